What follows belongs to an exercise in optimizing a design on an open flow for small area; a production flow would make more cautious choices. Function was checked by simulation only, so behaviour that the tests miss may differ from the original. Order is by start time. A run may have started before the one above it ended, and the first run may already hold edits. Not every run is shown, and edits may drop behaviour that the tests do not exercise. Power is estimated from default activity; no workload was simulated.

File: flow/design.v
`timescale 1ns / 1ps
module shifter(shifted_out, shift_amount_in, b_in, shift_operation_in);
input [31:0] b_in;
input [4:0] shift_amount_in;
input [1:0] shift_operation_in;
output [31:0] shifted_out;
wire [62:0] extended_out;
wire [46:0] mx_out1;
wire [38:0] mx_out2;
wire [34:0] mx_out3;
wire [32:0] mx_out4;
genvar i;
extender extender(.extended_out(extended_out),
						.b_in(b_in), 
						.shift_operation_in(shift_operation_in));
assign mx_out1 = (shift_amount_in[4]^(~(shift_operation_in[1] | shift_operation_in[0])))?  extended_out[62:16]:extended_out[46:0];
assign mx_out2 = (shift_amount_in[3]^(~(shift_operation_in[1] | shift_operation_in[0])))?  mx_out1[46:8]:mx_out1[38:0];
assign mx_out3 = (shift_amount_in[2]^(~(shift_operation_in[1] | shift_operation_in[0])))?  mx_out2[38:4]:mx_out2[34:0];
assign mx_out4 = (shift_amount_in[1]^(~(shift_operation_in[1] | shift_operation_in[0])))?  mx_out3[34:2]:mx_out3[32:0];
assign shifted_out = (shift_amount_in[0]^(~(shift_operation_in[1] | shift_operation_in[0])))?  mx_out4[32:1]:mx_out4[31:0];
endmodule
module extender(extended_out, b_in, shift_operation_in);
input [31:0] b_in;
input [1:0] shift_operation_in;
output reg [62:0] extended_out;
always @*
case(shift_operation_in)
	2'b00: extended_out = {b_in,{31{1'b0}}}; 
	2'b01: extended_out = {{31{1'b0}},b_in}; 
	2'b10: extended_out = {{31{b_in[31]}},b_in}; 
	2'b11: extended_out = {b_in[30:0],b_in}; 
endcase
endmodule
`timescale 1ns / 1ps
module alu(
	a_in,
	b_in,
	signed_operation_in,
	type_of_operation_in,
	shift_operation_in,
	arithmetic_operation_in,
	logical_operation_in,
	alu_result_out, 
	zero_out,
	overflow_out);
parameter SHIFT = 2'b00;
parameter SLT = 2'b01;
parameter ARITH = 2'b10;
parameter LOGIC = 2'b11;
parameter SLL = 2'b00;
parameter SRL = 2'b01;
parameter SRA = 2'b10;
parameter ROR = 2'b11;
parameter AND = 2'b00;
parameter OR = 2'b01;
parameter XOR = 2'b10;
parameter NOR = 2'b11;
input [31:0] a_in, b_in;
reg [32:0] b_for_operation;
input [1:0] type_of_operation_in, shift_operation_in, logical_operation_in;
input arithmetic_operation_in, signed_operation_in;
wire substract;
assign substract = arithmetic_operation_in|type_of_operation_in[0];
output reg [31:0]alu_result_out;
output zero_out, overflow_out;
reg [31:0] logical_out, arith_out;
wire [31:0] shifted_out; 
reg sign_ext;
reg signed [32:0] arith_out_ext, a_ext, b_ext;
wire [4:0] shift_amount_in;
assign shift_amount_in = a_in[4:0];
reg overflow;
assign zero_out = alu_result_out?0:1;
assign overflow_out = overflow;
shifter shifter(.shifted_out(shifted_out),
					.shift_amount_in(shift_amount_in), 
					.b_in(b_in), 
					.shift_operation_in(shift_operation_in));
always @(*) begin
	case(type_of_operation_in)
		SHIFT	: alu_result_out = shifted_out;
		SLT	: alu_result_out = arith_out_ext[32];
		ARITH	: alu_result_out = arith_out;
		LOGIC	: alu_result_out = logical_out;
	endcase
end
always @ (*) begin
  a_ext = {{signed_operation_in & a_in[31]}, a_in};  
  sign_ext = signed_operation_in & b_in[31];
  b_ext = {sign_ext, b_in};  
  b_for_operation = (substract)?(~b_ext):b_ext;
  arith_out_ext = b_for_operation + a_ext + substract;
  arith_out = arith_out_ext[31:0];
  overflow = signed_operation_in&(arith_out_ext[32]^arith_out_ext[31]);
end
always @(logical_operation_in or a_in or b_in) begin
	case(logical_operation_in)
				AND: logical_out = a_in & b_in;
				OR	: logical_out = a_in | b_in;
				NOR: logical_out = ~(a_in | b_in);
				XOR: logical_out = a_in ^ b_in;
	endcase
end
endmodule
module register_file (
	clk, 
	ra_in, 
	rb_in, 
	rw_in, 
	write_en_in, 
	bus_w_in, 
	bus_a_out, 
	bus_b_out
	);
input clk, write_en_in;
input [4:0] ra_in, rb_in, rw_in;
input [31:0] bus_w_in;
output reg [31:0] bus_a_out, bus_b_out;
reg [31:0] reg_file [31:0];
always @ (*) 
begin
	bus_a_out = (ra_in) ? reg_file[ra_in] : 0;
	bus_b_out = (rb_in) ? reg_file[rb_in] : 0;
end
always @ (posedge clk) 
begin
	if (write_en_in)
			reg_file[rw_in] <= bus_w_in;	
end
endmodule
`timescale 1ns / 1ps
module mips(
	clk, 
	n_rst,
	imem_addr,
	imem_data,
	dmem_addr,
	dmem_wdata,
	dmem_we,
	dmem_rdata
	);
input clk, n_rst;
output [31:0] imem_addr;
input [31:0] imem_data;
output [31:0] dmem_addr;
output [31:0] dmem_wdata;
output dmem_we;
input [31:0] dmem_rdata;
wire [31:0] instruction;
wire [6:0] special;
wire [4:0] rs, rt, rd, sa;
wire [5:0] func;
wire rotr_srl_switch;
wire [5:0] shift_amount;
wire [15:0] immediate;
	assign special = instruction[31:26];
	assign rs = instruction[25:21];
	assign rt = instruction [20:16];
	assign rd = instruction[15:11];
	assign sa = instruction[10:6];
	assign func = instruction[5:0];
	assign rotr_srl_switch = func[3]?sa[0]:rs[0];
	assign immediate = instruction[15:0];
reg [31:0] prog_counter;
reg [31:0] ext_pr_counter;
reg [15:0] next_instr;
reg [31:0] jump_address;
reg we_are_jumping;
assign imem_addr = prog_counter;
assign instruction = imem_data;
reg [4:0]  reg_a_addr, reg_b_addr, reg_write_addr;
reg [31:0] reg_write_data;
reg reg_we;
wire [31:0] reg_a, reg_b;
register_file reg_inst( 
					.clk(clk), 
					.ra_in(reg_a_addr), 
					.rb_in(reg_b_addr), 
					.rw_in(reg_write_addr), 
					.write_en_in(reg_we), 
					.bus_w_in(reg_write_data), 
					.bus_a_out(reg_a), 
					.bus_b_out(reg_b)
					);
reg [31:0] alu_a, alu_b;
wire [31:0] alu_out;
reg alu_signed_operation;
reg [1:0] alu_type_of_operation;
reg [1:0] alu_shift_operation;
reg alu_arith_operation;
reg [1:0] alu_logic_operation;
wire zero_out, overflow_out; 
assign shift_amount = func[3]?reg_a[4:0]:sa;
alu alu_inst( 
					.a_in(alu_a),
					.b_in(alu_b), 
					.signed_operation_in(alu_signed_operation),
					.type_of_operation_in(alu_type_of_operation),
					.shift_operation_in(alu_shift_operation),
					.arithmetic_operation_in(alu_arith_operation),
					.logical_operation_in(alu_logic_operation),
					.alu_result_out(alu_out), 
					.zero_out(zero_out),
					.overflow_out(overflow_out)
					);	
wire [31:0] mem_out; 
wire [31:0] ext_imm16; 
reg mem_we;
assign dmem_addr = alu_out;
assign dmem_wdata = reg_b;
assign dmem_we = mem_we;
assign mem_out = dmem_rdata;
always @(posedge clk or negedge n_rst)
begin
	if (!n_rst)
	prog_counter = 0;
	else if (we_are_jumping)
		prog_counter <=jump_address;
	else
		prog_counter[31:2]<= prog_counter[31:2]+1;
end
assign ext_imm16 = {{16{alu_signed_operation & immediate[15]}}, immediate[15:0]};
always @(*) begin
	reg_a_addr = rs;
	reg_b_addr = rt;
	reg_write_data = alu_out;
	reg_we = 1;
	mem_we = 0;
	reg_write_addr = rd;
	alu_logic_operation = special[1:0];
	alu_arith_operation = special[1];
	alu_signed_operation = special[0];
			case(func[1:0])
				2'b00: alu_shift_operation = 2'b00;
				2'b10: if(rotr_srl_switch)
							alu_shift_operation = 2'b11;
						 else
							alu_shift_operation = 2'b01;
				default: alu_shift_operation = 2'b10;
			endcase
	we_are_jumping = 0;
	jump_address = {prog_counter[31:28], instruction[25:0], 2'b00};
	next_instr = immediate[15:0]+1;
	ext_pr_counter = {{14{immediate[15]}}, next_instr, 2'b00};
	if(!special) begin  
		reg_write_addr = rd;
		alu_b = reg_b;
		alu_logic_operation = func[1:0];
		alu_arith_operation = func[1];
		if (!func[5:3]) begin  
			alu_type_of_operation = 2'b00;
			alu_signed_operation = 0;
			if (func[2]) 
				alu_a = reg_a;
			else 
				alu_a = shift_amount;
		end else begin  
			alu_a = reg_a;
			if(func[2]) 
			begin
				alu_type_of_operation = 2'b11;
				alu_signed_operation = 0;
			end
			else begin 
			alu_signed_operation = 1;
				if (func[5]^func[3]) begin  
					alu_type_of_operation = 2'b10;
					we_are_jumping = func[3];
				end else begin
					alu_type_of_operation = 2'b01;
					if (func[0]) alu_signed_operation = 0;
				end
			end
		end
	end else if (special[5:3]) begin  
		reg_write_addr = rt;
		alu_a = reg_a;
		alu_b = ext_imm16;
		alu_type_of_operation = 2'b10;
		if (special[5]) begin  
			reg_write_data = mem_out;
			mem_we = special[3];
			reg_we = ~special[3];
			alu_arith_operation = 0;
			alu_signed_operation = 0;
		end else if (&special[3:0]) begin  
			alu_b = {immediate, {16{1'b0}}};
			alu_arith_operation = 0;
			alu_signed_operation = 0;
		end else begin	 
			if(special[2]) 
			begin
				alu_type_of_operation = 2'b11;
				alu_signed_operation = 0;
			end
			else begin  
				alu_type_of_operation = 2'b10;
				alu_signed_operation = 1;
			end 
		end
	end else begin
		reg_we = 0;
		alu_a = reg_a;
		alu_b = reg_b;
		alu_type_of_operation = 2'b10;
		alu_arith_operation = 1;
		alu_signed_operation = 0;
		if (special[2]) begin	
			next_instr = immediate[15:0]+1;
			ext_pr_counter = {{14{immediate[15]}}, next_instr, 2'b00};
			jump_address = prog_counter + ext_pr_counter;
			we_are_jumping = zero_out^special[0];
		end else begin
			we_are_jumping = 1;
		end
	end
end
endmodule
File: flow/run.sh
#!/bin/bash
# synth_recipe.tcl (not shown) runs the flow's synth.tcl, then flattens the netlist and writes it again
# the make line also repeats each setting of config.mk as NAME=value (left out here)
make -C /OpenROAD-flow-scripts/flow DESIGN_CONFIG=/design/flow/config.mk WORK_HOME=/design/flow/orfs CLKGATE_MAP_FILE= SYNTH_SCRIPT=/design/flow/synth_recipe.tcl finish
File: flow/config.mk
export PLATFORM = sky130hd
export DESIGN_NAME = mips
export DESIGN_NICKNAME = mips
export VERILOG_FILES = /design/flow/design.v
export SDC_FILE = /design/flow/constraint.sdc
export NUM_CORES = 4
export LEC_CHECK = 0
export CAP_MARGIN = 20
export CORE_MARGIN = 2
export CORE_UTILIZATION = 40
export SETUP_SLACK_MARGIN = 0.2
export SLEW_MARGIN = 20
File: flow/constraint.sdc
create_clock -name core_clock -period 10.5 [get_ports {clk}]
set_input_delay 2.1000 -clock core_clock [delete_from_list [all_inputs] [get_ports {clk}]]
set_output_delay 2.1000 -clock core_clock [all_outputs]
set_load 0.01 [all_outputs]
==> results of run 1 <==
==> metal layers <==
metal | wire length, µm | share of wire, %
met5 | 36 | 0.014
met4 | 15200 | 6.0
met1 | 98300 | 38
met2 | 116000 | 45
met3 | 26100 | 10
==> cell type report <==
type | count | area (µm²)
Inverter | 95 | 359
Tap cell | 2030 | 2540
Clock inverter | 67 | 761
Antenna cell | 2 | 5.00
Clock buffer | 139 | 2880
Timing Repair Buffer | 663 | 5840
Fill cell | 13200 | 79600
Multi-Input combinational cell | 2828 | 28000
Sequential cell | 1054 | 31500
==> flip-flops by register name, summed over array words and instances, names as in the netlist <==
name	flops
prog_counter	30
reg_inst.reg_file	1024
==> final timing paths <==
kind / startpoint / end
setup / recovery: imem_data[19] / dmem_addr[11]
max in group asynchronous: n_rst / prog_counter[10]$_DFF_PN0_
min in group asynchronous: n_rst / prog_counter[24]$_DFF_PN0_
hold reg to reg: prog_counter[31]$_DFFE_PN0P_ / prog_counter[31]$_DFFE_PN0P_
setup reg to reg: reg_inst.reg_file[24][1]$_DFFE_PP_ / prog_counter[9]$_DFF_PN0_
hold / removal: prog_counter[31]$_DFFE_PN0P_ / prog_counter[31]$_DFFE_PN0P_
==> timing repair <==
item	4_1_cts	5_1_grt
endpoints found under the setup margin	3	10
endpoints found under the hold margin	0	0
cloned	0	2
pin swaps	2	5
gates resized for setup	13	24
setup buffers	5	2
==> synth_stat cells, types with 52 or more instances <==
cell      instances  area (µm²)
nor3_1           66         330
mux2i_1         227        2270
inv_1            90         338
buf_2            62         310
nand3_1          98         490
o22ai_1          60         375
xnor2_1          95         832
edfxtp_1       1024       30700
a21oi_1         162         811
mux2_2           76         856
nor2_1          207         777
ha_1            131        1640
a22oi_1          52         390
o21ai_0          95         475
nand2_1         276        1040
clkbuf_1        189         709
mux4_2          466       10500
==> power by group through the flow <==
| stage | Combinational (mW) | Clock, mW | Sequential [mW] |
|---|---|---|---|
| 2_1_floorplan | 1.91 | 0 | 5.26 |
| 3_3_place_gp | 3.69 | 0 | 5.29 |
| 3_5_place_dp | 3.70 | 0 | 5.29 |
| 4_1_cts | 3.72 | 3.99 | 5.20 |
| 5_1_grt | 4.00 | 4.16 | 5.21 |
| 6_report | 3.83 | 3.96 | 5.20 |
==> cells by family after synthesis <==
| family | share of synthesized area [%] |
|---|---|
| compound gates | 10.6 |
| xor+xnor | 1.93 |
| fa+ha+maj | 2.76 |
| buf+inv | 3.10 |
| flops | 51.7 |
| mux | 22.5 |
| other cells | 0.00616 |
| simple gates | 7.40 |
==> layout by cell type, fill, tap and decap left out, types with 30 or more instances in the layout <==
cell type	synthesis	routed
nand4_1	49	49
and2_1	49	48
nor3_1	66	63
a21oi_1	162	156
inv_1	90	88
a22o_1	42	42
mux2_2	76	76
o21ai_0	95	91
clkdlybuf4s50_1	0	149
o22ai_1	60	60
mux4_2	466	466
clkbuf_16	0	112
edfxtp_1	1024	1024
o211ai_1	36	36
buf_4	8	470
xor2_1	39	39
nand2_1	276	275
a211oi_1	33	32
mux2i_1	227	226
nor2_1	207	171
xnor2_1	95	95
dfrtp_1	30	30
a21o_1	31	30
ha_1	131	129
nor2_4	0	33
nor2b_1	33	31
a22oi_1	52	52
nand3_1	98	98
==> through the flow <==
| step | utilization (%) | power [mW] | cell area [µm²] |
|---|---|---|---|
| 5_1_grt | 47.5 | 13.4 | 71900 |
| 4_1_cts | 47.3 | 12.9 | 71700 |
| 2_1_floorplan | - | 7.17 | 60900 |
| 3_3_place_gp | 44.8 | 8.98 | 67900 |
| 6_report | 47.5 | 13.0 | 71900 |
| 3_5_place_dp | 44.8 | 8.99 | 67900 |
==> results.yml, run 1 <==
outcome:
  outcome: "timing/DRC/antenna clean"
power:
  p_sw_share_pct: 32.7
  power_density_nw_per_um2: 181
  switchingPower_mw: 4.25
  power.leakage_nw: 24.8
  ir_drop_uv: 140
  combPwrFrac_pct: 29.5
  clkPwrFrac_pct: 30.5
  internal-power_mw: 8.74
  p_seq_share_pct: 40.1
critical_path:
  slowest_delay_ps: 870
  worst_path_most_repeated_cell: "buf_4"
  r2r_slack_ps: 2910
  start_kind: "input port"
  slowest_stage: "o31ai_2"
  cp-end-kind: "output port"
  cp_top_family: "compound AO/OA/AOI/OAI gates"
  crit_path_cell_trace: "clkdlybuf4s50_1, buf_12, or3_2, buf_4, buf_4, buf_4, o221ai_1, a21oi_1, a22o_1, o21a_1, nor4_1, o21ai_0, nand2_1, a221oi_2, and2_1, o31ai_2, clkdlybuf4s50_1"
  crit_type: "in -> out"
  critical_path.max_fanout: 11
  required_ps: 8400
  worst-path-stages: 17
  r2r_cells: 29
  critical_path_buf_inv_count: 6
  crit_arrival_ps: 8160
floorplan:
  die-area_um2: 155000
  die_h_um: 394
  design.core.area_um2: 152000
  die_x_um: 394
  pin_count: 163
  num_rows: 143
  start_util_pct: 40.2
sta:
  timing.fmax_mhz: 97.5
  period_share_pct: 97.7
  clock_skew_ps: 82.9
  grt_setup_unrepaired: "false"
  hold_violations: 0
  tightest_slew_ps: 1060
  slew_headroom_pct: 28.6
  maxSlewViolCount: 0
  finalWorstSetupSlack_ps: 239
  fin_tns_setup_ps: 0
  holdWs_ps: 530
  layout_min_cycle_time_ps: 10260
  finalSetupViolations: 0
yosys:
  ys_types: 102
  synth_seq_cells: 1054
  seq_area_frac_synth_pct: 51.7
  yosysWarnings: 4
  synth_edf_count: 1024
  netlist_area_um2: 60900
  synth-main-ff-cell: "edfxtp_1"
  postSynthAreaPerCell_um2: 14.2
  asyncSetResetFlopFracSynth_pct: 2.85
  synthCells: 4298
grt:
  use_met1_pct: 42.8
  grt_util_all_layers_pct: 32.2
  grt_max_degree: 77
  use_met2_pct: 50.0
  grt_util_met3_pct: 6.88
  grt-ovfl-total: 0
  top_usage_layer: "met2"
  antenna_found_initial: 17
  grt_pass1_vias: 44300
  grt_pass1_wl_um: 353000
min_path:
  hp-class: "reg -> reg"
  hold_path_depth: 1
route:
  ant_nets: 0
  drt-total-wl_um: 256000
  drc: 0
  wl_per_cell_um: 37.2
  vias: 45500
  dr.first_iter.drc_count: 6529
  drt_first_pass_iters: 5
  viasPerCell: 6.61
clock_network:
  cts-hold-fix-buffers: 0
  clock_path_buffers: 3
  cts_root_buf: "clkbuf_16"
  cts_buffers: 110
  cts_tree: "built"
  h-tree-depth: 3
  clk_pin_slew_ps: 60
  clk_latency_ps: 780
  cts.sinks: 1054
finish:
  area_growth_pct: 18.1
  stdcell_count: 6878
  layout.nets: 4951
  final_layout_size_suffix_gt1_share_pct: 28.5
placed_design:
  placed_cells: 6660
  dp.final_hpwl_um: 175000
  place_ws_ps: -118
  gp_congestion: 1.01
  place.port_buffers: 160
flow_run:
  drv_cap: 0
==> run 2: changes to the inputs <==
==> flow/design.v (replaced) <==
`timescale 1ns / 1ps
module shifter(shifted_out, shift_amount_in, b_in, sll_in, nsll_in, ror_in, sra_in);
input [31:0] b_in;
input [4:0] shift_amount_in;    
input sll_in, nsll_in, ror_in, sra_in;   
output [31:0] shifted_out;
wire [62:0] ext_n;
genvar j;
generate
	for (j = 32; j < 63; j = j + 1) begin : hi
		c_a222oi u(.a1(b_in[j-32]), .a2(ror_in), .b1(b_in[j-31]), .b2(sll_in),
			.c1(b_in[31]), .c2(sra_in), .y(ext_n[j]));
	end
	for (j = 0; j < 31; j = j + 1) begin : lo
		c_nand2 u(.a(b_in[j]), .b(nsll_in), .y(ext_n[j]));
	end
endgenerate
c_mux2i u31(.a0(b_in[31]), .a1(b_in[0]), .s(sll_in), .y(ext_n[31]));
wire [46:0] s1;
wire [38:0] s2;
wire [34:0] s3;
wire [32:0] s4;
generate
	for (j = 0; j < 47; j = j + 1) begin : st1
		c_mux2i u(.a0(ext_n[j]), .a1(ext_n[j+16]), .s(shift_amount_in[4]), .y(s1[j]));
	end
	for (j = 0; j < 39; j = j + 1) begin : st2
		c_mux2i u(.a0(s1[j]), .a1(s1[j+8]), .s(shift_amount_in[3]), .y(s2[j]));
	end
	for (j = 0; j < 35; j = j + 1) begin : st3
		c_mux2i u(.a0(s2[j]), .a1(s2[j+4]), .s(shift_amount_in[2]), .y(s3[j]));
	end
	for (j = 0; j < 33; j = j + 1) begin : st4
		c_mux2i u(.a0(s3[j]), .a1(s3[j+2]), .s(shift_amount_in[1]), .y(s4[j]));
	end
	for (j = 0; j < 32; j = j + 1) begin : st5
		c_mux2i u(.a0(s4[j]), .a1(s4[j+1]), .s(shift_amount_in[0]), .y(shifted_out[j]));
	end
endgenerate
endmodule
`timescale 1ns / 1ps
module alu(
	a_in, b_in, imm_in, rdata_in,
	reg_b_sel_in, imm_lo_sel_in, lui_in, sxe_in, sub_in,
	slt_signed_in, s_g_in, s_p_in, s_n_in, s_sum_in, s_sh_in, s_ld_in, s_lt_in,
	shamt_in, sll_in, nsll_in, ror_in, sra_in,
	sum_out, result_out, eq_out);
input [31:0] a_in, b_in, rdata_in;
input [15:0] imm_in;
input reg_b_sel_in;   
input imm_lo_sel_in;  
input lui_in;         
input sxe_in;         
input sub_in, slt_signed_in;
input s_g_in, s_p_in, s_n_in, s_sum_in, s_sh_in, s_ld_in, s_lt_in;
input [4:0] shamt_in;
input sll_in, nsll_in, ror_in, sra_in;
output [31:0] sum_out, result_out;
output eq_out;
wire [31:0] nb, bp, p, g, nr, n1, n2, sh;
wire [32:0] c;
wire nlt;
assign c[0] = sub_in;
shifter shifter(.shifted_out(sh), .shift_amount_in(shamt_in), .b_in(b_in),
	.sll_in(sll_in), .nsll_in(nsll_in), .ror_in(ror_in), .sra_in(sra_in));
alu_carry carry(.g_in(g), .p_in(p), .c_in(sub_in), .c_out(c[32:1]));
genvar i;
generate
	for (i = 0; i < 32; i = i + 1) begin : bits
		if (i < 16) begin : lo
			c_a22oi ub(.a1(b_in[i]), .a2(reg_b_sel_in), .b1(imm_in[i]), .b2(imm_lo_sel_in), .y(nb[i]));
		end else begin : hi
			c_a222oi ub(.a1(b_in[i]), .a2(reg_b_sel_in), .b1(imm_in[i-16]), .b2(lui_in),
				.c1(imm_in[15]), .c2(sxe_in), .y(nb[i]));
		end
		c_xnor2 ux(.a(nb[i]), .b(sub_in), .y(bp[i]));
		c_ha uh(.a(a_in[i]), .b(bp[i]), .s(p[i]), .co(g[i]));
		c_xor2 us(.a(p[i]), .b(c[i]), .y(sum_out[i]));
		c_nor2 un(.a(p[i]), .b(g[i]), .y(nr[i]));
		c_a222oi ul(.a1(g[i]), .a2(s_g_in), .b1(p[i]), .b2(s_p_in), .c1(nr[i]), .c2(s_n_in), .y(n1[i]));
		c_a222oi ur(.a1(sum_out[i]), .a2(s_sum_in), .b1(sh[i]), .b2(s_sh_in), .c1(rdata_in[i]), .c2(s_ld_in), .y(n2[i]));
		if (i == 0) begin : b0
			c_nand3 uo(.a(n1[i]), .b(n2[i]), .c(nlt), .y(result_out[i]));
		end else begin : bn
			c_nand2 uo(.a(n1[i]), .b(n2[i]), .y(result_out[i]));
		end
	end
endgenerate
assign nlt = ~(s_lt_in & (~c[32] ^ (slt_signed_in & ~p[31])));
assign eq_out = &p;
endmodule
module alu_carry(g_in, p_in, c_in, c_out);
input [31:0] g_in, p_in;
input c_in;
output [31:0] c_out;   
reg [31:0] G, P;
integer l, i;
always @* begin
	G = g_in;
	P = p_in;
	G[0] = g_in[0] | (p_in[0] & c_in);
	for (l = 1; l <= 5; l = l + 1) begin
		for (i = (1 << l) - 1; i < 32; i = i + (1 << l)) begin
			G[i] = G[i] | (P[i] & G[i - (1 << (l-1))]);
			P[i] = P[i] & P[i - (1 << (l-1))];
		end
	end
	for (l = 4; l >= 1; l = l - 1) begin
		for (i = (1 << l) + (1 << (l-1)) - 1; i < 32; i = i + (1 << l)) begin
			G[i] = G[i] | (P[i] & G[i - (1 << (l-1))]);
		end
	end
end
assign c_out = G;
endmodule
`timescale 1ns / 1ps
module c_a222oi(a1, a2, b1, b2, c1, c2, y);
input a1, a2, b1, b2, c1, c2;
output y;
assign y = ~((a1 & a2) | (b1 & b2) | (c1 & c2));
endmodule
module c_a22oi(a1, a2, b1, b2, y);
input a1, a2, b1, b2;
output y;
assign y = ~((a1 & a2) | (b1 & b2));
endmodule
module c_a22o(a1, a2, b1, b2, y);
input a1, a2, b1, b2;
output y;
assign y = (a1 & a2) | (b1 & b2);
endmodule
module c_inv(a, y);
input a;
output y;
assign y = ~a;
endmodule
module c_and2(a, b, y);
input a, b;
output y;
assign y = a & b;
endmodule
module c_nand2(a, b, y);
input a, b;
output y;
assign y = ~(a & b);
endmodule
module c_nand3(a, b, c, y);
input a, b, c;
output y;
assign y = ~(a & b & c);
endmodule
module c_nor2(a, b, y);
input a, b;
output y;
assign y = ~(a | b);
endmodule
module c_xor2(a, b, y);
input a, b;
output y;
assign y = a ^ b;
endmodule
module c_xnor2(a, b, y);
input a, b;
output y;
assign y = ~(a ^ b);
endmodule
module c_mux2i(a0, a1, s, y);
input a0, a1, s;
output y;
assign y = ~(s ? a1 : a0);
endmodule
module c_ha(a, b, s, co);
input a, b;
output s, co;
assign s = a ^ b;
assign co = a & b;
endmodule
module c_fa(a, b, ci, s, co);
input a, b, ci;
output s, co;
assign s = a ^ b ^ ci;
assign co = (a & b) | (ci & (a ^ b));
endmodule
module register_file_hold(we_in, nwe_in, w_in, q_in, d_out);
input we_in, nwe_in;
input [31:0] w_in, q_in;
output [31:0] d_out;
genvar b;
generate
	for (b = 0; b < 32; b = b + 1) begin : bits
		c_a22o u(.a1(we_in), .a2(w_in[b]), .b1(nwe_in), .b2(q_in[b]), .y(d_out[b]));
	end
endgenerate
endmodule
module rf_read_bit(sel_in, d_in, q_out);
input [30:0] sel_in, d_in;
output q_out;
wire [10:0] n;
genvar k;
generate
	for (k = 0; k < 10; k = k + 1) begin : g
		c_a222oi u(.a1(sel_in[3*k]), .a2(d_in[3*k]), .b1(sel_in[3*k+1]),
			.b2(d_in[3*k+1]), .c1(sel_in[3*k+2]), .c2(d_in[3*k+2]), .y(n[k]));
	end
endgenerate
assign n[10] = ~(sel_in[30] & d_in[30]);
assign q_out = ~&n;
endmodule
module register_file_read(addr_in, d_in, q_out);
input [4:0] addr_in;
input [991:0] d_in;
output [31:0] q_out;
wire [30:0] sel;
genvar i, b;
generate
	for (i = 1; i < 32; i = i + 1) begin : dec
		assign sel[i-1] = (addr_in == i);
	end
	for (b = 0; b < 32; b = b + 1) begin : bits
		wire [30:0] db;
		for (i = 0; i < 31; i = i + 1) begin : c
			assign db[i] = d_in[32*i + b];
		end
		rf_read_bit u(.sel_in(sel), .d_in(db), .q_out(q_out[b]));
	end
endgenerate
endmodule
`timescale 1ns / 1ps
module mips(
	clk,
	n_rst,
	imem_addr,
	imem_data,
	dmem_addr,
	dmem_wdata,
	dmem_we,
	dmem_rdata
	);
input clk, n_rst;
output [31:0] imem_addr;
input [31:0] imem_data;
output [31:0] dmem_addr;
output [31:0] dmem_wdata;
output dmem_we;
input [31:0] dmem_rdata;
wire [5:0] op = imem_data[31:26];
wire [4:0] rs = imem_data[25:21];
wire [4:0] rt = imem_data[20:16];
wire [4:0] rd = imem_data[15:11];
wire [4:0] sa = imem_data[10:6];
wire [5:0] fn = imem_data[5:0];
wire [15:0] imm = imem_data[15:0];
wire rtype = ~|op;
wire itype = |op[5:3];                      
wire load = op[5] & ~op[3];
wire store = op[5] & op[3];
wire lui = ~op[5] & (&op[3:0]) & itype;     
wire imm_op = itype & ~op[5] & ~lui;
wire imm_logic = imm_op & op[2];
wire imm_arith = imm_op & ~op[2];           
wire brj = ~rtype & ~itype;                 
wire branch = brj & op[2];
wire r_shift = rtype & ~|fn[5:3];
wire r_other = rtype & |fn[5:3];
wire r_logic = r_other & fn[2];
wire r_arith = r_other & ~fn[2] & (fn[5] ^ fn[3]);
wire r_slt = r_other & ~fn[2] & ~(fn[5] ^ fn[3]);
wire jr = r_arith & fn[3];
wire jump = jr | (brj & ~op[2]);
wire logic_op = r_logic | imm_logic;
wire [1:0] lop = rtype ? fn[1:0] : op[1:0];
wire [31:0] reg_a, reg_b, reg_wdata;
wire reg_we = rtype | imm_op | lui | load;
wire [4:0] reg_w = rtype ? rd : rt;
wire [991:0] rf_bits;
wire [3:0] pre_lo = reg_we ? (4'b0001 << reg_w[1:0]) : 4'b0000;
wire [7:0] pre_hi = 8'b00000001 << reg_w[4:2];
genvar gi;
generate
	for (gi = 1; gi < 32; gi = gi + 1) begin : rf
		reg [31:0] r;
		wire [31:0] d;
		wire we, nwe;
		c_nor2 u_we(.a(~pre_lo[gi % 4]), .b(~pre_hi[gi / 4]), .y(we));
		c_nand2 u_nwe(.a(pre_lo[gi % 4]), .b(pre_hi[gi / 4]), .y(nwe));
		register_file_hold hold(.we_in(we), .nwe_in(nwe), .w_in(reg_wdata), .q_in(r), .d_out(d));
		always @(posedge clk)
			r <= d;
		assign rf_bits[32*gi-1 -: 32] = r;
	end
endgenerate
register_file_read read_a(.addr_in(rs), .d_in(rf_bits), .q_out(reg_a));
register_file_read read_b(.addr_in(rt), .d_in(rf_bits), .q_out(reg_b));
wire sll = r_shift & (fn[1:0] == 2'b00);
wire ror = r_shift & (fn[1:0] == 2'b10) & rs[0];
wire sra = r_shift & fn[0];
wire [4:0] shamt = (fn[2] ? reg_a[4:0] : sa) ^ {5{fn[1:0] == 2'b00}};
wire sub = (r_arith & fn[1]) | r_slt | (imm_arith & op[1]) | brj;
wire [31:0] sum;
wire eq;
alu alu_inst(
	.a_in(reg_a), .b_in(reg_b), .imm_in(imm), .rdata_in(dmem_rdata),
	.reg_b_sel_in(rtype | brj), .imm_lo_sel_in(itype & ~lui), .lui_in(lui),
	.sxe_in(imm_arith & imm[15]), .sub_in(sub), .slt_signed_in(~fn[0]),
	.s_g_in(logic_op & ~lop[1]), .s_p_in(logic_op & (lop[1] ^ lop[0])),
	.s_n_in(logic_op & (&lop)),
	.s_sum_in(r_arith | imm_arith | lui | store), .s_sh_in(r_shift),
	.s_ld_in(load), .s_lt_in(r_slt),
	.shamt_in(shamt), .sll_in(sll), .nsll_in(~sll), .ror_in(ror), .sra_in(sra),
	.sum_out(sum), .result_out(reg_wdata), .eq_out(eq));
assign dmem_addr = sum;
assign dmem_wdata = reg_b;
assign dmem_we = store;
reg [31:2] pc;
assign imem_addr = {pc, 2'b00};
wire taken = branch & (eq ^ op[0]);
wire [31:2] pc_next;
pc_logic pc_logic(.pc_in(pc), .instr_in(imem_data[25:0]), .taken_in(taken),
	.jump_in(jump), .pc_next_out(pc_next));
always @(posedge clk or negedge n_rst)
	if (!n_rst)
		pc <= 30'd0;
	else
		pc <= pc_next;
endmodule
module pc_logic(pc_in, instr_in, taken_in, jump_in, pc_next_out);
input [29:0] pc_in;
input [25:0] instr_in;
input taken_in, jump_in;
output [29:0] pc_next_out;
wire [15:0] imm = instr_in[15:0];
wire s = imm[15];
wire jsel = jump_in & ~taken_in;
wire seq = ~taken_in & ~jump_in;
wire [15:0] bt_lo;
wire [16:0] bc;
assign bt_lo[0] = ~(pc_in[0] ^ imm[0]);
assign bc[1] = pc_in[0] | imm[0];
wire [15:0] inc_lo;
wire [16:1] ti;
assign inc_lo[0] = ~pc_in[0];
assign ti[1] = pc_in[0];
genvar j;
generate
	for (j = 1; j < 16; j = j + 1) begin : lo_add
		c_fa u(.a(pc_in[j]), .b(imm[j]), .ci(bc[j]), .s(bt_lo[j]), .co(bc[j+1]));
		c_ha h(.a(pc_in[j]), .b(ti[j]), .s(inc_lo[j]), .co(ti[j+1]));
	end
	for (j = 0; j < 16; j = j + 1) begin : lo
		wire n;
		c_a222oi u(.a1(bt_lo[j]), .a2(taken_in), .b1(instr_in[j]), .b2(jsel),
			.c1(inc_lo[j]), .c2(seq), .y(n));
		c_inv i(.a(n), .y(pc_next_out[j]));
	end
endgenerate
wire c16 = bc[16] & ~&imm;
wire up = (taken_in & c16 & ~s) | (seq & ti[16]);
wire down = taken_in & ~c16 & s;
wire [29:16] t_inc, t_dec;
assign t_inc[16] = 1'b1;
assign t_dec[16] = 1'b1;
generate
	for (j = 17; j < 30; j = j + 1) begin : chain
		assign t_inc[j] = t_inc[j-1] & pc_in[j-1];
		assign t_dec[j] = t_dec[j-1] & ~pc_in[j-1];
	end
	for (j = 16; j < 30; j = j + 1) begin : hi
		wire nt, x;
		c_a22oi u(.a1(t_inc[j]), .a2(up), .b1(t_dec[j]), .b2(down), .y(nt));
		c_xnor2 v(.a(pc_in[j]), .b(nt), .y(x));
		if (j < 26) begin : jt
			assign pc_next_out[j] = jsel ? instr_in[j] : x;
		end else begin : keep
			assign pc_next_out[j] = x;
		end
	end
endgenerate
endmodule
==> flow/flow/run.sh (new file) <==
#!/bin/bash
# Own flow: the standard layout (standard.sh, unchanged synthesis) with
# two knobs the flow settings do not reach: the smallest buffer on each port,
# and clock tree synthesis without dummy loads and with set sink clusters.
# Each tool's full output stays in orfs/logs; the make output goes to
# standard.log.
set -euo pipefail
export BUFFER_PORTS_ARGS="-buffer_cell sky130_fd_sc_hd__buf_1"
export CTS_ARGS="-sink_clustering_enable -repair_clock_nets -dont_use_dummy_load -sink_clustering_size 16 -sink_clustering_max_diameter 50 -buf_list sky130_fd_sc_hd__clkbuf_8"
bash standard.sh > standard.log 2>&1
==> flow/standard.sh (new file) <==
#!/bin/bash
# synth_recipe.tcl (not shown) runs the flow's synth.tcl, then flattens the netlist and writes it again
# the make line also repeats each setting of config.mk as NAME=value (left out here)
make -C /OpenROAD-flow-scripts/flow DESIGN_CONFIG=/design/flow/config.mk WORK_HOME=/design/flow/orfs CLKGATE_MAP_FILE= SYNTH_SCRIPT=/design/flow/synth_recipe.tcl "${@:-finish}"
--- a/flow/config.mk
+++ b/flow/config.mk
@@ -6,7 +6,10 @@
 export NUM_CORES = 4
 export LEC_CHECK = 0
 export CAP_MARGIN = 20
+export CELL_PAD_IN_SITES_DETAIL_PLACEMENT = 1
+export CELL_PAD_IN_SITES_GLOBAL_PLACEMENT = 1
 export CORE_MARGIN = 2
-export CORE_UTILIZATION = 40
-export SETUP_SLACK_MARGIN = 0.2
+export CORE_UTILIZATION = 45
+export SETUP_SLACK_MARGIN = 0.25
 export SLEW_MARGIN = 20
+export SYNTH_HIERARCHICAL = 1
removed: flow/run.sh
==> run 2 against run 1 <==
Still clean; synthesized area is 25% lower; critical endpoint is now dmem_addr[31]; total power is 5.1% lower; via count is 4.7% higher; non-clock buffer count is 256 lower; highest routed layer unchanged; sequential share of layout area is 4.4 points lower; critical path depth is 2 higher.
==> results.yml, run 2 <==
critical_path:
  crit_arrival_ps: 8190
  critical_path.max_fanout: 23
  cp_top_family: "compound AO/OA/AOI/OAI gates"
  start_kind: "input port"
  cp-end-kind: "output port"
  slowest_stage: "a2111o_1"
  slowest_delay_ps: 630
  critical_path_buf_inv_count: 3
  crit_path_cell_trace: "buf_1, or3_1, nor2_4, buf_4, a222oi_1, nand4_1, a2111o_1, a222oi_1, xnor2_1, ha_1, nand2_1, nor2_1, nand4_2, a21oi_2, a221o_1, a31oi_4, o21bai_1, xor2_1, buf_1"
  required_ps: 8400
  crit_type: "in -> out"
yosys:
  netlist_area_um2: 45600
  synth_edf_count: 0
  synth_seq_cells: 1022
  seq_area_frac_synth_pct: 45.2
  postSynthAreaPerCell_um2: 11.6
  ys_types: 72
  synth-main-ff-cell: "dfxtp_1"
  asyncSetResetFlopFracSynth_pct: 2.94
  synth_largest_area_cell: "dfxtp_1"
  synth_top_area_share_pct: 43.6
  netlist_top_cells_count: "a22o_1, dfxtp_1, a222oi_1"
  synthCells: 3938
  yosysWarnings: 8
  synth.area.top_cells: "dfxtp_1, a22o_1, a222oi_1"
placed_design:
  dp.final_hpwl_um: 157000
  place.port_buffers: 160
  place_ws_ps: 462
  dpl_cell_area_um2: 50600
  gp_congestion: 0.984
grt:
  grt_util_all_layers_pct: 45.3
  grt_pass1_wl_um: 343000
  grt_pass1_vias: 45700
  grt_max_degree: 40
  grt-ovfl-total: 0
  antenna_found_initial: 7
sta:
  maxSlewViolCount: 0
  slew_headroom_pct: 13.2
  finalSetupViolations: 0
  hold_violations: 0
  tightest_slew_ps: 1300
  holdWs_ps: 487
  layout_min_cycle_time_ps: 10290
  grt_setup_unrepaired: "false"
  finalWorstSetupSlack_ps: 214
  timing.fmax_mhz: 97.2
  fin_tns_setup_ps: 0
  clock_skew_ps: 141
  period_share_pct: 98.0
power:
  power.leakage_nw: 21.0
  power_density_nw_per_um2: 236
  ir_drop_uv: 131
  finalPower_mw: 12.3
route:
  drt_first_pass_iters: 17
  viasPerCell: 8.21
  drc: 0
  vias: 47600
  ant_nets: 0
  drt-total-wl_um: 247000
  wl_per_cell_um: 42.5
  dr.first_iter.drc_count: 10700
floorplan:
  design.core.area_um2: 100000
  num_rows: 116
  die_h_um: 322
  pin_count: 163
  die_x_um: 322
  die-area_um2: 104000
  start_util_pct: 45.5
clock_network:
  cts-hold-fix-buffers: 0
  h-tree-depth: 3
  cts_root_buf: "clkbuf_8"
  clk_pin_slew_ps: 50
  clk_latency_ps: 860
  cts.sinks: 1022
  cts_buffers: 112
  clock_path_buffers: 3
  cts_tree: "built"
flow_run:
  drv_cap: 0
finish:
  layout.nets: 4572
  seqCellArea_um2: 20600
  reg.largest.list: "rf.r: 992 flops, pc: 30 flops"
  regMostFlops: "rf.r"
  most-common-layout-cells: "a22o_1, dfxtp_1, a222oi_1"
  largest_reg_flops: 992
  area_growth_pct: 14.8
  fillerInstances: 10700
  fin_area_um2: 52400
  multi_input_area_um2: 25600
  final_layout_size_suffix_gt1_share_pct: 13.0
min_path:
  hp-class: "reg -> reg"
outcome:
  outcome: "timing/DRC/antenna clean"
-- run 2: cell types whose count changed in the layout (fill, tap and decap cells not counted), sizes merged, moves of 149 or more --
cell           previous run  this run
clkdlybuf4s50           149         0
a22o                     42       992
edfxtp                 1024         0
mux4                    469         0
a222oi                    1       767
dfxtp                     0       992
-- run 2: cell families after synthesis --
family | Yosys count | synth area share [%]
AOI/OAI and AO/OA | 1931 | 39.6
other | 2 | 0.0165
xor gates and xnor gates | 86 | 1.65
DFF | 1022 | 45.2
muxes | 218 | 4.86
and+or+nand+nor | 555 | 6.10
adders and majority gates | 64 | 2.00
buffers and inverters | 60 | 0.579
-- run 2: Yosys stat by module (local to each module, per instance), a selection --
module,cell area [µm²],copies in the design,cells
alu_carry,532,1,81
pc_logic,458,1,67
register_file_read,218,2,46
alu,87.6,1,14
rf_read_bit,27.5,64,4
c_fa,20.0,15,1
c_ha,12.5,47,1
c_mux2i,10.0,187,1
c_a222oi,10.0,767,1
c_xnor2,8.76,46,1
c_xor2,8.76,32,1
c_nand3,5.00,1,1
c_inv,3.75,16,1
-- run 2: final timing paths --
kind / end / cells after the start / startpoint / slack (ps)
max: dmem_addr[31] / 19 / imem_data[18] / 210
min: pc[31]$_DFF_PN0_ / 1 / pc[31]$_DFF_PN0_ / 490
max reg2reg: pc[20]$_DFF_PN0_ / 24 / pc[2]$_DFF_PN0_ / 2380
min reg2reg: pc[31]$_DFF_PN0_ / 1 / pc[31]$_DFF_PN0_ / 490
max in group asynchronous: pc[4]$_DFF_PN0_ / 1 / n_rst / 8540
min in group asynchronous: pc[27]$_DFF_PN0_ / 1 / n_rst / 1380
-- run 2: where the power goes --
group,internal [mW],switching (mW),leakage (nW)
Clock,0.939,1.40,0.805
Combinational,1.49,2.35,11.6
Sequential,5.08,1.07,8.58
-- run 2: layout make-up --
cell class                      count  share of cell area, %
Antenna cell                        5                 0.0239
Timing Repair Buffer              407                   5.24
Multi-Input combinational cell   2862                   48.9
Clock buffer                      112                   2.94
Tap cell                         1357                   3.24
Inverter                           37                  0.275
Sequential cell                  1022                   39.4
-- run 2: routing by layer --
metal	part of all wire (%)	global-route usage, %	vias to the layer above
met4	6.9	27.1	2
met5	0.0061	0	-
met1	38	58.2	24100
met3	14	14.9	774
met2	41	65.7	3834
li1	-	-	18900
-- run 2: worst register-to-register path, delay by kind of cell, from the launching register on --
family	cells	cell delay, ps
DFF	1	390
muxes	1	260
and+or+nand+nor	1	440
xor gates and xnor gates	1	170
buffers and inverters	3	410
adders and majority gates	16	6190
AOI/OAI and AO/OA	2	150
-- run 2: repair_timing --
item | CTS | global route
setup buffers | 0 | 6
endpoints found under the setup margin | 0 | 3
gates resized for setup | 0 | 7
-- run 2: per-stage QoR --
step / instances / utilization [%]
2_1_floorplan: 3940 / -
3_3_place_gp: 5671 / 50.5
3_5_place_dp: 5672 / 50.5
4_1_cts: 5784 / 52.0
5_1_grt: 5799 / 52.2
6_report: 5802 / 52.2
==> run 3: changes to the inputs <==
==> flow/run.sh (new file) <==
#!/bin/bash
# synth_recipe.tcl (not shown) runs the flow's synth.tcl, then flattens the netlist and writes it again
# the make line also repeats each setting of config.mk as NAME=value (left out here)
make -C /OpenROAD-flow-scripts/flow DESIGN_CONFIG=/design/flow/config.mk WORK_HOME=/design/flow/orfs CLKGATE_MAP_FILE= SYNTH_SCRIPT=/design/flow/synth_recipe.tcl finish
--- a/flow/config.mk
+++ b/flow/config.mk
@@ -10,6 +10,9 @@
 export CELL_PAD_IN_SITES_GLOBAL_PLACEMENT = 1
 export CORE_MARGIN = 2
 export CORE_UTILIZATION = 45
+export CTS_BUF_LIST = sky130_fd_sc_hd__clkbuf_8
+export CTS_CLUSTER_DIAMETER = 50
+export CTS_CLUSTER_SIZE = 16
 export SETUP_SLACK_MARGIN = 0.25
 export SLEW_MARGIN = 20
 export SYNTH_HIERARCHICAL = 1
removed: flow/flow/run.sh
removed: flow/standard.sh
==> run 3 against run 2 <==
Maximum frequency shrank 0.21%; register-to-register slack lost 30 ps; via count grew 1.1%; cell count grew 2.6%; setup slack lost 21 ps; sequential cell count is the same; clock-buffer cell count grew 6; worst hold slack is essentially flat; die area is the same; total power grew 10%; non-clock buffer count grew 55; cell area grew 5.1%.
==> results.yml, run 3 <==
sta:
  finalWorstSetupSlack_ps: 193
  tightest_slew_ps: 1390
  timing.fmax_mhz: 97.0
  maxSlewViolCount: 0
  hold_violations: 0
  clock_skew_ps: 82.8
  grt_setup_unrepaired: "true"
  period_share_pct: 98.2
  slew_headroom_pct: 7.41
  layout_min_cycle_time_ps: 10310
  holdWs_ps: 487
  finalSetupViolations: 0
  fin_tns_setup_ps: 0
yosys:
  synth_xor_area_share_pct: 1.65
  synth-main-ff-cell: "dfxtp_1"
  asyncSetResetFlopFracSynth_pct: 2.94
  synth-compound-area-share_pct: 39.6
  postSynthAreaPerCell_um2: 11.6
  yosys.area_share.simple_pct: 6.10
  synth_top_family_by_area: "compound AO/OA/AOI/OAI gates"
  synth.area.top_cells: "dfxtp_1, a22o_1, a222oi_1"
  synth_edf_count: 0
  netlist_area_um2: 45600
  synthCells: 3938
  netlist_top_cells_count: "a22o_1, dfxtp_1, a222oi_1"
  synth_seq_cells: 1022
  synth_top_area_share_pct: 43.6
  yosysWarnings: 8
  ys_types: 72
  synth_largest_area_cell: "dfxtp_1"
  synth.area.mux_share_pct: 4.86
  synthAdderAreaFrac_pct: 2.00
  seq_area_frac_synth_pct: 45.2
critical_path:
  r2r_end: "pc[19]$_DFF_PN0_"
  worstReg2RegStart: "pc[2]$_DFF_PN0_"
  r2r_cells: 23
  crit_type: "in -> out"
  critical_path.max_fanout: 20
  r2r_slack_ps: 2350
  crit_arrival_ps: 8210
  critPathLaunch: "imem_data[17]"
  start_kind: "input port"
  cp-end-kind: "output port"
  crit_path_end: "dmem_addr[31]"
  required_ps: 8400
power:
  p_seq_share_pct: 45.3
  internal-power_mw: 8.41
  p_sw_share_pct: 38.0
  combPwrFrac_pct: 30.6
  clkPwrFrac_pct: 24.2
  finalPower_mw: 13.6
  ir_drop_uv: 132
  switchingPower_mw: 5.16
  power.leakage_nw: 22.3
  power_density_nw_per_um2: 247
finish:
  reg.largest.list: "rf.r: 992 flops, pc: 30 flops"
  largest_reg_flops: 992
  final_layout_size_suffix_gt1_share_pct: 15.6
  layout.nets: 4626
  fillerInstances: 10500
  regMostFlops: "rf.r"
  area_growth_pct: 20.7
  most-common-layout-cells: "a22o_1, dfxtp_1, a222oi_1"
placed_design:
  place.port_buffers: 160
  place_ws_ps: 164
  gp_congestion: 0.990
  dp.final_hpwl_um: 154000
clock_network:
  h-tree-depth: 3
  clk_pin_slew_ps: 80
  clk_latency_ps: 850
  cts_root_buf: "clkbuf_8"
  clock_path_buffers: 3
  cts-hold-fix-buffers: 0
  cts.sinks: 1022
  cts_buffers: 111
  cts_tree: "built"
grt:
  grt_pass1_vias: 45900
  antenna_found_initial: 10
  grt_util_all_layers_pct: 45.0
  grt_max_degree: 48
  grt-ovfl-total: 0
  grt_pass1_wl_um: 342000
floorplan:
  die-area_um2: 104000
  start_util_pct: 45.5
  num_rows: 116
  pin_count: 163
  die_h_um: 322
  design.core.area_um2: 100000
  die_x_um: 322
route:
  drt_first_pass_iters: 11
  vias: 48100
  drc: 0
  wl_per_cell_um: 41.2
  viasPerCell: 8.08
  ant_nets: 0
  dr.first_iter.drc_count: 10900
  drt-total-wl_um: 245000
flow_run:
  drv_cap: 0
min_path:
  hp-class: "reg -> reg"
outcome:
  outcome: "timing/DRC/antenna clean"
-- run 3: timing repair --
item | in CTS | in global routing
resized for setup | 2 | 6
setup buffers | 12 | 11
gates cloned | 1 | 3
pin swaps | 8 | 10
hold endpoints to repair | 0 | 0
endpoints found under the setup margin | 2 | 11
-- run 3: layout make-up --
type	count	area, µm²	share of cell area, %
clock inverter	91	1170	2.12
clock buffer	118	1620	2.95
multi-input combinational	2862	25600	46.6
sequential	1022	20600	37.5
tap	1357	1700	3.09
antenna	6	15.0	0.0273
inverter	37	144	0.261
timing repair buffer	462	4150	7.54
-- run 3: how the worst min path moves through the flow --
stage	endpoint	cells past startpoint	from	slack, ps
6_report	pc[31]$_DFF_PN0_	1	pc[31]$_DFF_PN0_	490
3_5_place_dp	pc[31]$_DFF_PN0_	1	pc[31]$_DFF_PN0_	460
4_1_cts	pc[31]$_DFF_PN0_	1	pc[31]$_DFF_PN0_	480
2_1_floorplan	rf[10].r[0]$_DFF_P_	1	rf[10].r[0]$_DFF_P_	460
5_1_grt	pc[31]$_DFF_PN0_	1	pc[31]$_DFF_PN0_	500
3_3_place_gp	pc[31]$_DFF_PN0_	1	pc[31]$_DFF_PN0_	470
-- run 3: Yosys stat by module (local to each module, per instance), excerpt --
module / copies in the design / cells
alu: 1 / 14
alu_carry: 1 / 81
c_a22oi: 30 / 1
c_fa: 15 / 1
c_mux2i: 187 / 1
c_nand2: 93 / 1
c_nand3: 1 / 1
c_nor2: 63 / 1
c_xor2: 32 / 1
mips: 1 / 1139
register_file_read: 2 / 46
-- run 3: routing by layer --
layer  part of all wire (%)  global-route usage [%]  wire (µm)  up-vias
met4                    6.9                    27.2      16800       16
met2                     41                    64.8     101000     3888
met1                     38                    58.4      93200    24300
met3                     14                    14.5      33800      787
li1                       -                       -          -    19100
met5                  0.076                   0.278        186        -
-- run 3: power groups by stage --
stage | Sequential (mW) | Clock [mW] | Combinational [mW]
4_1_cts | 6.07 | 3.28 | 3.99
2_1_floorplan | 5.85 | 0 | 2.32
5_1_grt | 6.26 | 3.44 | 4.30
3_5_place_dp | 6.12 | 0 | 3.97
3_3_place_gp | 6.12 | 0 | 3.87
6_report | 6.14 | 3.28 | 4.15
-- run 3: kinds of logic after synthesis --
kind of cell / Yosys count
other: 2
AOI/OAI and AO/OA: 1931
buffers and inverters: 60
muxes: 218
DFF: 1022
adders and majority gates: 64
and+or+nand+nor: 555
xor gates and xnor gates: 86
-- run 3: per-stage QoR --
step                cell area (µm²)  utilization, %  std cells
finish                        55000            54.9       5955
global route                  55000            54.9       5950
CTS                           54800            54.6       5932
detailed placement            51900            51.7       5710
global placement              51700            51.6       5703
floorplan                     45600               -       3940
-- run 3: critical path, stage by stage --
cell             delay [ps]
clkdlybuf4s50_1         500
buf_4                   230
nand3b_1                260
buf_4                   240
nor2_4                  740
buf_4                   400
a222oi_1                120
nand4_1                 210
a2111o_1                230
a22oi_2                 110
xnor2_1                 150
ha_1                    330
and4_1                  210
and2_1                  150
a211o_2                 400
nand4_2                 150
a21oi_2                  90
a221o_1                 420
a31oi_4                 240
o21bai_1                100
xor2_1                  200
clkdlybuf4s50_1         570
==> run 4: changes to the inputs <==
--- a/flow/design.v
+++ b/flow/design.v
@@ -210,11 +210,15 @@
 input [4:0] addr_in;
 input [991:0] d_in;
 output [31:0] q_out;
+wire [3:0] pre_lo = 4'b0001 << addr_in[1:0];
+wire [7:0] pre_hi = 8'b00000001 << addr_in[4:2];
 wire [30:0] sel;
 genvar i, b;
 generate
 	for (i = 1; i < 32; i = i + 1) begin : dec
-		assign sel[i-1] = (addr_in == i);
+		wire nsel;
+		c_nand2 n(.a(pre_lo[i % 4]), .b(pre_hi[i / 4]), .y(nsel));
+		c_inv d(.a(nsel), .y(sel[i-1]));
 	end
 	for (b = 0; b < 32; b = b + 1) begin : bits
 		wire [30:0] db;
@@ -280,9 +284,10 @@
 	for (gi = 1; gi < 32; gi = gi + 1) begin : rf
 		reg [31:0] r;
 		wire [31:0] d;
-		wire we, nwe;
-		c_nor2 u_we(.a(~pre_lo[gi % 4]), .b(~pre_hi[gi / 4]), .y(we));
-		c_nand2 u_nwe(.a(pre_lo[gi % 4]), .b(pre_hi[gi / 4]), .y(nwe));
+		wire t, we, nwe;
+		c_nand2 u_t(.a(pre_lo[gi % 4]), .b(pre_hi[gi / 4]), .y(t));
+		c_inv u_we(.a(t), .y(we));
+		c_inv u_nwe(.a(we), .y(nwe));
 		register_file_hold hold(.we_in(we), .nwe_in(nwe), .w_in(reg_wdata), .q_in(r), .d_out(d));
 		always @(posedge clk)
 			r <= d;
@@ -294,19 +299,45 @@
 wire sll = r_shift & (fn[1:0] == 2'b00);
 wire ror = r_shift & (fn[1:0] == 2'b10) & rs[0];
 wire sra = r_shift & fn[0];
-wire [4:0] shamt = (fn[2] ? reg_a[4:0] : sa) ^ {5{fn[1:0] == 2'b00}};
+wire [4:0] shamt_n = ~((fn[2] ? reg_a[4:0] : sa) ^ {5{fn[1:0] == 2'b00}});
 wire sub = (r_arith & fn[1]) | r_slt | (imm_arith & op[1]) | brj;
+wire [13:0] ctl_n = ~{
+	rtype | brj,                           
+	itype & ~lui,                          
+	lui,                                   
+	imm_arith & imm[15],                   
+	sub,                                   
+	logic_op & ~lop[1],                    
+	logic_op & (lop[1] ^ lop[0]),          
+	logic_op & (&lop),                     
+	r_arith | imm_arith | lui | store,     
+	r_shift,                               
+	load,                                  
+	sll,                                   
+	ror,                                   
+	sra};                                  
+wire [13:0] ctl;
+wire [4:0] shamt;
+wire nsll;
+genvar ci;
+generate
+	for (ci = 0; ci < 14; ci = ci + 1) begin : ctl_drv
+		c_inv u(.a(ctl_n[ci]), .y(ctl[ci]));
+	end
+	for (ci = 0; ci < 5; ci = ci + 1) begin : shamt_drv
+		c_inv u(.a(shamt_n[ci]), .y(shamt[ci]));
+	end
+endgenerate
+c_inv u_nsll(.a(ctl[2]), .y(nsll));
 wire [31:0] sum;
 wire eq;
 alu alu_inst(
 	.a_in(reg_a), .b_in(reg_b), .imm_in(imm), .rdata_in(dmem_rdata),
-	.reg_b_sel_in(rtype | brj), .imm_lo_sel_in(itype & ~lui), .lui_in(lui),
-	.sxe_in(imm_arith & imm[15]), .sub_in(sub), .slt_signed_in(~fn[0]),
-	.s_g_in(logic_op & ~lop[1]), .s_p_in(logic_op & (lop[1] ^ lop[0])),
-	.s_n_in(logic_op & (&lop)),
-	.s_sum_in(r_arith | imm_arith | lui | store), .s_sh_in(r_shift),
-	.s_ld_in(load), .s_lt_in(r_slt),
-	.shamt_in(shamt), .sll_in(sll), .nsll_in(~sll), .ror_in(ror), .sra_in(sra),
+	.reg_b_sel_in(ctl[13]), .imm_lo_sel_in(ctl[12]), .lui_in(ctl[11]),
+	.sxe_in(ctl[10]), .sub_in(ctl[9]), .slt_signed_in(~fn[0]),
+	.s_g_in(ctl[8]), .s_p_in(ctl[7]), .s_n_in(ctl[6]),
+	.s_sum_in(ctl[5]), .s_sh_in(ctl[4]), .s_ld_in(ctl[3]), .s_lt_in(r_slt),
+	.shamt_in(shamt), .sll_in(ctl[2]), .nsll_in(nsll), .ror_in(ctl[1]), .sra_in(ctl[0]),
 	.sum_out(sum), .result_out(reg_wdata), .eq_out(eq));
 assign dmem_addr = sum;
 assign dmem_wdata = reg_b;
==> flow/flow/run.sh (new file) <==
#!/bin/bash
# Own flow: the standard layout (standard.sh, unchanged synthesis) with
# two knobs the flow settings do not reach: the smallest buffer on each port,
# and clock tree synthesis without dummy loads and with set sink clusters.
# Each tool's full output stays in orfs/logs; the make output goes to
# standard.log.
set -euo pipefail
export BUFFER_PORTS_ARGS="-buffer_cell sky130_fd_sc_hd__buf_1"
export CTS_ARGS="-sink_clustering_enable -repair_clock_nets -dont_use_dummy_load -sink_clustering_size 24 -sink_clustering_max_diameter 80 -buf_list sky130_fd_sc_hd__clkbuf_16"
bash standard.sh > standard.log 2>&1
==> flow/standard.sh (new file) <==
#!/bin/bash
# synth_recipe.tcl (not shown) runs the flow's synth.tcl, then flattens the netlist and writes it again
# the make line also repeats each setting of config.mk as NAME=value (left out here)
make -C /OpenROAD-flow-scripts/flow DESIGN_CONFIG=/design/flow/config.mk WORK_HOME=/design/flow/orfs CLKGATE_MAP_FILE= SYNTH_SCRIPT=/design/flow/synth_recipe.tcl "${@:-finish}"
--- a/flow/config.mk
+++ b/flow/config.mk
@@ -10,9 +10,6 @@
 export CELL_PAD_IN_SITES_GLOBAL_PLACEMENT = 1
 export CORE_MARGIN = 2
 export CORE_UTILIZATION = 45
-export CTS_BUF_LIST = sky130_fd_sc_hd__clkbuf_8
-export CTS_CLUSTER_DIAMETER = 50
-export CTS_CLUSTER_SIZE = 16
 export SETUP_SLACK_MARGIN = 0.25
 export SLEW_MARGIN = 20
 export SYNTH_HIERARCHICAL = 1
removed: flow/run.sh
==> run 4 against run 3 <==
Still clean on timing, DRC and antenna; core utilization shrank 3.6 points; clock skew grew 29 ps; worst hold slack lost 15 ps; first-iteration DRC count grew 2.2%; cell count shrank 0.47%; sequential share of layout area grew 2.2 points; synthesized area grew 0.49%; clock-buffer cell count shrank 66; highest routed layer unchanged.
==> results.yml, run 4 <==
critical_path:
  crit_arrival_ps: 7990
  required_ps: 8400
  cp-end-kind: "output port"
  r2r_end: "pc[25]$_DFF_PN0_"
  start_kind: "input port"
  r2r_slack_ps: 2430
  r2r_cells: 23
  critical_path.max_fanout: 14
  worstReg2RegStart: "pc[2]$_DFF_PN0_"
  crit_type: "in -> out"
finish:
  reg.largest.list: "rf.r: 992 flops, pc: 30 flops"
  regMostFlops: "rf.r"
  largest_reg_flops: 992
  most-common-layout-cells: "a22o_1, dfxtp_1, a222oi_1"
  seqCellArea_um2: 20600
  post-route-util_pct: 51.2
  layout.nets: 4688
  area_growth_pct: 13.4
  final_layout_size_suffix_gt1_share_pct: 10.1
  multi_input_area_um2: 24400
  fillerInstances: 10900
sta:
  grt_setup_unrepaired: "false"
  timing.fmax_mhz: 99.1
  period_share_pct: 96.1
  maxSlewViolCount: 0
  finalSetupViolations: 0
  clock_skew_ps: 111
  tightest_slew_ps: 1220
  layout_min_cycle_time_ps: 10090
  fin_tns_setup_ps: 0
  hold_violations: 0
  slew_headroom_pct: 18.4
floorplan:
  num_rows: 117
  design.core.area_um2: 101000
  pin_count: 163
  die-area_um2: 104000
  die_x_um: 323
  start_util_pct: 45.2
  die_h_um: 323
yosys:
  netlist_area_um2: 45800
  ys_types: 73
  yosysWarnings: 8
  netlist_top_cells_count: "a22o_1, dfxtp_1, a222oi_1"
  synth.area.top_cells: "dfxtp_1, a22o_1, a222oi_1"
  asyncSetResetFlopFracSynth_pct: 2.94
  postSynthAreaPerCell_um2: 11.4
  synth-main-ff-cell: "dfxtp_1"
  synth_seq_cells: 1022
  synth_edf_count: 0
  synth_largest_area_cell: "dfxtp_1"
  seq_area_frac_synth_pct: 45.0
  synthCells: 4032
  synth_top_area_share_pct: 43.3
min_path:
  hold_path_depth: 1
  hp-start: "pc[31]$_DFF_PN0_"
  hold_end: "pc[31]$_DFF_PN0_"
  hp-class: "reg -> reg"
clock_network:
  cts_buffers: 52
  h-tree-depth: 2
  cts.sinks: 1022
  clk_latency_ps: 730
  cts_root_buf: "clkbuf_16"
  cts_tree: "built"
  cts-hold-fix-buffers: 0
  clk_pin_slew_ps: 80
  clock_path_buffers: 3
grt:
  antenna_found_initial: 5
  grt_max_degree: 36
  grt_pass1_vias: 44700
  grt_pass1_wl_um: 338000
  grt_util_all_layers_pct: 44.4
  grt-ovfl-total: 0
route:
  dr.first_iter.drc_count: 11100
  vias: 47300
  drc: 0
  wl_per_cell_um: 40.8
  drt_first_pass_iters: 14
  drt-total-wl_um: 242000
  ant_nets: 0
  viasPerCell: 7.98
outcome:
  outcome: "timing/DRC/antenna clean"
power:
  power.leakage_nw: 22.1
  ir_drop_uv: 152
  power_density_nw_per_um2: 246
flow_run:
  drv_cap: 0
placed_design:
  gp_congestion: 0.996
  place.port_buffers: 160
  dp.final_hpwl_um: 160000
## run 4: cell count changes after synthesis, moves of 5 or more
cell	delta
and3b_2	+6
clkbuf_1	-8
inv_1	+149
mux2_2	-5
mux2i_1	-7
nand2_1	+66
nand3b_1	-12
nor2_1	-92
nor2b_1	+6
o21ai_0	+7
or3b_4	-6
xnor2_1	-5
xor2_1	+5
## run 4: repair_timing
item	CTS	global route
setup endpoints to repair	0	8
setup buffers	0	3
gates resized for setup	0	8
## run 4: worst max-delay path by stage
stage	slack, ps	to	depth (start not counted)	startpoint
2_1_floorplan	1250	pc[22]$_DFF_PN0_	23	imem_data[0]
3_3_place_gp	500	dmem_addr[31]	21	imem_data[18]
3_5_place_dp	430	dmem_addr[31]	20	imem_data[18]
4_1_cts	390	dmem_addr[31]	20	imem_data[18]
5_1_grt	290	dmem_addr[31]	19	imem_data[23]
6_report	410	dmem_addr[31]	20	imem_data[16]
## run 4: cell type report
cell class / instances / area share [%]
Timing Repair Buffer: 482 / 6.12
Antenna cell: 3 / 0.0144
Multi-Input combinational cell: 2815 / 47.1
Inverter: 185 / 1.36
Clock buffer: 52 / 2.50
Sequential cell: 1022 / 39.7
Tap cell: 1368 / 3.29
## run 4: modules after synthesis (local to each module, per instance), a selection
module     copies in the design  cells inside  cell area (µm²)  flops+latches
c_xor2                       32             1             8.76              0
c_inv                       160             1             3.75              0
c_ha                         47             1             12.5              0
c_a222oi                    767             1             10.0              0
c_nand2                     155             1             3.75              0
c_xnor2                      46             1             8.76              0
alu                           1            14             87.6              0
alu_carry                     1            81              532              0
c_a22o                      992             1             8.76              0
c_nor2                       32             1             3.75              0
c_mux2i                     187             1             10.0              0
## run 4: report_power, final
| part | switching, mW | internal, mW |
|---|---|---|
| registers | 1.20 | 5.19 |
| clock network | 1.33 | 0.883 |
| logic | 2.54 | 1.64 |
| total | 5.08 | 7.71 |
## run 4: worst max-delay path: stages
cell and delay (ps):
clkbuf_2 220, and2_1 360, nand2_1 210, inv_1 420, buf_4 360, a222oi_1 400
nand4_1 440, a2111o_1 650, a22oi_2 250, xnor2_1 160, ha_1 360, and2_1 170
a211o_2 400, nand4_2 150, a21oi_2 90, a221o_1 390, a31oi_4 290, o21bai_1 100
xor2_1 240, buf_1 180
## run 4: routing by layer
layer	up-vias	GRT usage (%)	part of all wire (%)
li1	19100	-	-
met1	23900	58.0	38
met2	3642	65.6	42
met3	656	13.6	13
met4	10	23.2	6.0
met5	-	0.231	0.033
## run 4: cells by family (layout without fill, tap and decap cells)
family,Yosys count,count (layout),synth area share (%)
adder cells (fa/ha/maj),64,64,1.99
other,2,7,0.0164
flip-flops,1022,1022,45.0
buffers and inverters,197,719,1.68
multiplexers,203,203,4.46
AND/OR/NAND/NOR,522,522,5.76
XOR/XNOR,86,86,1.64
AO/OA/AOI/OAI,1936,1936,39.5
## run 4: stage by stage
stage | instances | setup WS, ps | power, mW | area, µm² | hold WS (ps)
floorplan | 4034 | 1250 | 8.52 | 45800 | 460
global placement | 5867 | 496 | 10.3 | 50600 | 459
detailed placement | 5868 | 434 | 10.4 | 50600 | 453
CTS | 5920 | 394 | 12.5 | 51900 | 475
global route | 5925 | 294 | 13.2 | 52000 | 510
finish | 5927 | 407 | 12.8 | 52000 | 473
==> run 5: changes to the inputs <==
--- a/flow/config.mk
+++ b/flow/config.mk
@@ -9,7 +9,7 @@
 export CELL_PAD_IN_SITES_DETAIL_PLACEMENT = 1
 export CELL_PAD_IN_SITES_GLOBAL_PLACEMENT = 1
 export CORE_MARGIN = 2
-export CORE_UTILIZATION = 45
+export CORE_UTILIZATION = 53
 export SETUP_SLACK_MARGIN = 0.25
 export SLEW_MARGIN = 20
 export SYNTH_HIERARCHICAL = 1
==> run 5 against run 4 <==
Still clean on timing, DRC and antenna; clock-buffer cell count down 1; clock skew up 11 ps; cell area down 1.8%; routed wire length down 4.5%; core utilization up 8.5 points; sequential power about the same; critical path type unchanged; critical endpoint unchanged.
==> results.yml, run 5 <==
yosys:
  synth_largest_area_cell: "dfxtp_1"
  yosys.area_share.simple_pct: 5.76
  postSynthAreaPerCell_um2: 11.4
  synth_xor_area_share_pct: 1.64
  synthCells: 4032
  synth-compound-area-share_pct: 39.5
  synth.area.top_cells: "dfxtp_1, a22o_1, a222oi_1"
  netlist_top_cells_count: "a22o_1, dfxtp_1, a222oi_1"
  asyncSetResetFlopFracSynth_pct: 2.94
  synth-main-ff-cell: "dfxtp_1"
  synth_top_family_by_area: "compound AO/OA/AOI/OAI gates"
  synth_edf_count: 0
  synth_top_area_share_pct: 43.3
  yosysWarnings: 8
  synth.area.mux_share_pct: 4.46
  synth_seq_cells: 1022
  seq_area_frac_synth_pct: 45.0
  ys_types: 73
  netlist_area_um2: 45800
  synthAdderAreaFrac_pct: 1.99
sta:
  grt_setup_unrepaired: "false"
  tightest_slew_ps: 1190
  holdWs_ps: 479
  period_share_pct: 97.0
  clock_skew_ps: 122
  fin_tns_setup_ps: 0
  slew_headroom_pct: 20.5
  finalSetupViolations: 0
  layout_min_cycle_time_ps: 10190
  finalWorstSetupSlack_ps: 311
  maxSlewViolCount: 0
  hold_violations: 0
  timing.fmax_mhz: 98.1
finish:
  regMostFlops: "rf.r"
  fillerInstances: 9072
  final_layout_size_suffix_gt1_share_pct: 8.57
  multi_input_area_um2: 24500
  largest_reg_flops: 992
  area_growth_pct: 11.4
  layout.nets: 4611
  most-common-layout-cells: "a22o_1, dfxtp_1, a222oi_1"
  reg.largest.list: "rf.r: 992 flops, pc: 30 flops"
  seqCellArea_um2: 20600
  fin_area_um2: 51000
placed_design:
  place.port_buffers: 160
  dpl_cell_area_um2: 49600
  dp.final_hpwl_um: 152000
  place_ws_ps: 353
  gp_congestion: 1.01
clock_network:
  clock_path_buffers: 3
  clk_latency_ps: 700
  h-tree-depth: 2
  cts_tree: "built"
  cts_root_buf: "clkbuf_16"
  cts.sinks: 1022
  cts_buffers: 51
  clk_pin_slew_ps: 80
power:
  power.leakage_nw: 21.7
  power_density_nw_per_um2: 249
  combPwrFrac_pct: 32.6
  ir_drop_uv: 208
  p_sw_share_pct: 39.8
  finalPower_mw: 12.7
  internal-power_mw: 7.66
  p_seq_share_pct: 50.3
  clkPwrFrac_pct: 17.0
  switchingPower_mw: 5.05
grt:
  grt-ovfl-total: 0
  antenna_found_initial: 17
  grt_max_degree: 36
  grt_util_all_layers_pct: 49.1
  grt_pass1_vias: 46400
  grt_pass1_wl_um: 327000
critical_path:
  critical_path.max_fanout: 24
  r2r_end: "pc[22]$_DFF_PN0_"
  worstReg2RegStart: "pc[2]$_DFF_PN0_"
  r2r_cells: 23
  crit_path_end: "dmem_addr[31]"
  crit_arrival_ps: 8090
  start_kind: "input port"
  required_ps: 8400
  cp-end-kind: "output port"
  critPathLaunch: "imem_data[16]"
  r2r_slack_ps: 2260
  crit_type: "in -> out"
floorplan:
  design.core.area_um2: 85400
  num_rows: 107
  start_util_pct: 53.6
  die-area_um2: 88800
  die_h_um: 298
  pin_count: 163
  die_x_um: 298
route:
  drc: 0
  drt-total-wl_um: 231000
  ant_nets: 0
  viasPerCell: 8.56
  wl_per_cell_um: 41.0
  drt_first_pass_iters: 13
  vias: 48200
  dr.first_iter.drc_count: 11900
min_path:
  hp-start: "pc[31]$_DFF_PN0_"
  hp-class: "reg -> reg"
outcome:
  outcome: "timing/DRC/antenna clean"
flow_run:
  drv_cap: 0
==> run 5: cell counts after synthesis <==
Identical to the previous run, type by type.
==> run 5: worst min-delay path by stage <==
stage,endpoint,slack [ps],cells after the start
after detailed placement,pc[31]$_DFF_PN0_,460,1
after global routing,pc[31]$_DFF_PN0_,480,1
final,pc[31]$_DFF_PN0_,480,1
after global placement,pc[31]$_DFF_PN0_,460,1
after CTS,pc[31]$_DFF_PN0_,480,1
after floorplan,rf[10].r[0]$_DFF_P_,460,1
==> run 5: final cells by class <==
type | count | area share, %
multi-input cells | 2815 | 47.9
repair buffers | 406 | 5.01
well taps | 1144 | 2.80
clock buffers | 51 | 2.50
diodes | 4 | 0.0196
inverters | 185 | 1.38
flip-flops and latches | 1022 | 40.4
==> run 5: critical path: stages <==
cell and delay [ps]:
clkbuf_2 290, nor2b_1 240, nand2_1 220, clkinvlp_4 620
a222oi_1 580, nand2_1 260, a2111o_1 690, a22oi_2 290
xnor2_1 140, ha_1 410, a21oi_1 210, o21a_1 150
o21ai_0 160, a211oi_1 350, a21oi_2 150, a221o_1 420
a31oi_4 240, o21bai_1 90, xor2_1 210, buf_1 230
==> run 5: cell families (layout without fill, tap and decap cells) <==
kind of cell / Yosys count / in the layout
AOI/OAI and AO/OA: 1936 / 1936
muxes: 203 / 203
buffers and inverters: 197 / 642
xor gates and xnor gates: 86 / 86
and+or+nand+nor: 522 / 522
adders and majority gates: 64 / 64
DFF: 1022 / 1022
other: 2 / 8
==> run 5: power groups by stage <==
stage               sequential (mW)  combinational [mW]  clock, mW
floorplan                      6.03                2.49          0
global placement               6.32                3.77          0
detailed placement             6.35                3.92          0
CTS                            6.31                3.94       2.14
global route                   6.51                4.27       2.27
finish                         6.40                4.15       2.16
==> run 5: stage by stage <==
| step | util (%) | std cells |
|---|---|---|
| 3_3_place_gp | 58.1 | 5566 |
| 3_5_place_dp | 58.1 | 5566 |
| 5_1_grt | 59.8 | 5625 |
| 4_1_cts | 59.6 | 5617 |
| 6_report | 59.8 | 5627 |
| 2_1_floorplan | - | 4034 |
==> run 5: modules after synthesis, one instance, submodules excluded, a selection <==
module     area, µm²  flops+latches
alu_carry        532              0
pc_logic         458              0
alu             87.6              0
c_fa            20.0              0
c_a22oi         12.5              0
c_ha            12.5              0
c_xor2          8.76              0
c_nand3         5.00              0
c_inv           3.75              0
c_nand2         3.75              0
==> run 5: what timing repair did <==
item,CTS,global route
endpoints found under the setup margin,0,20
hold buffers,0,0
setup buffers,0,4
resized for setup,0,8
==> run 5: metal layers <==
metal	GRT usage, %	wire, µm	vias to the layer above
li1	-	-	18900
met1	62.3	82500	23900
met2	69.7	93900	4386
met3	17.6	36300	896
met4	33.5	18000	24
met5	0	166	-
==> run 6: changes to the inputs <==
--- a/flow/design.v
+++ b/flow/design.v
@@ -1,40 +1,42 @@
 `timescale 1ns / 1ps
-module shifter(shifted_out, shift_amount_in, b_in, sll_in, nsll_in, ror_in, sra_in);
+module shifter(shifted_out, shift_amount_in, shift_amount2_in, b_in, sll_in, nsll_in, ror_in, sra_in);
 input [31:0] b_in;
 input [4:0] shift_amount_in;    
-input sll_in, nsll_in, ror_in, sra_in;   
+input [4:0] shift_amount2_in;   
+input [1:0] sll_in, ror_in, sra_in;   
+input nsll_in;                   
 output [31:0] shifted_out;
 wire [62:0] ext_n;
 genvar j;
 generate
 	for (j = 32; j < 63; j = j + 1) begin : hi
-		c_a222oi u(.a1(b_in[j-32]), .a2(ror_in), .b1(b_in[j-31]), .b2(sll_in),
-			.c1(b_in[31]), .c2(sra_in), .y(ext_n[j]));
+		c_a222oi u(.a1(b_in[j-32]), .a2(ror_in[j / 48]), .b1(b_in[j-31]), .b2(sll_in[j / 48]),
+			.c1(b_in[31]), .c2(sra_in[j / 48]), .y(ext_n[j]));
 	end
 	for (j = 0; j < 31; j = j + 1) begin : lo
 		c_nand2 u(.a(b_in[j]), .b(nsll_in), .y(ext_n[j]));
 	end
 endgenerate
-c_mux2i u31(.a0(b_in[31]), .a1(b_in[0]), .s(sll_in), .y(ext_n[31]));
+c_mux2i u31(.a0(b_in[31]), .a1(b_in[0]), .s(sll_in[0]), .y(ext_n[31]));
 wire [46:0] s1;
 wire [38:0] s2;
 wire [34:0] s3;
 wire [32:0] s4;
 generate
 	for (j = 0; j < 47; j = j + 1) begin : st1
-		c_mux2i u(.a0(ext_n[j]), .a1(ext_n[j+16]), .s(shift_amount_in[4]), .y(s1[j]));
+		c_mux2i u(.a0(ext_n[j]), .a1(ext_n[j+16]), .s(j < 24 ? shift_amount_in[4] : shift_amount2_in[4]), .y(s1[j]));
 	end
 	for (j = 0; j < 39; j = j + 1) begin : st2
-		c_mux2i u(.a0(s1[j]), .a1(s1[j+8]), .s(shift_amount_in[3]), .y(s2[j]));
+		c_mux2i u(.a0(s1[j]), .a1(s1[j+8]), .s(j < 20 ? shift_amount_in[3] : shift_amount2_in[3]), .y(s2[j]));
 	end
 	for (j = 0; j < 35; j = j + 1) begin : st3
-		c_mux2i u(.a0(s2[j]), .a1(s2[j+4]), .s(shift_amount_in[2]), .y(s3[j]));
+		c_mux2i u(.a0(s2[j]), .a1(s2[j+4]), .s(j < 18 ? shift_amount_in[2] : shift_amount2_in[2]), .y(s3[j]));
 	end
 	for (j = 0; j < 33; j = j + 1) begin : st4
-		c_mux2i u(.a0(s3[j]), .a1(s3[j+2]), .s(shift_amount_in[1]), .y(s4[j]));
+		c_mux2i u(.a0(s3[j]), .a1(s3[j+2]), .s(j < 17 ? shift_amount_in[1] : shift_amount2_in[1]), .y(s4[j]));
 	end
 	for (j = 0; j < 32; j = j + 1) begin : st5
-		c_mux2i u(.a0(s4[j]), .a1(s4[j+1]), .s(shift_amount_in[0]), .y(shifted_out[j]));
+		c_mux2i u(.a0(s4[j]), .a1(s4[j+1]), .s(j < 16 ? shift_amount_in[0] : shift_amount2_in[0]), .y(shifted_out[j]));
 	end
 endgenerate
 endmodule
@@ -43,46 +45,51 @@
 	a_in, b_in, imm_in, rdata_in,
 	reg_b_sel_in, imm_lo_sel_in, lui_in, sxe_in, sub_in,
 	slt_signed_in, s_g_in, s_p_in, s_n_in, s_sum_in, s_sh_in, s_ld_in, s_lt_in,
-	shamt_in, sll_in, nsll_in, ror_in, sra_in,
-	sum_out, result_out, eq_out);
+	shamt_in, shamt2_in, sll_in, nsll_in, ror_in, sra_in,
+	sum_out, result_out, result2_out, eq_out);
 input [31:0] a_in, b_in, rdata_in;
 input [15:0] imm_in;
-input reg_b_sel_in;   
+input [1:0] reg_b_sel_in;   
 input imm_lo_sel_in;  
 input lui_in;         
 input sxe_in;         
-input sub_in, slt_signed_in;
-input s_g_in, s_p_in, s_n_in, s_sum_in, s_sh_in, s_ld_in, s_lt_in;
-input [4:0] shamt_in;
-input sll_in, nsll_in, ror_in, sra_in;
-output [31:0] sum_out, result_out;
+input [1:0] sub_in;
+input slt_signed_in;
+input [1:0] s_g_in, s_p_in, s_n_in, s_sum_in, s_sh_in, s_ld_in;
+input s_lt_in;
+input [4:0] shamt_in, shamt2_in;   
+input [1:0] sll_in, ror_in, sra_in;
+input nsll_in;
+output [31:0] sum_out, result_out, result2_out;   
 output eq_out;
 wire [31:0] nb, bp, p, g, nr, n1, n2, sh;
 wire [32:0] c;
 wire nlt;
-assign c[0] = sub_in;
-shifter shifter(.shifted_out(sh), .shift_amount_in(shamt_in), .b_in(b_in),
+assign c[0] = sub_in[0];
+shifter shifter(.shifted_out(sh), .shift_amount_in(shamt_in), .shift_amount2_in(shamt2_in), .b_in(b_in),
 	.sll_in(sll_in), .nsll_in(nsll_in), .ror_in(ror_in), .sra_in(sra_in));
-alu_carry carry(.g_in(g), .p_in(p), .c_in(sub_in), .c_out(c[32:1]));
+alu_carry carry(.g_in(g), .p_in(p), .c_in(sub_in[0]), .c_out(c[32:1]));
 genvar i;
 generate
 	for (i = 0; i < 32; i = i + 1) begin : bits
 		if (i < 16) begin : lo
-			c_a22oi ub(.a1(b_in[i]), .a2(reg_b_sel_in), .b1(imm_in[i]), .b2(imm_lo_sel_in), .y(nb[i]));
+			c_a22oi ub(.a1(b_in[i]), .a2(reg_b_sel_in[0]), .b1(imm_in[i]), .b2(imm_lo_sel_in), .y(nb[i]));
 		end else begin : hi
-			c_a222oi ub(.a1(b_in[i]), .a2(reg_b_sel_in), .b1(imm_in[i-16]), .b2(lui_in),
+			c_a222oi ub(.a1(b_in[i]), .a2(reg_b_sel_in[1]), .b1(imm_in[i-16]), .b2(lui_in),
 				.c1(imm_in[15]), .c2(sxe_in), .y(nb[i]));
 		end
-		c_xnor2 ux(.a(nb[i]), .b(sub_in), .y(bp[i]));
+		c_xnor2 ux(.a(nb[i]), .b(sub_in[i / 16]), .y(bp[i]));
 		c_ha uh(.a(a_in[i]), .b(bp[i]), .s(p[i]), .co(g[i]));
 		c_xor2 us(.a(p[i]), .b(c[i]), .y(sum_out[i]));
 		c_nor2 un(.a(p[i]), .b(g[i]), .y(nr[i]));
-		c_a222oi ul(.a1(g[i]), .a2(s_g_in), .b1(p[i]), .b2(s_p_in), .c1(nr[i]), .c2(s_n_in), .y(n1[i]));
-		c_a222oi ur(.a1(sum_out[i]), .a2(s_sum_in), .b1(sh[i]), .b2(s_sh_in), .c1(rdata_in[i]), .c2(s_ld_in), .y(n2[i]));
+		c_a222oi ul(.a1(g[i]), .a2(s_g_in[i / 16]), .b1(p[i]), .b2(s_p_in[i / 16]), .c1(nr[i]), .c2(s_n_in[i / 16]), .y(n1[i]));
+		c_a222oi ur(.a1(sum_out[i]), .a2(s_sum_in[i / 16]), .b1(sh[i]), .b2(s_sh_in[i / 16]), .c1(rdata_in[i]), .c2(s_ld_in[i / 16]), .y(n2[i]));
 		if (i == 0) begin : b0
 			c_nand3 uo(.a(n1[i]), .b(n2[i]), .c(nlt), .y(result_out[i]));
+			c_nand3 uo2(.a(n1[i]), .b(n2[i]), .c(nlt), .y(result2_out[i]));
 		end else begin : bn
 			c_nand2 uo(.a(n1[i]), .b(n2[i]), .y(result_out[i]));
+			c_nand2 uo2(.a(n1[i]), .b(n2[i]), .y(result2_out[i]));
 		end
 	end
 endgenerate
@@ -182,13 +189,13 @@
 assign co = (a & b) | (ci & (a ^ b));
 endmodule
 module register_file_hold(we_in, nwe_in, w_in, q_in, d_out);
-input we_in, nwe_in;
+input [1:0] we_in, nwe_in;
 input [31:0] w_in, q_in;
 output [31:0] d_out;
 genvar b;
 generate
 	for (b = 0; b < 32; b = b + 1) begin : bits
-		c_a22o u(.a1(we_in), .a2(w_in[b]), .b1(nwe_in), .b2(q_in[b]), .y(d_out[b]));
+		c_a22o u(.a1(we_in[b / 16]), .a2(w_in[b]), .b1(nwe_in[b / 16]), .b2(q_in[b]), .y(d_out[b]));
 	end
 endgenerate
 endmodule
@@ -212,20 +219,21 @@
 output [31:0] q_out;
 wire [3:0] pre_lo = 4'b0001 << addr_in[1:0];
 wire [7:0] pre_hi = 8'b00000001 << addr_in[4:2];
-wire [30:0] sel;
+wire [30:0] sel, sel2;   
 genvar i, b;
 generate
 	for (i = 1; i < 32; i = i + 1) begin : dec
 		wire nsel;
 		c_nand2 n(.a(pre_lo[i % 4]), .b(pre_hi[i / 4]), .y(nsel));
 		c_inv d(.a(nsel), .y(sel[i-1]));
+		c_inv e(.a(nsel), .y(sel2[i-1]));
 	end
 	for (b = 0; b < 32; b = b + 1) begin : bits
 		wire [30:0] db;
 		for (i = 0; i < 31; i = i + 1) begin : c
 			assign db[i] = d_in[32*i + b];
 		end
-		rf_read_bit u(.sel_in(sel), .d_in(db), .q_out(q_out[b]));
+		rf_read_bit u(.sel_in(b < 16 ? sel : sel2), .d_in(db), .q_out(q_out[b]));
 	end
 endgenerate
 endmodule
@@ -273,7 +281,7 @@
 wire jump = jr | (brj & ~op[2]);
 wire logic_op = r_logic | imm_logic;
 wire [1:0] lop = rtype ? fn[1:0] : op[1:0];
-wire [31:0] reg_a, reg_b, reg_wdata;
+wire [31:0] reg_a, reg_b, reg_wdata, reg_wdata2;   
 wire reg_we = rtype | imm_op | lui | load;
 wire [4:0] reg_w = rtype ? rd : rt;
 wire [991:0] rf_bits;
@@ -284,11 +292,14 @@
 	for (gi = 1; gi < 32; gi = gi + 1) begin : rf
 		reg [31:0] r;
 		wire [31:0] d;
-		wire t, we, nwe;
+		wire t;
+		wire [1:0] we, nwe;
 		c_nand2 u_t(.a(pre_lo[gi % 4]), .b(pre_hi[gi / 4]), .y(t));
-		c_inv u_we(.a(t), .y(we));
-		c_inv u_nwe(.a(we), .y(nwe));
-		register_file_hold hold(.we_in(we), .nwe_in(nwe), .w_in(reg_wdata), .q_in(r), .d_out(d));
+		c_inv u_we0(.a(t), .y(we[0]));
+		c_inv u_we1(.a(t), .y(we[1]));
+		c_inv u_nwe0(.a(we[0]), .y(nwe[0]));
+		c_inv u_nwe1(.a(we[1]), .y(nwe[1]));
+		register_file_hold hold(.we_in(we), .nwe_in(nwe), .w_in(gi < 16 ? reg_wdata : reg_wdata2), .q_in(r), .d_out(d));
 		always @(posedge clk)
 			r <= d;
 		assign rf_bits[32*gi-1 -: 32] = r;
@@ -316,16 +327,18 @@
 	sll,                                   
 	ror,                                   
 	sra};                                  
-wire [13:0] ctl;
-wire [4:0] shamt;
+wire [13:0] ctl, ctl2;    
+wire [4:0] shamt, shamt2;
 wire nsll;
 genvar ci;
 generate
 	for (ci = 0; ci < 14; ci = ci + 1) begin : ctl_drv
 		c_inv u(.a(ctl_n[ci]), .y(ctl[ci]));
+		c_inv v(.a(ctl_n[ci]), .y(ctl2[ci]));
 	end
 	for (ci = 0; ci < 5; ci = ci + 1) begin : shamt_drv
 		c_inv u(.a(shamt_n[ci]), .y(shamt[ci]));
+		c_inv v(.a(shamt_n[ci]), .y(shamt2[ci]));
 	end
 endgenerate
 c_inv u_nsll(.a(ctl[2]), .y(nsll));
@@ -333,12 +346,13 @@
 wire eq;
 alu alu_inst(
 	.a_in(reg_a), .b_in(reg_b), .imm_in(imm), .rdata_in(dmem_rdata),
-	.reg_b_sel_in(ctl[13]), .imm_lo_sel_in(ctl[12]), .lui_in(ctl[11]),
-	.sxe_in(ctl[10]), .sub_in(ctl[9]), .slt_signed_in(~fn[0]),
-	.s_g_in(ctl[8]), .s_p_in(ctl[7]), .s_n_in(ctl[6]),
-	.s_sum_in(ctl[5]), .s_sh_in(ctl[4]), .s_ld_in(ctl[3]), .s_lt_in(r_slt),
-	.shamt_in(shamt), .sll_in(ctl[2]), .nsll_in(nsll), .ror_in(ctl[1]), .sra_in(ctl[0]),
-	.sum_out(sum), .result_out(reg_wdata), .eq_out(eq));
+	.reg_b_sel_in({ctl2[13], ctl[13]}), .imm_lo_sel_in(ctl[12]), .lui_in(ctl2[11]),
+	.sxe_in(ctl2[10]), .sub_in({ctl2[9], ctl[9]}), .slt_signed_in(~fn[0]),
+	.s_g_in({ctl2[8], ctl[8]}), .s_p_in({ctl2[7], ctl[7]}), .s_n_in({ctl2[6], ctl[6]}),
+	.s_sum_in({ctl2[5], ctl[5]}), .s_sh_in({ctl2[4], ctl[4]}), .s_ld_in({ctl2[3], ctl[3]}), .s_lt_in(r_slt),
+	.shamt_in(shamt), .shamt2_in(shamt2), .sll_in({ctl2[2], ctl[2]}), .nsll_in(nsll),
+	.ror_in({ctl2[1], ctl[1]}), .sra_in({ctl2[0], ctl[0]}),
+	.sum_out(sum), .result_out(reg_wdata), .result2_out(reg_wdata2), .eq_out(eq));
 assign dmem_addr = sum;
 assign dmem_wdata = reg_b;
 assign dmem_we = store;
--- a/flow/config.mk
+++ b/flow/config.mk
@@ -9,7 +9,7 @@
 export CELL_PAD_IN_SITES_DETAIL_PLACEMENT = 1
 export CELL_PAD_IN_SITES_GLOBAL_PLACEMENT = 1
 export CORE_MARGIN = 2
-export CORE_UTILIZATION = 53
+export CORE_UTILIZATION = 45
 export SETUP_SLACK_MARGIN = 0.25
 export SLEW_MARGIN = 20
 export SYNTH_HIERARCHICAL = 1
==> run 6 against run 5 <==
Synthesized cell count is 4.3% higher; critical path type unchanged; clock-buffer cell count is 5 higher; non-clock buffer count is 126 lower; worst hold slack worse by 14 ps; via count is 5.1% lower; synthesized area is 1.4% higher; global-route usage is 11 points lower; clock power is 5% higher; combinational power is 2% lower; critical endpoint unchanged; maximum frequency is 0.58% lower.
==> results.yml, run 6 <==
clock_network:
  cts_setup_buffers: 0
  cts_root_buf: "clkbuf_16"
  cts_tree: "built"
  cts.sinks: 1022
  cts_buffers: 56
  clk_pin_slew_ps: 70
  clock_path_buffers: 3
  clk_latency_ps: 720
  h-tree-depth: 2
yosys:
  synth_largest_area_cell: "dfxtp_1"
  netlist_top_cells_count: "a22o_1, dfxtp_1, a222oi_1"
  synth_seq_cells: 1022
  postSynthAreaPerCell_um2: 11.1
  netlist_area_um2: 46500
  synthCells: 4204
  asyncSetResetFlopFracSynth_pct: 2.94
  synth_top_area_share_pct: 42.7
  synth.area.top_cells: "dfxtp_1, a22o_1, a222oi_1"
  seq_area_frac_synth_pct: 44.4
  ys_types: 73
  synth-main-ff-cell: "dfxtp_1"
  yosysWarnings: 8
  synth_edf_count: 0
placed_design:
  place.port_buffers: 160
  gp_congestion: 1.04
  placed_cells: 5841
  dp.final_hpwl_um: 160000
sta:
  finalSetupViolations: 0
  hold_violations: 0
  tightest_slew_ps: 1120
  layout_min_cycle_time_ps: 10250
  timing.fmax_mhz: 97.6
  period_share_pct: 97.6
  clock_skew_ps: 116
  slew_headroom_pct: 24.9
  fin_tns_setup_ps: 0
  grt_setup_unrepaired: "false"
  maxSlewViolCount: 0
route:
  dr.first_iter.drc_count: 8728
  vias: 45700
  drc: 0
  wl_per_cell_um: 36.1
  ant_nets: 0
  viasPerCell: 7.74
  drt_first_pass_iters: 12
  drt-total-wl_um: 213000
grt:
  grt_pass1_wl_um: 307000
  grt_max_degree: 35
  antenna_found_initial: 5
  grt_util_all_layers_pct: 38.1
  grt-ovfl-total: 0
  grt_pass1_vias: 43300
critical_path:
  r2r_cells: 23
  crit_arrival_ps: 8150
  critPathLaunch: "imem_data[18]"
  worstReg2RegStart: "pc[2]$_DFF_PN0_"
  r2r_end: "pc[19]$_DFF_PN0_"
  required_ps: 8400
  cp-end-kind: "output port"
  crit_type: "in -> out"
  r2r_slack_ps: 2430
  critical_path.max_fanout: 16
  start_kind: "input port"
finish:
  reg.largest.list: "rf.r: 992 flops, pc: 30 flops"
  stdcell_count: 5898
  fillerInstances: 11100
  area_growth_pct: 9.88
  final_layout_size_suffix_gt1_share_pct: 5.72
  n_antenna_cell: 0
  layout.nets: 4662
  largest_reg_flops: 992
  most-common-layout-cells: "a22o_1, dfxtp_1, a222oi_1"
  regMostFlops: "rf.r"
floorplan:
  start_util_pct: 45.5
  design.core.area_um2: 102000
  die_h_um: 325
  die-area_um2: 106000
  num_rows: 117
  pin_count: 163
  die_x_um: 325
min_path:
  hp-class: "reg -> reg"
  hold_path_depth: 1
  hp-start: "pc[31]$_DFF_PN0_"
  hold_end: "pc[31]$_DFF_PN0_"
power:
  ir_drop_uv: 168
  power.leakage_nw: 22.4
  power_density_nw_per_um2: 249
flow_run:
  drv_cap: 0
outcome:
  outcome: "timing/DRC/antenna clean"
[run 6: cell count changes after synthesis, sizes merged]
cell	before	now
nand2	242	273
nand3	10	11
inv	185	325
[run 6: power by group]
group,total [mW],internal [mW],switching [mW]
combinational,4.06,1.56,2.50
sequential,6.37,5.19,1.18
clock,2.26,0.945,1.31
total,12.7,7.70,4.99
[run 6: repair_timing]
item                                    in CTS  in global routing
resized for setup                            0                  9
hold endpoints to repair                     0                  0
endpoints found under the setup margin       0                 12
hold buffers                                 0                  0
[run 6: per-stage QoR]
stage               utilization (%)  setup slack [ps]  hold slack, ps  power, mW  area (µm²)
detailed placement             48.6               280             457       10.3       49600
global placement               48.6               277             460       10.2       49600
CTS                            50.0               271             471       12.5       51000
finish                         50.0               251             465       12.7       51100
floorplan                         -              1250             460       8.53       46500
global route                   50.0               264             489       13.2       51100
[run 6: cells by family after synthesis]
group	synth area share, %
AOI/OAI and AO/OA	38.9
xor gates and xnor gates	1.62
adders and majority gates	1.97
buffers and inverters	2.79
DFF	44.4
muxes	4.40
other	0.0162
and+or+nand+nor	5.94
[run 6: modules after synthesis, one instance, submodules excluded, excerpt]
| module | cell area (µm²) | cells inside | flip-flops and latches | times used |
|---|---|---|---|---|
| mips | 21300 | 1126 | 1022 | 1 |
| pc_logic | 458 | 67 | 0 | 1 |
| c_ha | 12.5 | 1 | 0 | 47 |
| c_a22oi | 12.5 | 1 | 0 | 30 |
| c_a222oi | 10.0 | 1 | 0 | 767 |
| c_xnor2 | 8.76 | 1 | 0 | 46 |
| c_xor2 | 8.76 | 1 | 0 | 32 |
| c_nand3 | 5.00 | 1 | 0 | 2 |
| c_nand2 | 3.75 | 1 | 0 | 186 |
| c_inv | 3.75 | 1 | 0 | 300 |
[run 6: routing by layer]
layer  vias to the layer above  wire (µm)  GRT usage (%)
met5                         -         27              0
met4                         4       8390           13.5
met3                       383      23500           10.4
met2                      2679      89500           55.7
met1                     23500      91500           53.6
li1                      19100          -              -
[run 6: how the worst max path moves through the flow]
stage                            end  cells after the start
floorplan           pc[22]$_DFF_PN0_                     23
global placement       dmem_addr[31]                     20
global route           dmem_addr[19]                     21
finish                 dmem_addr[31]                     20
CTS                    dmem_addr[31]                     19
detailed placement     dmem_addr[31]                     19
[run 6: area by class of cell]
| cell class | count | area (µm²) | area share [%] |
|---|---|---|---|
| Tap cell | 1368 | 1710 | 3.35 |
| Inverter | 325 | 1220 | 2.39 |
| Timing Repair Buffer | 280 | 1510 | 2.96 |
| Multi-Input combinational cell | 2847 | 24600 | 48.2 |
| Sequential cell | 1022 | 20600 | 40.4 |
| Clock buffer | 56 | 1400 | 2.74 |
[run 6: worst max-delay path, cell delays in order]
cell,delay [ps]
clkbuf_2,300
buf_4,250
and3_2,220
nand2_1,100
inv_1,300
a222oi_1,670
nand4_1,460
a2111o_1,590
a222oi_1,440
xnor2_1,110
ha_1,430
nand2_1,100
nor2_2,300
nand4_2,280
a21oi_2,420
a221o_1,350
a31oi_4,120
o21bai_1,190
xor2_1,210
buf_1,180
==> run 7: changes to the inputs <==
--- a/flow/config.mk
+++ b/flow/config.mk
@@ -9,7 +9,7 @@
 export CELL_PAD_IN_SITES_DETAIL_PLACEMENT = 1
 export CELL_PAD_IN_SITES_GLOBAL_PLACEMENT = 1
 export CORE_MARGIN = 2
-export CORE_UTILIZATION = 45
+export CORE_UTILIZATION = 53
 export SETUP_SLACK_MARGIN = 0.25
 export SLEW_MARGIN = 20
 export SYNTH_HIERARCHICAL = 1
==> run 7 against run 6 <==
Still clean on timing, DRC and antenna; total power grew 0.78%; critical path depth shrank 1; non-clock buffer count shrank 7; sequential share of layout area grew 0.25 points; highest routed layer unchanged.
==> results.yml, run 7 <==
power:
  power_density_nw_per_um2: 252
  ir_drop_uv: 193
  power.leakage_nw: 22.3
sta:
  slew_headroom_pct: 19.1
  tightest_slew_ps: 1210
  clock_skew_ps: 83.3
  period_share_pct: 98.2
  maxSlewViolCount: 0
  finalWorstSetupSlack_ps: 190
  layout_min_cycle_time_ps: 10310
  finalSetupViolations: 0
  fin_tns_setup_ps: 0
  timing.fmax_mhz: 97.0
  grt_setup_unrepaired: "false"
  hold_violations: 0
route:
  vias: 46600
  drc: 0
  drt-total-wl_um: 209000
  dr.first_iter.drc_count: 10400
  wl_per_cell_um: 36.7
  ant_nets: 0
  viasPerCell: 8.20
  drt_first_pass_iters: 15
finish:
  regMostFlops: "rf.r"
  reg.largest.list: "rf.r: 992 flops, pc: 30 flops"
  largest_reg_flops: 992
  most-common-layout-cells: "a22o_1, dfxtp_1, a222oi_1"
  n_antenna_cell: 0
  area_growth_pct: 9.19
  final_layout_size_suffix_gt1_share_pct: 5.66
  post-route-util_pct: 58.4
  stdcell_count: 5676
  layout.nets: 4653
yosys:
  synth_top_area_share_pct: 42.7
  yosysWarnings: 8
  netlist_area_um2: 46500
  ys_types: 73
  synthCells: 4204
  synth_largest_area_cell: "dfxtp_1"
  netlist_top_cells_count: "a22o_1, dfxtp_1, a222oi_1"
  synth.area.top_cells: "dfxtp_1, a22o_1, a222oi_1"
  synth_edf_count: 0
  synth_seq_cells: 1022
  postSynthAreaPerCell_um2: 11.1
  seq_area_frac_synth_pct: 44.4
  synth-main-ff-cell: "dfxtp_1"
  asyncSetResetFlopFracSynth_pct: 2.94
critical_path:
  cp-end-kind: "output port"
  start_kind: "input port"
  required_ps: 8400
  crit_type: "in -> out"
  crit_arrival_ps: 8210
  critical_path.max_fanout: 16
floorplan:
  design.core.area_um2: 86900
  die_x_um: 300
  die-area_um2: 90100
  pin_count: 163
  num_rows: 108
  die_h_um: 300
  start_util_pct: 53.5
clock_network:
  clk_latency_ps: 700
  cts-hold-fix-buffers: 0
  cts.sinks: 1022
  cts_root_buf: "clkbuf_16"
  clk_pin_slew_ps: 80
  h-tree-depth: 2
  cts_buffers: 54
  cts_tree: "built"
  clock_path_buffers: 3
grt:
  grt-ovfl-total: 0
  grt_pass1_vias: 44600
  antenna_found_initial: 5
  grt_util_all_layers_pct: 44.1
  grt_max_degree: 35
  grt_pass1_wl_um: 302000
placed_design:
  dp.final_hpwl_um: 154000
  place_ws_ps: 7.11
  gp_congestion: 1.01
  placed_cells: 5613
  place.port_buffers: 160
outcome:
  outcome: "timing/DRC/antenna clean"
min_path:
  hp-class: "reg -> reg"
flow_run:
  drv_cap: 0
-- run 7: cell counts after synthesis --
No cell type changed its count.
-- run 7: report_power, final --
group / leakage (nW) / internal (mW) / switching [mW]
combinational: 13.0 / 1.58 / 2.59
sequential: 8.59 / 5.19 / 1.22
clock: 0.665 / 0.913 / 1.30
-- run 7: kinds of logic after synthesis --
logic type | after synthesis | synth area share [%]
other cells | 2 | 0.0162
simple gates | 554 | 5.94
xor+xnor | 86 | 1.62
fa+ha+maj | 64 | 1.97
compound gates | 1936 | 38.9
flops | 1022 | 44.4
mux | 203 | 4.40
buf+inv | 337 | 2.79
-- run 7: what timing repair did --
item                                    4_1_cts  5_1_grt
gates resized for setup                       4       10
endpoints found under the setup margin        4        6
hold endpoints to repair                      0        0
pin swaps                                     3        6
setup buffers                                 1        8
-- run 7: cell type report --
type | count | area, µm²
inverter | 325 | 1240
timing repair buffer | 273 | 1470
multi-input combinational | 2847 | 24600
tap | 1155 | 1450
fill | 9266 | 36200
sequential | 1022 | 20600
clock buffer | 54 | 1350
-- run 7: through the flow --
step | power, mW | instance area (µm²) | hold WS (ps)
2_1_floorplan | 8.53 | 46500 | 460
3_3_place_gp | 10.1 | 49200 | 453
3_5_place_dp | 10.3 | 49200 | 462
4_1_cts | 12.5 | 50600 | 481
5_1_grt | 13.2 | 50700 | 515
6_report | 12.8 | 50700 | 475
-- run 7: per-layer routing --
layer	vias up	global-route usage, %	share of wire [%]
li1	19100	-	-
met1	23400	58.9	39
met2	3505	66.1	42
met3	606	13.9	14
met4	6	17.5	4.7
met5	-	0	0.017
-- run 7: path summary, 6_finish.rpt --
kind	start	to	slack, ps	cells after the start
worst max-delay path	imem_data[19]	dmem_addr[31]	190	19
worst min-delay path	pc[31]$_DFF_PN0_	pc[31]$_DFF_PN0_	480	1
worst max register to register	pc[2]$_DFF_PN0_	pc[27]$_DFF_PN0_	2340	23
worst min register to register	pc[31]$_DFF_PN0_	pc[31]$_DFF_PN0_	480	1
max in group asynchronous	n_rst	pc[2]$_DFF_PN0_	8350	1
min in group asynchronous	n_rst	pc[30]$_DFF_PN0_	1560	1
-- run 7: worst max-delay path: stages --
cell	delay (ps)
buf_1	510
and3b_2	340
nand2_1	100
inv_1	350
a222oi_1	480
nand4_1	380
a2111o_1	650
a222oi_1	470
xnor2_1	130
ha_1	440
nand2_1	140
nor2_4	260
nand4_2	350
a21oi_4	360
a221o_1	300
a31oi_4	110
o21bai_1	190
xor2_1	310
buf_1	210
-- run 7: Yosys stat by module, one instance, submodules excluded, a selection --
| module | times used | flip-flops and latches |
|---|---|---|
| c_mux2i | 187 | 0 |
| register_file_read | 2 | 0 |
| c_nor2 | 32 | 0 |
| alu | 1 | 0 |
| c_nand2 | 186 | 0 |
| c_nand3 | 2 | 0 |
| c_xnor2 | 46 | 0 |
| c_ha | 47 | 0 |
| c_inv | 300 | 0 |
| c_a22o | 992 | 0 |
| c_a22oi | 30 | 0 |
| c_a222oi | 767 | 0 |
| rf_read_bit | 64 | 0 |
| c_xor2 | 32 | 0 |
| mips | 1 | 1022 |
==> run 8: changes to the inputs <==
--- a/flow/flow/run.sh
+++ b/flow/flow/run.sh
@@ -6,5 +6,5 @@
 # standard.log.
 set -euo pipefail
 export BUFFER_PORTS_ARGS="-buffer_cell sky130_fd_sc_hd__buf_1"
-export CTS_ARGS="-sink_clustering_enable -repair_clock_nets -dont_use_dummy_load -sink_clustering_size 24 -sink_clustering_max_diameter 80 -buf_list sky130_fd_sc_hd__clkbuf_16"
+export CTS_ARGS="-sink_clustering_enable -repair_clock_nets -dont_use_dummy_load -sink_clustering_size 28 -sink_clustering_max_diameter 80 -buf_list sky130_fd_sc_hd__clkbuf_16"
 bash standard.sh > standard.log 2>&1
--- a/flow/config.mk
+++ b/flow/config.mk
@@ -10,6 +10,6 @@
 export CELL_PAD_IN_SITES_GLOBAL_PLACEMENT = 1
 export CORE_MARGIN = 2
 export CORE_UTILIZATION = 53
-export SETUP_SLACK_MARGIN = 0.25
+export SETUP_SLACK_MARGIN = 0.2
 export SLEW_MARGIN = 20
 export SYNTH_HIERARCHICAL = 1
==> run 8 against run 7 <==
Global-route usage is essentially flat; cell area shrank 0.21%; synthesized area did not move; sequential share of layout area up 0.085 points; largest cell class unchanged; via count decreased by 0.21%; critical path type unchanged; sequential power barely moved; clock-buffer cell count is 5 lower; register-to-register slack is essentially flat; highest routed layer unchanged; worst hold slack about the same; die area is the same.
==> results.yml, run 8 <==
outcome:
  outcome: "timing/DRC/antenna clean"
min_path:
  hp-class: "reg -> reg"
clock_network:
  clk_latency_ps: 710
  clk_pin_slew_ps: 80
  clock_path_buffers: 3
  cts_root_buf: "clkbuf_16"
  cts_tree: "built"
  cts_buffers: 49
  cts.sinks: 1022
  h-tree-depth: 2
grt:
  grt_pass1_vias: 44500
  grt_max_degree: 35
  grt-ovfl-total: 0
  grt_util_all_layers_pct: 44.1
  antenna_found_initial: 3
  grt_pass1_wl_um: 302000
sta:
  fin_tns_setup_ps: 0
  finalWorstSetupSlack_ps: 121
  tightest_slew_ps: 1160
  layout_min_cycle_time_ps: 10380
  holdWs_ps: 475
  clock_skew_ps: 81.1
  grt_setup_unrepaired: "false"
  maxSlewViolCount: 0
  slew_headroom_pct: 22.1
  finalSetupViolations: 0
  timing.fmax_mhz: 96.3
  hold_violations: 0
  period_share_pct: 98.9
critical_path:
  critical_path.max_fanout: 8
  critical_path_buf_inv_count: 4
  slowest_stage: "a2111o_1"
  crit_arrival_ps: 8280
  crit_type: "in -> out"
  required_ps: 8400
  cp_top_family: "compound AO/OA/AOI/OAI gates"
  cp-end-kind: "output port"
  slowest_delay_ps: 720
  start_kind: "input port"
  crit_path_cell_trace: "buf_1, buf_4, and2_1, nand2_1, clkinvlp_4, a222oi_1, nand4_1, a2111o_1, a222oi_1, xnor2_1, ha_1, nand2_1, nor2_4, nand4_2, a21oi_4, a221o_1, a31oi_4, o21bai_1, xor2_1, buf_1"
yosys:
  synth.area.top_cells: "dfxtp_1, a22o_1, a222oi_1"
  synth_edf_count: 0
  netlist_area_um2: 46500
  postSynthAreaPerCell_um2: 11.1
  synth_top_area_share_pct: 42.7
  seq_area_frac_synth_pct: 44.4
  synth-main-ff-cell: "dfxtp_1"
  yosysWarnings: 8
  synth_seq_cells: 1022
  synthCells: 4204
  ys_types: 73
  netlist_top_cells_count: "a22o_1, dfxtp_1, a222oi_1"
  synth_largest_area_cell: "dfxtp_1"
  asyncSetResetFlopFracSynth_pct: 2.94
power:
  ir_drop_uv: 197
  power.leakage_nw: 22.2
  power_density_nw_per_um2: 251
  finalPower_mw: 12.7
finish:
  layout.nets: 4650
  largest_reg_flops: 992
  multi_input_area_um2: 24600
  fin_area_um2: 50600
  post-route-util_pct: 58.3
  regMostFlops: "rf.r"
  most-common-layout-cells: "a22o_1, dfxtp_1, a222oi_1"
  area_growth_pct: 8.96
  seqCellArea_um2: 20600
  stdcell_count: 5674
  fillerInstances: 9268
  final_layout_size_suffix_gt1_share_pct: 5.62
  reg.largest.list: "rf.r: 992 flops, pc: 30 flops"
route:
  drt_first_pass_iters: 17
  drt-total-wl_um: 208000
  drc: 0
  dr.first_iter.drc_count: 10200
  vias: 46500
  ant_nets: 0
  viasPerCell: 8.19
  wl_per_cell_um: 36.7
flow_run:
  drv_cap: 0
placed_design:
  placed_cells: 5613
  dpl_cell_area_um2: 49200
  place_ws_ps: 7.11
  place.port_buffers: 160
  gp_congestion: 1.01
  dp.final_hpwl_um: 154000
floorplan:
  design.core.area_um2: 86900
  pin_count: 163
  die-area_um2: 90100
  die_h_um: 300
  start_util_pct: 53.5
  die_x_um: 300
  num_rows: 108
[run 8: modules after synthesis, one instance, submodules excluded, a selection]
| module | times used | flip-flops and latches | cells |
|---|---|---|---|
| c_nand3 | 2 | 0 | 1 |
| c_mux2i | 187 | 0 | 1 |
| rf_read_bit | 64 | 0 | 4 |
| mips | 1 | 1022 | 1126 |
| c_a22o | 992 | 0 | 1 |
| c_ha | 47 | 0 | 1 |
| alu | 1 | 0 | 14 |
| c_a222oi | 767 | 0 | 1 |
| c_inv | 300 | 0 | 1 |
[run 8: layout make-up]
class	instances	share of cell area [%]
Clock buffer	49	2.42
Sequential cell	1022	40.7
Antenna cell	1	0.00494
Inverter	325	2.45
Tap cell	1155	2.85
Multi-Input combinational cell	2847	48.6
Timing Repair Buffer	275	2.93
[run 8: path summary, 6_finish.rpt]
kind | start | to | slack [ps] | cells after the start
setup reg to reg | pc[2]$_DFF_PN0_ | pc[27]$_DFF_PN0_ | 2330 | 23
hold / removal | pc[31]$_DFF_PN0_ | pc[31]$_DFF_PN0_ | 480 | 1
max in group asynchronous | n_rst | pc[2]$_DFF_PN0_ | 8340 | 1
hold reg to reg | pc[31]$_DFF_PN0_ | pc[31]$_DFF_PN0_ | 480 | 1
setup / recovery | imem_data[17] | dmem_addr[31] | 120 | 20
min in group asynchronous | n_rst | pc[30]$_DFF_PN0_ | 1540 | 1
[run 8: repair_timing]
action | 4_1_cts | 5_1_grt
hold buffers | 0 | 0
pin swaps | 0 | 5
setup buffers | 0 | 11
endpoints found under the setup margin | 3 | 8
resized for setup | 1 | 14
endpoints found under the hold margin | 0 | 0
[run 8: logic make-up after synthesis]
logic type,after synthesis,share of synthesized area (%)
AOI/OAI and AO/OA,1936,38.9
xor gates and xnor gates,86,1.62
adders and majority gates,64,1.97
buffers and inverters,337,2.79
DFF,1022,44.4
muxes,203,4.40
other,2,0.0162
and+or+nand+nor,554,5.94
[run 8: power breakdown]
group / total [mW] / internal (mW) / switching [mW] / leakage (nW)
registers: 6.41 / 5.19 / 1.22 / 8.59
logic: 4.17 / 1.58 / 2.59 / 13.0
clock network: 2.12 / 0.835 / 1.28 / 0.604
total: 12.7 / 7.60 / 5.09 / 22.2
[run 8: metal layers]
metal  vias up  global-route usage, %  wire length, µm
li1      19100                      -                -
met1     23500                   59.3            81600
met2      3348                   65.8            88000
met4         4                   17.7            10000
met3       566                   13.6            28500
met5         -                      0               27
==> run 9: changes to the inputs <==
--- a/flow/flow/run.sh
+++ b/flow/flow/run.sh
@@ -6,5 +6,5 @@
 # standard.log.
 set -euo pipefail
 export BUFFER_PORTS_ARGS="-buffer_cell sky130_fd_sc_hd__buf_1"
-export CTS_ARGS="-sink_clustering_enable -repair_clock_nets -dont_use_dummy_load -sink_clustering_size 28 -sink_clustering_max_diameter 80 -buf_list sky130_fd_sc_hd__clkbuf_16"
+export CTS_ARGS="-sink_clustering_enable -repair_clock_nets -dont_use_dummy_load -sink_clustering_size 24 -sink_clustering_max_diameter 80 -buf_list sky130_fd_sc_hd__clkbuf_16"
 bash standard.sh > standard.log 2>&1
--- a/flow/config.mk
+++ b/flow/config.mk
@@ -9,7 +9,7 @@
 export CELL_PAD_IN_SITES_DETAIL_PLACEMENT = 1
 export CELL_PAD_IN_SITES_GLOBAL_PLACEMENT = 1
 export CORE_MARGIN = 2
-export CORE_UTILIZATION = 53
+export CORE_UTILIZATION = 49
 export SETUP_SLACK_MARGIN = 0.2
 export SLEW_MARGIN = 20
 export SYNTH_HIERARCHICAL = 1
==> run 9 against run 8 <==
Still clean on timing, DRC and antenna; via count decreased by 1.4%; combinational power fell by 2%; maximum frequency rose by 2.5%; global-route usage fell by 3.4 points; sequential share of layout area down 0.13 points; critical path type unchanged; largest cell class unchanged; largest power group unchanged.
==> results.yml, run 9 <==
grt:
  antenna_found_initial: 8
  grt_pass1_wl_um: 301000
  grt_pass1_vias: 43200
  grt_util_all_layers_pct: 40.7
  grt_max_degree: 35
  grt-ovfl-total: 0
power:
  power_density_nw_per_um2: 249
  clkPwrFrac_pct: 17.4
  internal-power_mw: 7.68
  power.leakage_nw: 22.3
  p_sw_share_pct: 39.4
  ir_drop_uv: 169
  combPwrFrac_pct: 32.4
  switchingPower_mw: 4.99
  p_seq_share_pct: 50.2
yosys:
  yosysWarnings: 8
  synth-main-ff-cell: "dfxtp_1"
  netlist_top_cells_count: "a22o_1, dfxtp_1, a222oi_1"
  synth_top_area_share_pct: 42.7
  postSynthAreaPerCell_um2: 11.1
  ys_types: 73
  asyncSetResetFlopFracSynth_pct: 2.94
  netlist_area_um2: 46500
  synth.area.top_cells: "dfxtp_1, a22o_1, a222oi_1"
  synth_largest_area_cell: "dfxtp_1"
  synth_seq_cells: 1022
  synth_edf_count: 0
  seq_area_frac_synth_pct: 44.4
  synthCells: 4204
finish:
  most-common-layout-cells: "a22o_1, dfxtp_1, a222oi_1"
  final_layout_size_suffix_gt1_share_pct: 5.47
  largest_reg_flops: 992
  fin_area_um2: 50800
  regMostFlops: "rf.r"
  layout.nets: 4651
  reg.largest.list: "rf.r: 992 flops, pc: 30 flops"
  seqCellArea_um2: 20600
  fillerInstances: 10100
  area_growth_pct: 9.32
  multi_input_area_um2: 24600
min_path:
  hp-start: "pc[31]$_DFF_PN0_"
  hold_path_depth: 1
  hold_end: "pc[31]$_DFF_PN0_"
  hp-class: "reg -> reg"
sta:
  layout_min_cycle_time_ps: 10130
  hold_violations: 0
  fin_tns_setup_ps: 0
  period_share_pct: 96.4
  finalWorstSetupSlack_ps: 374
  tightest_slew_ps: 1170
  finalSetupViolations: 0
  slew_headroom_pct: 19.7
  grt_setup_unrepaired: "false"
  clock_skew_ps: 106
  timing.fmax_mhz: 98.8
  maxSlewViolCount: 0
critical_path:
  start_kind: "input port"
  required_ps: 8400
  crit_type: "in -> out"
  r2r_cells: 23
  crit_arrival_ps: 8030
  cp-end-kind: "output port"
  r2r_slack_ps: 2090
  r2r_end: "pc[20]$_DFF_PN0_"
  worstReg2RegStart: "pc[2]$_DFF_PN0_"
  critical_path.max_fanout: 16
route:
  vias: 45800
  drt-total-wl_um: 209000
  viasPerCell: 7.93
  dr.first_iter.drc_count: 9259
  drt_first_pass_iters: 13
  drc: 0
  ant_nets: 0
  wl_per_cell_um: 36.2
placed_design:
  dp.final_hpwl_um: 157000
  place_ws_ps: 109
  place.port_buffers: 160
  dpl_cell_area_um2: 49400
  gp_congestion: 1.06
floorplan:
  pin_count: 163
  die_x_um: 312
  design.core.area_um2: 93600
  die-area_um2: 97300
  die_h_um: 312
  num_rows: 112
  start_util_pct: 49.6
clock_network:
  clk_latency_ps: 720
  clock_path_buffers: 3
  cts_root_buf: "clkbuf_16"
  cts-hold-fix-buffers: 0
  clk_pin_slew_ps: 90
  cts_tree: "built"
  h-tree-depth: 2
  cts.sinks: 1022
  cts_buffers: 54
outcome:
  outcome: "timing/DRC/antenna clean"
flow_run:
  drv_cap: 0
-- run 9: cell count changes in the layout (fill, tap and decap cells not counted), sizes merged --
cell      previous run  this run
clkbuf              54        58
clkinvlp             6         0
inv                319       325
buf                270       267
diode                1         3
-- run 9: layout make-up --
class                   count  area share, %
well taps                1254           3.09
repair buffers            271           2.83
inverters                 325           2.40
clock buffers              54           2.66
multi-input cells        2847           48.4
flip-flops and latches   1022           40.6
diodes                      3         0.0148
-- run 9: through the flow --
| step | utilization [%] | instances | hold WS (ps) | total power, mW |
|---|---|---|---|---|
| final | 54.3 | 5776 | 472 | 12.7 |
| after global routing | 54.3 | 5774 | 502 | 13.1 |
| after CTS | 54.2 | 5769 | 475 | 12.5 |
| after detailed placement | 52.7 | 5715 | 456 | 10.3 |
| after global placement | 52.7 | 5715 | 453 | 10.1 |
| after floorplan | - | 4206 | 460 | 8.53 |
-- run 9: worst max-delay path by stage --
stage	from	to	slack (ps)	cells after the start
2_1_floorplan	imem_data[0]	pc[22]$_DFF_PN0_	1250	23
3_3_place_gp	imem_data[17]	dmem_addr[31]	160	19
3_5_place_dp	imem_data[17]	dmem_addr[31]	110	20
4_1_cts	imem_data[17]	dmem_addr[31]	330	20
5_1_grt	imem_data[19]	dmem_addr[31]	200	22
6_report	imem_data[19]	dmem_addr[31]	370	20
-- run 9: power by group through the flow --
stage | Clock, mW | Combinational (mW) | Sequential (mW)
after global routing | 2.35 | 4.29 | 6.49
after CTS | 2.24 | 3.94 | 6.29
after global placement | 0 | 3.81 | 6.30
after detailed placement | 0 | 3.93 | 6.34
final | 2.21 | 4.10 | 6.36
after floorplan | 0 | 2.50 | 6.03
-- run 9: worst max-delay path, cell delays in order --
cell	delay [ps]
buf_1	290
and3_2	370
nand2_1	140
inv_1	320
a222oi_1	600
nand4_1	430
a2111o_1	460
buf_4	200
a222oi_1	470
xnor2_1	120
ha_1	420
nand2_1	140
nor2_4	250
nand4_2	330
a21oi_4	330
a221o_1	300
a31oi_4	110
o21bai_1	170
xor2_1	230
buf_1	200
-- run 9: timing repair --
item | 4_1_cts | 5_1_grt
setup endpoints to repair | 1 | 6
pin swaps | 0 | 12
gates resized for setup | 1 | 8
setup buffers | 0 | 4
-- run 9: kinds of logic (layout without fill, tap and decap cells) --
logic type,Yosys count,after routing,share of synthesized area [%]
buffers and inverters,337,650,2.79
other,2,7,0.0162
and+or+nand+nor,554,554,5.94
DFF,1022,1022,44.4
xor gates and xnor gates,86,86,1.62
muxes,203,203,4.40
AOI/OAI and AO/OA,1936,1936,38.9
adders and majority gates,64,64,1.97
-- run 9: per-layer routing --
layer	global-route usage (%)	share of wire [%]	vias up
met3	11.7	13	409
met1	56.9	41	23400
met2	59.6	42	2988
met4	14.2	4.0	8
li1	-	-	19100
met5	0	0.025	-
-- run 9: per-module statistics from Yosys, one instance, submodules excluded, a selection --
module,cells inside,area [µm²],flip-flops and latches
mips,1126,21300,1022
pc_logic,67,458,0
register_file_read,12,87.6,0
alu,14,87.6,0
rf_read_bit,4,27.5,0
c_fa,1,20.0,0
c_ha,1,12.5,0
c_a22oi,1,12.5,0
c_a222oi,1,10.0,0
c_mux2i,1,10.0,0
c_a22o,1,8.76,0
c_xnor2,1,8.76,0
c_nand3,1,5.00,0
c_nand2,1,3.75,0
==> run 10: changes to the inputs <==
--- a/flow/config.mk
+++ b/flow/config.mk
@@ -10,6 +10,6 @@
 export CELL_PAD_IN_SITES_GLOBAL_PLACEMENT = 1
 export CORE_MARGIN = 2
 export CORE_UTILIZATION = 49
-export SETUP_SLACK_MARGIN = 0.2
+export SETUP_SLACK_MARGIN = 0.15
 export SLEW_MARGIN = 20
 export SYNTH_HIERARCHICAL = 1
==> run 10 against run 9 <==
Still clean on timing, DRC and antenna; cell area about the same; non-clock buffer count unchanged; core utilization is essentially flat; via count decreased by 0.11%; global-route usage stayed put; clock skew shrank 3.5 ps; sequential share of layout area barely moved; cell count stayed put; maximum frequency is 0.51% lower; die area unchanged; clock power hardly changed; highest routed layer unchanged.
==> results.yml, run 10 <==
outcome:
  outcome: "timing/DRC/antenna clean"
clock_network:
  cts_tree: "built"
  clk_latency_ps: 720
  clk_pin_slew_ps: 90
  cts_buffers: 54
  cts.sinks: 1022
  cts-hold-fix-buffers: 0
  clock_path_buffers: 3
  cts_root_buf: "clkbuf_16"
  h-tree-depth: 2
power:
  p_seq_share_pct: 50.2
  ir_drop_uv: 168
  finalPower_mw: 12.7
  combPwrFrac_pct: 32.4
  power.leakage_nw: 22.3
  switchingPower_mw: 4.99
  clkPwrFrac_pct: 17.4
  p_sw_share_pct: 39.4
  internal-power_mw: 7.68
  power_density_nw_per_um2: 249
yosys:
  synth.area.top_cells: "dfxtp_1, a22o_1, a222oi_1"
  seq_area_frac_synth_pct: 44.4
  synth_top_area_share_pct: 42.7
  synth_edf_count: 0
  yosysWarnings: 8
  ys_types: 73
  synthCells: 4204
  asyncSetResetFlopFracSynth_pct: 2.94
  synth_largest_area_cell: "dfxtp_1"
  netlist_top_cells_count: "a22o_1, dfxtp_1, a222oi_1"
  synth_seq_cells: 1022
  netlist_area_um2: 46500
  synth-main-ff-cell: "dfxtp_1"
  postSynthAreaPerCell_um2: 11.1
placed_design:
  placed_cells: 5715
  place_ws_ps: 109
  gp_congestion: 1.06
  dp.final_hpwl_um: 157000
  place.port_buffers: 160
floorplan:
  die-area_um2: 97300
  die_x_um: 312
  pin_count: 163
  die_h_um: 312
  num_rows: 112
  start_util_pct: 49.6
  design.core.area_um2: 93600
route:
  wl_per_cell_um: 36.1
  viasPerCell: 7.93
  drc: 0
  dr.first_iter.drc_count: 9156
  drt_first_pass_iters: 12
  ant_nets: 0
  vias: 45800
  drt-total-wl_um: 209000
finish:
  most-common-layout-cells: "a22o_1, dfxtp_1, a222oi_1"
  layout.nets: 4651
  reg.largest.list: "rf.r: 992 flops, pc: 30 flops"
  stdcell_count: 5776
  largest_reg_flops: 992
  final_layout_size_suffix_gt1_share_pct: 5.44
  regMostFlops: "rf.r"
  area_growth_pct: 9.30
grt:
  grt-ovfl-total: 0
  grt_max_degree: 35
  grt_pass1_vias: 43200
  antenna_found_initial: 8
  grt_util_all_layers_pct: 40.7
  grt_pass1_wl_um: 301000
sta:
  finalSetupViolations: 0
  fin_tns_setup_ps: 0
  holdWs_ps: 473
  tightest_slew_ps: 1180
  timing.fmax_mhz: 98.3
  clock_skew_ps: 102
  layout_min_cycle_time_ps: 10180
  hold_violations: 0
  finalWorstSetupSlack_ps: 322
  slew_headroom_pct: 18.8
  period_share_pct: 96.9
  maxSlewViolCount: 0
  grt_setup_unrepaired: "false"
flow_run:
  drv_cap: 0
min_path:
  hp-class: "reg -> reg"
critical_path:
  crit_type: "in -> out"
  cp-end-kind: "output port"
  required_ps: 8400
  start_kind: "input port"
  crit_arrival_ps: 8080
  critical_path.max_fanout: 16
==> run 10: cell counts after synthesis <==
Identical to the previous run, type by type.
==> run 10: kinds of logic after synthesis <==
family | after synthesis | share of synthesized area, %
AND/OR/NAND/NOR | 554 | 5.94
multiplexers | 203 | 4.40
AO/OA/AOI/OAI | 1936 | 38.9
adder cells (fa/ha/maj) | 64 | 1.97
buffers and inverters | 337 | 2.79
flip-flops | 1022 | 44.4
XOR/XNOR | 86 | 1.62
other | 2 | 0.0162
==> run 10: stage by stage <==
stage / util [%] / instance area, µm²
2_1_floorplan: - / 46500
3_3_place_gp: 52.7 / 49400
3_5_place_dp: 52.7 / 49400
4_1_cts: 54.2 / 50700
5_1_grt: 54.2 / 50800
6_report: 54.3 / 50800
==> run 10: path summary, 6_finish.rpt <==
| path | cells after the start | end | slack (ps) | start |
|---|---|---|---|---|
| min in group asynchronous | 1 | pc[29]$_DFF_PN0_ | 1520 | n_rst |
| setup reg to reg | 23 | pc[20]$_DFF_PN0_ | 2080 | pc[2]$_DFF_PN0_ |
| hold / removal | 1 | pc[31]$_DFF_PN0_ | 470 | pc[31]$_DFF_PN0_ |
| setup / recovery | 20 | dmem_addr[31] | 320 | imem_data[16] |
| max in group asynchronous | 1 | pc[4]$_DFF_PN0_ | 8390 | n_rst |
| hold reg to reg | 1 | pc[31]$_DFF_PN0_ | 470 | pc[31]$_DFF_PN0_ |
==> run 10: what timing repair did <==
action / 4_1_cts / 5_1_grt
endpoints found under the hold margin: 0 / 0
endpoints found under the setup margin: 1 / 4
resized for setup: 1 / 6
cloned: 0 / 0
pin swaps: 0 / 9
setup buffers: 0 / 4
==> run 10: worst max-delay path, stage by stage <==
cell      delay (ps)
buf_1            330
nor2_1           300
nand2_1          220
inv_1            320
a222oi_1         590
nand4_1          430
a2111o_1         460
buf_4            200
a222oi_1         440
xnor2_1          110
ha_1             430
nand2_1          140
nor2_4           240
nand4_2          310
a21oi_2          380
a221o_1          330
a31oi_4          120
o21bai_1         170
xor2_1           230
buf_1            200
==> run 10: power by group through the flow <==
| stage | sequential (mW) | combinational (mW) | clock, mW |
|---|---|---|---|
| floorplan | 6.03 | 2.50 | 0 |
| global placement | 6.30 | 3.81 | 0 |
| detailed placement | 6.34 | 3.93 | 0 |
| CTS | 6.29 | 3.94 | 2.24 |
| global route | 6.49 | 4.29 | 2.35 |
| finish | 6.36 | 4.10 | 2.20 |
==> run 10: cell type report <==
type,instances,area [µm²]
Antenna cell,3,7.51
Multi-Input combinational cell,2847,24600
Timing Repair Buffer,271,1440
Sequential cell,1022,20600
Inverter,325,1220
Fill cell,10100,42800
Clock buffer,54,1350
Tap cell,1254,1570
==> run 10: layer usage <==
metal  track usage (%)  up-vias  wire length [µm]
met5                 0        -                41
met4              14.2        6              8010
met3              11.7      384             26600
met2              59.6     2959             88000
met1              56.9    23400             85900
li1                  -    19100                 -
==> run 10: per-module statistics from Yosys (local to each module, per instance), excerpt <==
module / cell area (µm²) / copies in the design / cells / flip-flops and latches
alu_carry: 532 / 1 / 81 / 0
pc_logic: 458 / 1 / 67 / 0
register_file_read: 87.6 / 2 / 12 / 0
alu: 87.6 / 1 / 14 / 0
c_fa: 20.0 / 15 / 1 / 0
c_ha: 12.5 / 47 / 1 / 0
c_a22oi: 12.5 / 30 / 1 / 0
c_mux2i: 10.0 / 187 / 1 / 0
c_a222oi: 10.0 / 767 / 1 / 0
c_a22o: 8.76 / 992 / 1 / 0
c_xor2: 8.76 / 32 / 1 / 0
c_xnor2: 8.76 / 46 / 1 / 0
c_nand3: 5.00 / 2 / 1 / 0
c_nand2: 3.75 / 186 / 1 / 0
c_nor2: 3.75 / 32 / 1 / 0
c_inv: 3.75 / 300 / 1 / 0

port drivers added, routing unchanged:
The flow's constraints put no driver on any port. The routed layouts listed below were extracted and timed again, unchanged, in two steps.
Step 1 (the two cells are an assumption about what drives the block):
set clk [get_ports {clk}]
set_driving_cell -lib_cell sky130_fd_sc_hd__clkbuf_16 $clk
set_driving_cell -lib_cell sky130_fd_sc_hd__buf_2 [delete_from_list [all_inputs] $clk]
Step 2 times the ports against the registers' clock, not the clock port: input delays grow and output delays shrink by t, the midpoint of the rising clock arrivals with the driver on.
Slacks: ideal ports / drivers / drivers and shift; pairs: ideal ports / drivers.
| run | shift t [ns] | slack for setup (ns) | worst hold slack (ns) | worst setup path after step 2 | worst register clock-pin slew, ns |
|---|---|---|---|---|---|
| run 1 | 0.830 | 0.239 / 0.216 / 0.216 | 0.530 / 0.530 / 0.530 | input to output | 0.07 / 0.07 |
| run 2 | 0.871 | 0.214 / 0.158 / 0.158 | 0.487 / 0.487 / 0.487 | input to output | 0.11 / 0.11 |
| run 3 | 0.883 | 0.193 / 0.143 / 0.143 | 0.487 / 0.487 / 0.487 | input to output | 0.10 / 0.10 |
| run 4 | 0.754 | 0.407 / 0.378 / 0.378 | 0.473 / 0.473 / 0.473 | input to output | 0.10 / 0.10 |
| run 5 | 0.721 | 0.311 / 0.270 / 0.270 | 0.479 / 0.479 / 0.479 | input to output | 0.11 / 0.11 |
| run 6 | 0.743 | 0.251 / 0.229 / 0.229 | 0.465 / 0.465 / 0.465 | input to output | 0.10 / 0.10 |
| run 7 | 0.728 | 0.190 / 0.165 / 0.165 | 0.475 / 0.475 / 0.475 | input to output | 0.10 / 0.10 |
| run 8 | 0.741 | 0.121 / 0.094 / 0.094 | 0.475 / 0.475 / 0.475 | input to output | 0.11 / 0.11 |
| run 9 | 0.750 | 0.374 / 0.320 / 0.266 | 0.472 / 0.472 / 0.472 | input to register | 0.10 / 0.10 |
| run 10 | 0.750 | 0.322 / 0.277 / 0.246 | 0.473 / 0.473 / 0.473 | input to register | 0.10 / 0.10 |
After both steps every run listed still meets setup and hold. For run 9, which loses most, drivers alone change the setup slack by -0.054 ns; drivers and shift together by -0.108 ns.
